This design comes from an exercise in tuning for small area on the open sky130 flow, not from production work. Only simulation tests tie the RTL to the original design; equivalence was not proved. Runs are listed by start time; runs that overlapped did not see each other's results, and the first one shown may already differ from the original design. Some runs may be left out. An edit can pass the tests and still lose a function that they never use. Power and IR drop assume default switching activity.

--- flow/run.sh ---
#!/bin/bash
# synth_recipe.tcl (not shown) runs the flow's synth.tcl, then flattens the netlist and writes it again
# the make line also repeats each setting of config.mk as NAME=value (left out here)
make -C /OpenROAD-flow-scripts/flow DESIGN_CONFIG=/design/flow/config.mk WORK_HOME=/design/flow/orfs CLKGATE_MAP_FILE= SYNTH_SCRIPT=/design/flow/synth_recipe.tcl finish
--- flow/config.mk ---
export PLATFORM = sky130hd
export DESIGN_NAME = core
export DESIGN_NICKNAME = core
export VERILOG_FILES = /design/flow/design.v
export SDC_FILE = /design/flow/constraint.sdc
export NUM_CORES = 4
export LEC_CHECK = 0
export CAP_MARGIN = 20
export CORE_MARGIN = 2
export CORE_UTILIZATION = 40
export SLEW_MARGIN = 20
--- flow/constraint.sdc ---
create_clock -name core_clock -period 25.0 [get_ports {i_clk}]
set_input_delay 5.0000 -clock core_clock [delete_from_list [all_inputs] [get_ports {i_clk}]]
set_output_delay 5.0000 -clock core_clock [all_outputs]
set_load 0.01 [all_outputs]
--- flow/design.v ---
module pe (
    input  signed [7:0]  a,
    input  signed [7:0]  b,
    input  signed [7:0]  k0,
    input  signed [7:0]  k1,
    input  signed [7:0]  k2,
    input                px2,
    output signed [16:0] p0,
    output signed [16:0] p1,
    output signed [16:0] t0,
    output signed [15:0] t1
);
assign t0 = a * k0 + b * k1;
assign t1 = b * k0;
assign p0 = px2 ? a * k2 : t0;
assign p1 = px2 ? a * k1 + b * k2 : t1;
endmodule
module core(
            i_clk,
            i_rst,
            i_data,
            i_valid,
            o_data,
            o_valid
            );
input      i_clk;
input      i_rst;
input      i_valid;
output     o_valid;
input      [15:0] i_data;
output     [ 7:0] o_data;
parameter  idle      = 0;
parameter  kernel_in = 1;
parameter  image_in  = 2;
parameter  mul_plse  = 3;
parameter  linear    = 4;
localparam signed [21:0] MIN = 22'h200000;
reg         [7:0] data_o_w, data_o_r;
reg         o_valid_w, o_valid_r;
reg         [  3:0] channel_count, next_channel_count;
reg         [  1:0] x_axis       , next_x_axis;
reg         [  1:0] y_axis       , next_y_axis;
reg         [  5:0] x_image      , next_x_image;
reg         [  5:0] y_image      , next_y_image;
reg         [  2:0] state        , next_state;
reg  signed [ 21:0] max_out      , next_max;
reg         [  4:0] linear_count , next_linear_count;
reg         [  3:0] outcha_count , next_outcha_count;
reg         [  5:0] layer        , next_layer;
reg         [  3:0] max_new      , next_max_new;
reg         [  3:0] max_before   , next_max_before;
reg  [7:0] kr [0:7][0:8];
reg  [7:0] s0w [0:8];
reg  signed [21:0] P00, P10, P01, P11;
reg  signed [20:0] Q00, Q10, Q01, Q11;
integer i, s;
wire acc       = (state == image_in) && i_valid;
wire px2       = (x_image != 0) || x_axis[1];
wire [1:0] ky0 = y_axis;                
wire [1:0] ky1 = y_axis - 2'd1;         
wire signed [7:0] pa = i_data[15:8];
wire signed [7:0] pb = i_data[ 7:0];
wire signed [7:0] r0k0 = (ky0 == 0) ? kr[0][0] : (ky0 == 1) ? kr[0][1] : kr[0][2];
wire signed [7:0] r0k1 = (ky0 == 0) ? kr[0][3] : (ky0 == 1) ? kr[0][4] : kr[0][5];
wire signed [7:0] r0k2 = (ky0 == 0) ? kr[0][6] : (ky0 == 1) ? kr[0][7] : kr[0][8];
wire signed [7:0] r1k0 = (ky1 == 0) ? kr[0][0] : (ky1 == 1) ? kr[0][1] : kr[0][2];
wire signed [7:0] r1k1 = (ky1 == 0) ? kr[0][3] : (ky1 == 1) ? kr[0][4] : kr[0][5];
wire signed [7:0] r1k2 = (ky1 == 0) ? kr[0][6] : (ky1 == 1) ? kr[0][7] : kr[0][8];
wire signed [16:0] p0_0, p1_0, t0_0, p0_1, p1_1, t0_1;
wire signed [15:0] t1_0, t1_1;
pe PE_R0 (.a(pa), .b(pb), .k0(r0k0), .k1(r0k1), .k2(r0k2), .px2(px2),
          .p0(p0_0), .p1(p1_0), .t0(t0_0), .t1(t1_0));
pe PE_R1 (.a(pa), .b(pb), .k0(r1k0), .k1(r1k1), .k2(r1k2), .px2(px2),
          .p0(p0_1), .p1(p1_1), .t0(t0_1), .t1(t1_1));
wire row0_ok = (y_axis != 2'd3);
wire row1_ok = (y_axis != 2'd0);
wire signed [21:0] conv_out = y_axis[0] ? (x_axis[0] ? P11 : P01)
                                        : (x_axis[0] ? P10 : P00);
wire conv_gt = conv_out > max_out;
assign o_data  = data_o_r;
assign o_valid = o_valid_r;
always @(*)
begin
    next_max        = max_out;
    o_valid_w       = 0;
    data_o_w        = 0;
    next_max_new    = max_new;
    next_max_before = max_before;
    case (state)
        idle:
            next_max = MIN;
        image_in:
        begin
            if (i_valid)
            begin
                if (next_state == mul_plse) next_max = MIN;
                if (linear_count == 1 || linear_count == 11 || linear_count == 21)
                begin
                    next_max        = MIN;
                    next_max_new    = 0;
                    next_max_before = 0;
                end
            end
        end
        mul_plse:
        begin
            if (conv_gt && !conv_out[21]) next_max = conv_out;
            if ((x_axis == 1) && (y_axis == 1))
            begin
                o_valid_w = 1;
                if (layer == 30) data_o_w = {1'b0, next_max[9:3]};
                else             data_o_w = next_max[14:7];
            end
        end
        linear:
        begin
            next_max_new = max_new + 1;
            if (conv_gt)
            begin
                next_max_before = max_new;
                next_max        = conv_out;
            end
            if (linear_count == 10 || linear_count == 20 || linear_count == 30)
            begin
                o_valid_w = 1;
                data_o_w  = next_max_before;
            end
        end
        default: ;
    endcase
end
always@ (*)
begin
    next_x_axis        = x_axis;
    next_y_axis        = y_axis;
    next_state         = state;
    next_x_image       = x_image;
    next_y_image       = y_image;
    next_channel_count = channel_count;
    next_layer         = layer;
    next_linear_count  = linear_count;
    next_outcha_count  = outcha_count;
    case(state)
        idle:
        begin
            next_state            = kernel_in;
            next_x_axis           = 0;
            next_y_axis           = 0;
            next_x_image          = 0;
            next_y_image          = 0;
            next_channel_count    = 1;
            next_outcha_count     = outcha_count+1;
            if (layer == 0)
            begin
                next_layer        = 30;
                next_outcha_count = 0;
            end
            if (layer == 30 && outcha_count == 3)
            begin
                next_layer        = 14;
                next_outcha_count = 0;
            end
            if (layer == 14 && outcha_count == 7)
            begin
                next_layer        = 6;
                next_outcha_count = 0;
            end
            if (layer ==  6 && outcha_count == 3)
            begin
                next_layer        = 1;
                next_outcha_count = 0;
                next_linear_count = 1;
            end
        end
        kernel_in:
        begin
            if (i_valid)
            begin
                next_y_axis = y_axis+1;
                if (y_axis == 2)
                begin
                    next_y_axis = 0;
                    if (x_axis == 2)
                    begin
                        next_x_axis        = 0;
                        next_channel_count = channel_count+1;
                        if (channel_count == 8)
                        begin
                            next_channel_count = 1;
                            next_state         = image_in;
                        end
                    end
                    else
                        next_x_axis = x_axis+1;
                end
            end
        end
        image_in:
        begin
            if (i_valid)
            begin
                next_y_axis = y_axis+1;
                if (y_axis == 3)
                begin
                    next_y_axis = 0;
                    if (x_image == 0 && x_axis != 2)
                        next_x_axis = x_axis+2;
                    else
                    begin
                        next_x_axis        = 0;
                        next_channel_count = channel_count+1;
                        if (channel_count == 8)
                        begin
                            next_channel_count = 1;
                            next_state         = mul_plse;
                            if (x_image == 0 && layer == 1) next_state = linear;
                        end
                    end
                end
            end
        end
        mul_plse:
        begin
            if ((x_axis == 0) && (y_axis == 0))
            begin
                next_x_axis    = 1;
                next_y_axis    = 0;
            end
            else if ((x_axis == 1) && (y_axis == 0))
            begin
                next_x_axis    = 0;
                next_y_axis    = 1;
            end
            else if ((x_axis == 0) && (y_axis == 1))
            begin
                next_x_axis    = 1;
                next_y_axis    = 1;
            end
            else if ((x_axis == 1) && (y_axis == 1))
            begin
                next_x_axis    = 0;
                next_y_axis    = 0;
                next_state     = image_in;
                next_x_image   = x_image+2;
                if (x_image == layer)
                begin
                    next_x_image = 0;
                    next_y_image = y_image+2;
                    if (y_image == layer)
                    begin
                        next_y_image = 0;
                        next_state   = idle;
                    end
                end
            end
        end
        linear:
        begin
            next_state            = image_in;
            next_linear_count     = linear_count+1;
            if (linear_count == 30)
            begin
                next_state        = idle;
                next_linear_count = 0;
            end
        end
        default: ;
    endcase
end
wire wr_k  = (state == kernel_in) && i_valid;
wire rot   = (wr_k && x_axis == 2 && y_axis == 2) ||
             (acc && y_axis == 3 && (x_image != 0 || x_axis == 2));
wire [3:0] kidx = x_axis * 3 + y_axis;
wire tile_end = (state == mul_plse) && x_axis[0] && y_axis[0];
always @(*)
begin
    for (i = 0; i < 9; i = i + 1)
        s0w[i] = (wr_k && kidx == i) ? i_data[7:0] : kr[0][i];
end
always @(posedge i_clk)
begin
    if (rot)
    begin
        for (i = 0; i < 9; i = i + 1)
        begin
            kr[0][i] <= kr[7][i];
            kr[1][i] <= s0w[i];
            for (s = 2; s < 8; s = s + 1)
                kr[s][i] <= kr[s-1][i];
        end
    end
    else
    begin
        for (i = 0; i < 9; i = i + 1)
            kr[0][i] <= s0w[i];
    end
end
always @(posedge i_clk)
begin
    if (state == idle || state == linear)
    begin
        P00 <= 0; P10 <= 0; P01 <= 0; P11 <= 0;
        Q00 <= 0; Q10 <= 0; Q01 <= 0; Q11 <= 0;
    end
    else if (tile_end)
    begin
        if (x_image != layer)
        begin
            P00 <= Q00; P10 <= Q10; P01 <= Q01; P11 <= Q11;
        end
        else
        begin
            P00 <= 0; P10 <= 0; P01 <= 0; P11 <= 0;
        end
        Q00 <= 0; Q10 <= 0; Q01 <= 0; Q11 <= 0;
    end
    else if (acc)
    begin
        if (row0_ok)
        begin
            P00 <= P00 + p0_0;
            P10 <= P10 + p1_0;
            if (px2)
            begin
                Q00 <= Q00 + t0_0;
                Q10 <= Q10 + t1_0;
            end
        end
        if (row1_ok)
        begin
            P01 <= P01 + p0_1;
            P11 <= P11 + p1_1;
            if (px2)
            begin
                Q01 <= Q01 + t0_1;
                Q11 <= Q11 + t1_1;
            end
        end
    end
end
always@(posedge i_clk or negedge i_rst)
begin
    if (!i_rst)
    begin
        data_o_r      <= 0;
        o_valid_r     <= 0;
        state         <= 0;
        x_axis        <= 0;
        y_axis        <= 0;
        x_image       <= 0;
        y_image       <= 0;
        channel_count <= 1;
        max_out       <= 0;
        layer         <= 0;
        linear_count  <= 0;
        outcha_count  <= 0;
        max_new       <= 0;
        max_before    <= 0;
    end
    else
    begin
        data_o_r      <= data_o_w;
        o_valid_r     <= o_valid_w;
        state         <= next_state;
        x_axis        <= next_x_axis;
        y_axis        <= next_y_axis;
        x_image       <= next_x_image;
        y_image       <= next_y_image;
        channel_count <= next_channel_count;
        max_out       <= next_max;
        layer         <= next_layer;
        linear_count  <= next_linear_count;
        outcha_count  <= next_outcha_count;
        max_new       <= next_max_new;
        max_before    <= next_max_before;
    end
end
endmodule
==> impl_results.md, run 1 <==
* Synth area leaders: edfxtp_1 (21%), fa_1 (19%), ha_1 (11%)
* Port Buf Inserts at 27
* Most common cell after layout, fill and taps aside: inv_1
* Pre-CTS WS at 11.34 ns
* # setup viols final at 0
* EDFF count, synth at 504
* Final Skew at 0.03080 ns
* Asr flop ratio synth at 0.08892
* CP startpoint kind: primary input
* Hold Crit Class: register to register
* Final core utilization at 0.4365
* Seq/Total Area, Yosys at 0.3071
* Yosys reg bits at 821
* Most frequent cells in the layout: inv_1 (1055), fa_1 (674), ha_1 (622)
* Setup TNS at 0 ns
* Fmax at 0.07656 GHz
* Clk buf depth at 3
* ANT cells at 0
* Gr usage total at 0.2027
* TritonCTS clock tree: built
* # resized after CTS at 0
* DRT antenna net count at 0
* Die ar. at 181200 um2
* Starting DRT DRC Count at 3552
* Vias in the first global route at 50720
* Final hold violation count at 0
* Site row count at 154
* Post-synth top flop: edfxtp_1
* Slew Viols, Final at 0
* H-tree depth at 3
* Top cell type's share of synthesized area at 0.2128
* Status: no timing/DRC/antenna violations
* First-pass GRT wire length at 286600 um
* Largest net degree at the start of global routing at 180
* Worst slew pin tran at 1.091 ns
* Drt first pass iters at 5
* Setup bufs post-CTS at 0
* Hold buffer count at cts at 0
* Layout cells sized above 1 at 0.07730
* Max-cap check violation count at 0
* Nets@finish at 8345
* WP data required at 25.60 ns
* Area grow syn2layout at 8.318%
* Clock transition at the registers of the reported paths at 0.06 ns
* Max FO, Critical Path at 32
* Die Span X at 425.7 um
* Post-route setup slack at 11.94 ns
* CTS Buf Count at 88
* Fillers at 16950
* Cell Area, Synth at 71130 um2
* Gate Count Post-Synth at 7096
* Via count at 49770
* Tmin final at 13.06 ns
* Core ar. at 176500 um2
* Slew margin rel. at 0.2724
* Worst-Skew Late Latency at 0.73 ns
* CP arrival at 13.66 ns
* Routed WL at 181900 um
* Drt via density at 5.272
* Number of library cell types mapped by synthesis at 94
* Total grt overflow at 0
* DRC violations left at 0
* Critical path class: primary input to register
* DP Wirelength at 135700 um
* Register area at 21850 um2
* Die height at 425.7 um
* CTS sink count at 821
* Clk root buf: clkbuf_16
* Avg Cell Area, Syn at 10.02 um2
* Critical Path Slowest Stage Cell: a21oi_1
* Initial antenna violation count at 4
* Average wire per standard cell at 19.26 um
* Endpoint type of the worst setup path: register
* Synth warnings at 3
* Fin crit share at 0.5225
* Worst stage delay on the critical path at 0.68 ns
* Post-synth top area cell: edfxtp_1
* RSZ-0062 raised after global routing: false
* Initial Util at 0.4030
* I/O Pins at 28
* Routability cong. at 0.9125
* Multi-input logic area at 44360 um2
==> synth_stat cells (all sizes together), types with 54 or more instances <==
cell       n
clkbuf   245
dfxtp    244
nor2     381
a21o     118
o21bai    68
nor3      71
nand2    526
mux2i     66
fa       674
xor2     115
xnor2    274
mux2     157
nor2b    225
a211oi    54
a21oi    389
edfxtp   504
and2     290
ha       625
o21ai    276
dfrtp     72
inv     1056
nand3     90
==> critical path: cells and delay by family <==
kind | cells | cell delay, ns
AOI/OAI and AO/OA | 14 | 3.09
xor gates and xnor gates | 1 | 0.10
adders and majority gates | 7 | 2.92
buffers and inverters | 4 | 1.14
muxes | 2 | 0.84
and+or+nand+nor | 3 | 0.47
==> flip-flops by register name, indices dropped and copies added (netlist names), 8 cells and up <==
register  flops
max_out      22
data_o_r      8
P11          22
Q01          21
Q10          21
Q00          21
kr          576
Q11          21
P10          22
P00          22
P01          22
==> cells by family after synthesis <==
group,synth area share
multiplexers,0.04206
XOR/XNOR,0.04790
flip-flops,0.3071
buffers and inverters,0.07135
AND/OR/NAND/NOR,0.1231
AO/OA/AOI/OAI,0.1088
adder cells (fa/ha/maj),0.2996
==> layout make-up <==
type,count,share of cell area
well taps,2340,0.03800
clock buffers,129,0.03321
multi-input cells,4941,0.5758
flip-flops and latches,821,0.2836
clock inverters,36,0.005992
inverters,1056,0.05145
repair buffers,119,0.01198
==> metal layers <==
| metal | global-route usage | share of wire | vias up |
|---|---|---|---|
| met5 | 0 | 0.00016 | - |
| met4 | 0.08433 | 0.044 | 4 |
| met3 | 0.03026 | 0.051 | 320 |
| met2 | 0.3267 | 0.45 | 1160 |
| met1 | 0.2724 | 0.45 | 24830 |
| li1 | - | - | 23460 |
==> stage by stage <==
step	instance area, um2	hold WS, ns	cells
2_1_floorplan	71130	0.4003	7096
3_3_place_gp	73980	0.4001	9275
3_5_place_dp	73980	0.4045	9275
4_1_cts	77000	0.3963	9440
5_1_grt	77050	0.4122	9442
6_report	77050	0.4059	9442
==> worst paths after layout <==
check	start	endpoint	slack, ns	cells past startpoint
worst max-delay path	i_data[5]	P01[18]	11.94	31
min in group asynchronous	i_rst	layer[4]	4.43	1
worst min-delay path	kr[47][1]	kr[56][1]	0.41	0
worst max register to register	y_axis[0]	P00[21]	14.42	38
max in group asynchronous	i_rst	x_axis[0]	19.94	1
worst min register to register	kr[47][1]	kr[56][1]	0.41	0
Power of run 1 is not shown: the default activity estimate is doubtful for this run.
--- run 2: outline of the changes from run 1 ---
flow/design.v: 378 -> 3120 lines; modules unchanged: 0
  fa_c: new, 4 lines
  ha_c: new, 4 lines
  core: edited, 361 -> 3112 lines, shown in part
  removed: pe
==> module fa_c as of run 2 <==
module fa_c(input a, input b, input c, output s, output co);
assign s  = a ^ b ^ c;
assign co = (a & b) | (a & c) | (b & c);
endmodule
==> module ha_c as of run 2 <==
module ha_c(input a, input b, output s, output co);
assign s  = a ^ b;
assign co = a & b;
endmodule
==> module core, changes in run 2, first 36 of 2873 lines <==
@@ -34,31 +34,2799 @@
 reg         [  3:0] max_before   , next_max_before;
 reg  [7:0] kr [0:7][0:8];
 reg  [7:0] s0w [0:8];
-reg  signed [21:0] P00, P10, P01, P11;
-reg  signed [20:0] Q00, Q10, Q01, Q11;
+reg  [21:0] nP00, nP10, nP01, nP11;
+reg  [20:0] nQ00, nQ01;
+reg  [19:0] nQ10, nQ11;
 integer i, s;
 wire acc       = (state == image_in) && i_valid;
 wire px2       = (x_image != 0) || x_axis[1];
 wire [1:0] ky0 = y_axis;                
 wire [1:0] ky1 = y_axis - 2'd1;         
-wire signed [7:0] pa = i_data[15:8];
-wire signed [7:0] pb = i_data[ 7:0];
-wire signed [7:0] r0k0 = (ky0 == 0) ? kr[0][0] : (ky0 == 1) ? kr[0][1] : kr[0][2];
-wire signed [7:0] r0k1 = (ky0 == 0) ? kr[0][3] : (ky0 == 1) ? kr[0][4] : kr[0][5];
-wire signed [7:0] r0k2 = (ky0 == 0) ? kr[0][6] : (ky0 == 1) ? kr[0][7] : kr[0][8];
-wire signed [7:0] r1k0 = (ky1 == 0) ? kr[0][0] : (ky1 == 1) ? kr[0][1] : kr[0][2];
-wire signed [7:0] r1k1 = (ky1 == 0) ? kr[0][3] : (ky1 == 1) ? kr[0][4] : kr[0][5];
-wire signed [7:0] r1k2 = (ky1 == 0) ? kr[0][6] : (ky1 == 1) ? kr[0][7] : kr[0][8];
-wire signed [16:0] p0_0, p1_0, t0_0, p0_1, p1_1, t0_1;
-wire signed [15:0] t1_0, t1_1;
-pe PE_R0 (.a(pa), .b(pb), .k0(r0k0), .k1(r0k1), .k2(r0k2), .px2(px2),
-          .p0(p0_0), .p1(p1_0), .t0(t0_0), .t1(t1_0));
-pe PE_R1 (.a(pa), .b(pb), .k0(r1k0), .k1(r1k1), .k2(r1k2), .px2(px2),
-          .p0(p0_1), .p1(p1_1), .t0(t0_1), .t1(t1_1));
-wire row0_ok = (y_axis != 2'd3);
-wire row1_ok = (y_axis != 2'd0);
-wire signed [21:0] conv_out = y_axis[0] ? (x_axis[0] ? P11 : P01)
-                                        : (x_axis[0] ? P10 : P00);
+wire en0       = acc && (y_axis != 2'd3);
+wire en1       = acc && (y_axis != 2'd0);
+wire [7:0] ga0 = i_data[15:8] & {8{en0}};
+wire [7:0] gb0 = i_data[ 7:0] & {8{en0}};
--- a/flow/config.mk
+++ b/flow/config.mk
@@ -5,7 +5,10 @@
 export SDC_FILE = /design/flow/constraint.sdc
 export NUM_CORES = 4
 export LEC_CHECK = 0
+export ABC_AREA = 1
 export CAP_MARGIN = 20
 export CORE_MARGIN = 2
 export CORE_UTILIZATION = 40
 export SLEW_MARGIN = 20
+export SYNTH_HIERARCHICAL = 1
+export SYNTH_MINIMUM_KEEP_SIZE = 0
==> run 2 against run 1 <==
Effect of this change: routed wire length is 26% lower; sequential cell count is 2 lower; global-route usage is 0.16 points lower; core utilization is 0.52 points higher.
==> impl_results.md, run 2 <==
* Status: no timing/DRC/antenna violations
* Via count at 34000
* Worst path bufs/invs at 5
* Fin crit share at 0.6541
* # setup viols final at 0
* Port Buf Inserts at 27
* Placed Cells at 6415
* Top Family by Delay on Critical Path: adder cells
* DRC violations left at 0
* Most frequent cells in the layout: nand2_1 (1320), fa_1 (864), edfxtp_1 (504)
* Layout cells sized above 1 at 0.06354
* Total grt overflow at 0
* First-pass GRT wire length at 209600 um
* Yosys reg bits at 819
* Die ar. at 135800 um2
* Asr flop ratio synth at 0.08913
* Number of library cell types mapped by synthesis at 56
* Gr usage total at 0.2011
* WP data required at 25.55 ns
* Nets@finish at 5690
* # resized after CTS at 0
* Hold_ws at 0.4104 ns
* Critical path class: primary input to register
* Initial Util at 0.4036
* Post-synth top flop: edfxtp_1
* CP startpoint kind: primary input
* Starting DRT DRC Count at 3124
* Worst-Skew Late Latency at 0.67 ns
* Cell Area, Synth at 53130 um2
* Multi-input logic area at 29220 um2
* Most common cell after layout, fill and taps aside: nand2_1
* DP Wirelength at 94940 um
* Synth area leaders: fa_1 (33%), edfxtp_1 (28%), nand2_1 (9.3%)
* Most numerous cell in the Yosys netlist: nand2_1
* Tmin final at 16.35 ns
* CP arrival at 16.90 ns
* Gate Count Post-Synth at 4741
* Max reg flops at 576
* Fmax at 0.06115 GHz
* Vias in the first global route at 35310
* Average wire per standard cell at 20.54 um
* Hold Crit Class: register to register
* Largest net degree at the start of global routing at 164
* Worst slew pin tran at 1.058 ns
* Critical path's most frequent cell: fa_1
* TritonCTS clock tree: built
* EDFF count, synth at 504
* Synth warnings at 9
* Critical Path Slowest Stage Cell: clkdlybuf4s50_1
* Endpoint type of the worst setup path: register
* Final hold violation count at 0
* I/O Pins at 28
* Register area at 21810 um2
* RSZ-0062 raised after global routing: false
* Top cell type's share of synthesized area at 0.3255
* ANT cells at 0
* Setup bufs post-CTS at 0
* Final Skew at 0.04129 ns
* Area grow syn2layout at 9.443%
* Hold buffer count at cts at 0
* Drt first pass iters at 6
* Die Span X at 368.5 um
* Site row count at 133
* Seq/Total Area, Yosys at 0.4104
* Fillers at 12100
* H-tree depth at 3
* Initial antenna violation count at 0
* Clk buf depth at 3
* Clock transition at the registers of the reported paths at 0.07 ns
* Max-cap check violation count at 0
* Largest Register: kr
* Avg Cell Area, Syn at 11.21 um2
* Slew margin rel. at 0.2946
* Drt via density at 5.174
* Max FO, Critical Path at 22
* Layout Cells excl Fill at 6571
* CTS Buf Count at 83
* Setup TNS at 0 ns
* CTS sink count at 819
* Routability cong. at 0.8807
* Die height at 368.5 um
* Slew Viols, Final at 0
* Clk root buf: clkbuf_16
* DRT antenna net count at 0
* Routed WL at 135000 um
* Post-synth top cells: nand2_1 (1321), fa_1 (864), edfxtp_1 (504)
* Post-synth top area cell: fa_1
* Core ar. at 131600 um2
* Worst stage delay on the critical path at 0.61 ns
[run 2: cell types whose count changed after synthesis, sizes merged, moves of 86 or more]
cell / change
a21o: -117
inv: -706
mux2: -155
clkbuf: -86
xnor2: -261
nand2: +798
ha: -565
nor2b: -225
and2: -241
xor2: -106
a21oi: -277
fa: +190
[run 2: kinds of logic (layout without fill, tap and decap cells)]
kind of cell,Yosys count,after routing,share of synthesized area
simple gates,1892,1892,0.1467
mux,2,2,0.0004238
buf+inv,608,604,0.04561
flops,819,819,0.4104
fa+ha+maj,924,924,0.3397
compound gates,473,473,0.05350
other cells,1,80,0.00007058
xor+xnor,22,22,0.003627
[run 2: metrics by stage]
step | util | setup slack [ns] | instance area [um2]
after floorplan | - | 9.731 | 53430
after global placement | 0.4205 | 8.021 | 55350
after detailed placement | 0.4205 | 7.939 | 55350
after CTS | 0.4413 | 8.558 | 58090
after global routing | 0.4418 | 8.097 | 58150
final | 0.4418 | 8.647 | 58150
[run 2: modules after synthesis (local to each module, per instance)]
module / cells inside / cell area [um2] / flops+latches
ha_c: 1 / 12.51 / 0
fa_c: 1 / 20.02 / 0
core: 3863 / 35680 / 819
[run 2: area by class of cell]
class                   instances  share of cell area
inverters                     351             0.02292
multi-input cells            3393              0.5025
repair buffers                 99             0.01459
clock inverters                42            0.008607
clock buffers                 112             0.03854
flip-flops and latches        819              0.3750
well taps                    1755             0.03776
[run 2: final timing paths]
kind,from,to,slack [ns],cells after the start
worst max register to register,y_axis[0],nP00[21],12.16,35
worst min-delay path,kr[60][5],kr[69][5],0.41,0
min in group asynchronous,i_rst,layer[4],4.26,1
max in group asynchronous,i_rst,max_out[12],20.12,2
worst min register to register,kr[60][5],kr[69][5],0.41,0
worst max-delay path,i_valid,nP01[21],8.65,34
[run 2: metal layers]
layer / GRT usage / part of all wire / up-vias
li1: - / - / 15100
met1: 0.2845 / 0.43 / 17480
met2: 0.3141 / 0.46 / 1184
met3: 0.03523 / 0.069 / 228
met4: 0.06790 / 0.036 / 0
met5: 0 / 0 / -
Power of run 2 is left out: the tool's default activity adds up to more than one toggle a clock period on the data nets, which glitch-free logic cannot reach.
==> run 3: changes to the inputs <==
--- a/flow/design.v
+++ b/flow/design.v
@@ -31,8 +31,12 @@
 reg         [  3:0] channel_count, next_channel_count;
 reg         [  1:0] x_axis       , next_x_axis;
 reg         [  1:0] y_axis       , next_y_axis;
-reg         [  5:0] x_image      , next_x_image;
-reg         [  5:0] y_image      , next_y_image;
+reg         [  5:0] next_x_image;
+reg         [  4:0] x_half;                        
+wire        [  5:0] x_image = {x_half, 1'b0};
+reg         [  5:0] next_y_image;
+reg         [  4:0] y_half;
+wire        [  5:0] y_image = {y_half, 1'b0};
 reg         [  2:0] state        , next_state;
 reg  signed [ 21:0] max_out      , next_max;
 reg         [  4:0] linear_count , next_linear_count;
@@ -48,6 +52,7 @@
 integer i, s;
 wire acc       = (state == image_in) && i_valid;
 wire px2       = (x_image != 0) || x_axis[1];
+wire qen       = px2 && (x_image != layer);   
 wire [1:0] ky0 = y_axis;                
 wire [1:0] ky1 = y_axis - 2'd1;         
 wire en0       = acc && (y_axis != 2'd3);
@@ -2250,8 +2255,8 @@
 assign s0_U1 = {n715, n713, n711, n709, n707, n705, n703, n701, n699, n697, n695, n693, n691, n689, n687, n685, n683};
 assign s0_m0 = px2 ? {s0_U0[15], s0_U0} : s0_T0;
 assign s0_m1 = px2 ? s0_U1 : {s0_T1[15], s0_T1};
-assign s0_q0 = s0_T0 | {17{~px2}};
-assign s0_q1 = s0_T1 | {16{~px2}};
+assign s0_q0 = s0_T0 | {17{~qen}};
+assign s0_q1 = s0_T1 | {16{~qen}};
 fa_c u355 (.a(nP00[16]), .b(~s0_m0[16]), .c(1'b1), .s(n721), .co(n722));
 assign n723 = ~nP00[17];
 assign n724 = ~nP00[18];
@@ -2723,8 +2728,8 @@
 assign s1_U1 = {n1627, n1625, n1623, n1621, n1619, n1617, n1615, n1613, n1611, n1609, n1607, n1605, n1603, n1601, n1599, n1597, n1595};
 assign s1_m0 = px2 ? {s1_U0[15], s1_U0} : s1_T0;
 assign s1_m1 = px2 ? s1_U1 : {s1_T1[15], s1_T1};
-assign s1_q0 = s1_T0 | {17{~px2}};
-assign s1_q1 = s1_T1 | {16{~px2}};
+assign s1_q0 = s1_T0 | {17{~qen}};
+assign s1_q1 = s1_T1 | {16{~qen}};
 fa_c u794 (.a(nP01[16]), .b(~s1_m0[16]), .c(1'b1), .s(n1633), .co(n1634));
 assign n1635 = ~nP01[17];
 assign n1636 = ~nP01[18];
@@ -2835,7 +2840,15 @@
 wire [21:0] nsel = y_axis[0] ? (x_axis[0] ? nP11 : nP01)
                              : (x_axis[0] ? nP10 : nP00);
 wire signed [21:0] conv_out = ~nsel;
-wire conv_gt = conv_out > max_out;
+wire [21:0] cmp_y = {~max_out[21], max_out[20:0]};
+wire [21:0] cmp_x = {~nsel[21], nsel[20:0]};
+wire [22:0] cmp_c;
+assign cmp_c[0] = 1'b1;
+genvar gi;
+generate for (gi = 0; gi < 22; gi = gi + 1) begin : g_cmp
+    assign cmp_c[gi+1] = (cmp_y[gi] & cmp_x[gi]) | (cmp_y[gi] & cmp_c[gi]) | (cmp_x[gi] & cmp_c[gi]);
+end endgenerate
+wire conv_gt = ~cmp_c[22];
 assign o_data  = data_o_r;
 assign o_valid = o_valid_r;
 always @(*)
@@ -3063,15 +3076,8 @@
     end
     else if (tile_end)
     begin
-        if (x_image != layer)
-        begin
-            nP00 <= {nQ00[20], nQ00};      nP01 <= {nQ01[20], nQ01};
-            nP10 <= {{2{nQ10[19]}}, nQ10}; nP11 <= {{2{nQ11[19]}}, nQ11};
-        end
-        else
-        begin
-            nP00 <= {22{1'b1}}; nP10 <= {22{1'b1}}; nP01 <= {22{1'b1}}; nP11 <= {22{1'b1}};
-        end
+        nP00 <= {nQ00[20], nQ00};      nP01 <= {nQ01[20], nQ01};
+        nP10 <= {{2{nQ10[19]}}, nQ10}; nP11 <= {{2{nQ11[19]}}, nQ11};
         nQ00 <= {21{1'b1}}; nQ01 <= {21{1'b1}}; nQ10 <= {20{1'b1}}; nQ11 <= {20{1'b1}};
     end
     else
@@ -3084,37 +3090,29 @@
 begin
     if (!i_rst)
     begin
-        data_o_r      <= 0;
         o_valid_r     <= 0;
         state         <= 0;
-        x_axis        <= 0;
-        y_axis        <= 0;
-        x_image       <= 0;
-        y_image       <= 0;
-        channel_count <= 1;
-        max_out       <= 0;
         layer         <= 0;
-        linear_count  <= 0;
-        outcha_count  <= 0;
-        max_new       <= 0;
-        max_before    <= 0;
     end
     else
     begin
-        data_o_r      <= data_o_w;
         o_valid_r     <= o_valid_w;
         state         <= next_state;
-        x_axis        <= next_x_axis;
-        y_axis        <= next_y_axis;
-        x_image       <= next_x_image;
-        y_image       <= next_y_image;
-        channel_count <= next_channel_count;
-        max_out       <= next_max;
         layer         <= next_layer;
-        linear_count  <= next_linear_count;
-        outcha_count  <= next_outcha_count;
-        max_new       <= next_max_new;
-        max_before    <= next_max_before;
     end
 end
+always@(posedge i_clk)
+begin
+    data_o_r      <= data_o_w;
+    x_axis        <= next_x_axis;
+    y_axis        <= next_y_axis;
+    x_half        <= next_x_image[5:1];
+    y_half        <= next_y_image[5:1];
+    channel_count <= next_channel_count;
+    max_out       <= next_max;
+    linear_count  <= next_linear_count;
+    outcha_count  <= next_outcha_count;
+    max_new       <= next_max_new;
+    max_before    <= next_max_before;
+end
 endmodule
--- a/flow/config.mk
+++ b/flow/config.mk
@@ -9,6 +9,8 @@
 export CAP_MARGIN = 20
 export CORE_MARGIN = 2
 export CORE_UTILIZATION = 40
+export CTS_CLUSTER_DIAMETER = 70
+export CTS_CLUSTER_SIZE = 32
 export SLEW_MARGIN = 20
 export SYNTH_HIERARCHICAL = 1
 export SYNTH_MINIMUM_KEEP_SIZE = 0
==> run 3 against run 2 <==
Effect of this change: routed wire length shrank 1.7%; non-clock buffer count grew 7; fmax grew 0.16%; hold slack lost 0.016 ns; synthesized area shrank 1.5%; highest routed layer unchanged; core utilization shrank 0.68 points; critical path type unchanged; register-to-register slack lost 0.31 ns; first-iteration DRC count shrank 6.0%.
==> impl_results.md, run 3 <==
* Hold_ws at 0.3949 ns
* Total grt overflow at 0
* Avg Cell Area, Syn at 11.18 um2
* Tmin final at 16.33 ns
* # setup viols final at 0
* Critical path class: primary input to register
* Critical path's most frequent cell: fa_1
* Drt via density at 5.110
* RSZ-0062 raised after global routing: false
* Slew Viols, Final at 0
* DP Wirelength at 94790 um
* P_sw at 1.071 mW
* ANT cells at 0
* TritonCTS clock tree: built
* Endpoint type of the worst setup path: register
* Power Density at 62.12 nW/um2
* Max reg flops at 576
* Post-synth top flop: edfxtp_1
* CP startpoint kind: primary input
* Worst stage delay on the critical path at 0.74 ns
* Worst hold path depth at 0
* Most numerous cell in the Yosys netlist: nand2_1
* Initial Util at 0.4036
* Port Buf Inserts at 27
* Max IR drop VDD at 58.45 uV
* Top Usage Layer GRT: met2
* Critical Path Slowest Stage Cell: clkdlybuf4s50_1
* Drt first pass iters at 6
* DRT antenna net count at 0
* EDFF count, synth at 561
* Area after DPL at 54750 um2
* First-pass GRT wire length at 206000 um
* WP data required at 25.52 ns
* Met1 Use GR at 0.2884
* Via count at 32940
* Synth warnings at 9
* R2R cell count at 37
* Synth area leaders: fa_1 (33%), edfxtp_1 (32%), nand2_1 (9.9%)
* Average wire per standard cell at 20.59 um
* CTS Buf Count at 46
* DRC violations left at 0
* Worst slew pin tran at 1.056 ns
* Max-cap check violation count at 0
* H-tree depth at 2
* XOR/XNOR Fraction of Synth Area at 0.004351
* Most frequent cells in the layout: nand2_1 (1373), fa_1 (864), edfxtp_1 (561)
* I/O Pins at 28
* Most common cell after layout, fill and taps aside: nand2_1
* Largest family of logic cells by synthesized area: adder cells
* Routed WL at 132700 um
* Post-synthesis adder-cell area fraction at 0.3398
* Hold buffer count at cts at 0
* Die ar. at 133700 um2
* Final hold violation count at 0
* Largest Register: kr
* Final total power at 3.504 mW
* Hold Crit Class: register to register
* Initial antenna violation count at 0
* Yosys reg bits at 819
* Die Span X at 365.7 um
* Int Pwr at 2.433 mW
* Clk buf depth at 3
* Fmax at 0.06124 GHz
* M3 GR Usage at 0.03530
* Gate Count Post-Synth at 4681
* Gr usage total at 0.1999
* Layout Cells excl Fill at 6446
* Final Skew at 0.07616 ns
* Design Area, Final at 56400 um2
* Routability cong. at 0.8790
* Seq/Total Area, Yosys at 0.4214
* Asr flop ratio synth at 0.009768
* Setup bufs post-CTS at 0
* Slew margin rel. at 0.2958
* Post-synth top area cell: fa_1
* Setup TNS at 0 ns
* Largest net degree at the start of global routing at 195
* Max FO, Critical Path at 22
* Reg power frac at 0.496
* Number of library cell types mapped by synthesis at 46
* CTS sink count at 819
* Site row count at 132
* Placed Cells at 6361
* Status: no timing/DRC/antenna violations
* Synth Area in Compound Gates at 0.03864
* Clock transition at the registers of the reported paths at 0.12 ns
* Clk network pwr share at 0.255
* Post-synth top cells: nand2_1 (1374), fa_1 (864), edfxtp_1 (561)
* Area share of and/or/nand/nor cells after synthesis at 0.1532
* Worst-Skew Late Latency at 0.68 ns
* CP arrival at 16.85 ns
* Core ar. at 129600 um2
* Die height at 365.7 um
* Nets@finish at 5589
* Combinational share of power at 0.249
* Switching Share at 0.3057
* Met2 Track Usage GR at 0.3027
* Layout cells sized above 1 at 0.05655
* Cell Area, Synth at 52330 um2
* Starting DRT DRC Count at 2935
* Vias in the first global route at 33920
* # resized after CTS at 0
* Clk root buf: clkbuf_16
* Leakage at 17.69 nW
* Area grow syn2layout at 7.768%
* Mux share of post-synthesis cell area at 0
* Top cell type's share of synthesized area at 0.3305
* Fin crit share at 0.6531
run 3: final timing paths:
| path | endpoint | from | slack (ns) |
|---|---|---|---|
| min in group asynchronous | o_valid_r | i_rst | 4.67 |
| max in group asynchronous | layer[2] | i_rst | 20.01 |
| worst max register to register | nP00[21] | y_axis[0] | 11.85 |
| worst min register to register | kr[70][4] | kr[61][4] | 0.39 |
| worst max-delay path | nP00[21] | i_valid | 8.67 |
| worst min-delay path | kr[70][4] | kr[61][4] | 0.39 |
run 3: per-stage QoR:
stage / worst slack (ns) / utilization
after floorplan: 4.408 / -
after global placement: 8.301 / 0.4223
after detailed placement: 8.107 / 0.4223
after CTS: 8.769 / 0.4350
after global routing: 8.338 / 0.4350
final: 8.672 / 0.4350
run 3: final cells by class:
cell class / instances / area, um2
Clock buffer: 53 / 1177
Clock inverter: 32 / 465.4
Fill cell: 12090 / 73250
Inverter: 332 / 1249
Multi-Input combinational cell: 3362 / 28380
Sequential cell: 819 / 22050
Tap cell: 1742 / 2180
Timing Repair Buffer: 106 / 892.1
run 3: power by group through the flow:
stage	Sequential [mW]	Combinational (mW)	Clock, mW
floorplan	1.73	0.672	0
global placement	1.77	0.845	0
detailed placement	1.77	0.871	0
CTS	1.74	0.880	0.923
global route	1.77	1.03	0.963
finish	1.74	0.872	0.893
run 3: logic make-up after synthesis:
kind of cell / count (synthesis)
AO/OA/AOI/OAI: 374
XOR/XNOR: 26
adder cells (fa/ha/maj): 903
buffers and inverters: 579
flip-flops: 819
other: 1
AND/OR/NAND/NOR: 1979
run 3: worst max-delay path: cells and delay by family:
| family | cells | cell delay [ns] |
|---|---|---|
| AND/OR/NAND/NOR | 6 | 0.91 |
| buffers and inverters | 5 | 1.60 |
| AO/OA/AOI/OAI | 1 | 0.14 |
| adder cells (fa/ha/maj) | 22 | 9.13 |
run 3: routing by layer:
layer | share of wire | up-vias
met3 | 0.073 | 188
met1 | 0.44 | 16910
met2 | 0.45 | 1184
met4 | 0.041 | 0
li1 | - | 14660
met5 | 0 | -
run 3: modules after synthesis, one instance, submodules excluded:
module  area [um2]  times used  flip-flops and latches  cells
core         34880           1                     819   3803
ha_c         12.51          16                       0      1
fa_c         20.02         862                       0      1
==> run 4: changes to the inputs <==
==> flow/flow/run.sh (new file) <==
#!/bin/bash
# Own layout flow: the standard synthesis, its glue logic mapped again by
# ABC (flow/untie.py, flow/remap.ys), then the standard layout with a
# clock tree built without dummy loads.  Each tool's output goes to a log
# file in the work folder.
set -euo pipefail
W=$PWD
R=$W/orfs/results/${FLOW_PLATFORM:-sky130hd}/core/base
LIB=$FLOW_HOME/platforms/sky130hd/lib/sky130_fd_sc_hd__tt_025C_1v80.lib
YOSYS=$FLOW_HOME/../tools/install/yosys/bin/yosys
[[ -x $YOSYS ]] || YOSYS=yosys

bash standard.sh synth > log_1_synth.txt 2>&1

cp "$R/1_2_yosys.v" std_synth.v
python3 flow/untie.py std_synth.v std_untied.v 2> log_2_untie.txt
sed -e "s#@LIB@#$LIB#g" -e "s#@FLOW@#$W/flow#g" flow/remap.ys > remap.ys
"$YOSYS" -s remap.ys > log_2_remap.txt 2>&1
cp remapped.v "$R/1_2_yosys.v"
rm -f "$R/1_synth.odb" "$R/1_synth.sdc"

bash standard.sh \
  "CTS_ARGS=-sink_clustering_enable -repair_clock_nets -dont_use_dummy_load -sink_clustering_size 30 -sink_clustering_max_diameter 70" \
  finish > log_3_layout.txt 2>&1
==> flow/flow/abc.constr (new file) <==
set_driving_cell sky130_fd_sc_hd__buf_1
set_load 5
==> flow/flow/abc.script (new file) <==
strash
&get -n
&fraig -x
&put
scorr
dc2
dretime
strash
&get -n
&dch -f
&nf
&put
buffer -c
upsize -c
dnsize -c
==> flow/flow/remap.ys (new file) <==
# Re-maps the glue logic of the standard synthesis netlist (std_untied.v, the
# standard netlist with its tied full adders opened up by untie.py) with ABC.  Registers, full/half adders and tie cells are
# kept as they are (same instances and names); everything else is flattened
# to logic and mapped again.  Writes the netlist to remapped.v.
read_liberty -ignore_miss_func @LIB@
read_verilog std_untied.v
hierarchy -top core
setattr -mod -set keep_hierarchy 1 sky130_fd_sc_hd__*df* sky130_fd_sc_hd__*dl* sky130_fd_sc_hd__fa_* sky130_fd_sc_hd__ha_* sky130_fd_sc_hd__conb_*
flatten
techmap
opt -fast
opt_clean -purge
abc -script @FLOW@/abc.script -constr @FLOW@/abc.constr -D 25000 -liberty @LIB@ -dont_use sky130_fd_sc_hd__probe_p_8 -dont_use sky130_fd_sc_hd__probec_p_8 -dont_use sky130_fd_sc_hd__lpflow_bleeder_1 -dont_use sky130_fd_sc_hd__lpflow_clkbufkapwr_1 -dont_use sky130_fd_sc_hd__lpflow_clkbufkapwr_16 -dont_use sky130_fd_sc_hd__lpflow_clkbufkapwr_2 -dont_use sky130_fd_sc_hd__lpflow_clkbufkapwr_4 -dont_use sky130_fd_sc_hd__lpflow_clkbufkapwr_8 -dont_use sky130_fd_sc_hd__lpflow_clkinvkapwr_1 -dont_use sky130_fd_sc_hd__lpflow_clkinvkapwr_16 -dont_use sky130_fd_sc_hd__lpflow_clkinvkapwr_2 -dont_use sky130_fd_sc_hd__lpflow_clkinvkapwr_4 -dont_use sky130_fd_sc_hd__lpflow_clkinvkapwr_8 -dont_use sky130_fd_sc_hd__lpflow_decapkapwr_12 -dont_use sky130_fd_sc_hd__lpflow_decapkapwr_3 -dont_use sky130_fd_sc_hd__lpflow_decapkapwr_4 -dont_use sky130_fd_sc_hd__lpflow_decapkapwr_6 -dont_use sky130_fd_sc_hd__lpflow_decapkapwr_8 -dont_use sky130_fd_sc_hd__lpflow_inputiso0n_1 -dont_use sky130_fd_sc_hd__lpflow_inputiso0p_1 -dont_use sky130_fd_sc_hd__lpflow_inputiso1n_1 -dont_use sky130_fd_sc_hd__lpflow_inputiso1p_1 -dont_use sky130_fd_sc_hd__lpflow_inputisolatch_1 -dont_use sky130_fd_sc_hd__lpflow_isobufsrc_1 -dont_use sky130_fd_sc_hd__lpflow_isobufsrc_16 -dont_use sky130_fd_sc_hd__lpflow_isobufsrc_2 -dont_use sky130_fd_sc_hd__lpflow_isobufsrc_4 -dont_use sky130_fd_sc_hd__lpflow_isobufsrc_8 -dont_use sky130_fd_sc_hd__lpflow_isobufsrckapwr_16 -dont_use sky130_fd_sc_hd__lpflow_lsbuf_lh_hl_isowell_tap_1 -dont_use sky130_fd_sc_hd__lpflow_lsbuf_lh_hl_isowell_tap_2 -dont_use sky130_fd_sc_hd__lpflow_lsbuf_lh_hl_isowell_tap_4 -dont_use sky130_fd_sc_hd__lpflow_lsbuf_lh_isowell_4 -dont_use sky130_fd_sc_hd__lpflow_lsbuf_lh_isowell_tap_1 -dont_use sky130_fd_sc_hd__lpflow_lsbuf_lh_isowell_tap_2 -dont_use sky130_fd_sc_hd__lpflow_lsbuf_lh_isowell_tap_4 
opt_clean -purge
hilomap -singleton -hicell sky130_fd_sc_hd__conb_1 HI -locell sky130_fd_sc_hd__conb_1 LO
select core
write_verilog -noattr -noexpr -nohex -nodec -selected remapped.v
==> flow/flow/untie.py (new file) <==
#!/usr/bin/env python3
"""Replaces each full adder cell with an input tied to 1 by a tie cell by the
two gates it computes (x + y + 1: sum ~(x^y), carry x|y), and drops the tie
cell, so that ABC maps them in the remap step.  usage: untie.py IN OUT"""
import re, sys
txt = open(sys.argv[1]).read()
cell_re = re.compile(r'^\s*(sky130_fd_sc_hd__\w+)\s+(\S+)\s*\((.*?)\);\n', re.S | re.M)
pin_re = re.compile(r'\.(\w+)\(\s*([^()]*?)\s*\)')
cells = [(m, m.group(1), dict(pin_re.findall(m.group(3)))) for m in cell_re.finditer(txt)]
hi = {}
for m, t, p in cells:
    if t == 'sky130_fd_sc_hd__conb_1' and 'HI' in p and 'LO' not in p:
        hi[p['HI']] = m
uses = {}
for m, t, p in cells:
    for k, v in p.items():
        if v in hi and t != 'sky130_fd_sc_hd__conb_1':
            uses.setdefault(v, []).append((m, t, k))
edits = []
n = 0
for net, lst in uses.items():
    done = 0
    for m, t, k in lst:
        if t != 'sky130_fd_sc_hd__fa_1': continue
        p = dict(pin_re.findall(m.group(3)))
        xs = [p[x] for x in ('A', 'B', 'CIN') if x != k]
        if any(x in hi for x in xs): continue
        rep = (f"  assign {p['SUM']} = ~( {xs[0]} ^ {xs[1]} ) ;\n"
               f"  assign {p['COUT']} = {xs[0]} | {xs[1]} ;\n")
        edits.append((m.start(), m.end(), rep))
        done += 1
    n += done
    if done == len(lst):
        hm = hi[net]
        edits.append((hm.start(), hm.end(), ""))
for s, e, r in sorted(edits, reverse=True):
    txt = txt[:s] + r + txt[e:]
open(sys.argv[2], 'w').write(txt)
print(f"untied {n} full adders", file=sys.stderr)
==> flow/standard.sh (new file) <==
#!/bin/bash
# synth_recipe.tcl (not shown) runs the flow's synth.tcl, then flattens the netlist and writes it again
# the make line also repeats each setting of config.mk as NAME=value (left out here)
make -C /OpenROAD-flow-scripts/flow DESIGN_CONFIG=/design/flow/config.mk WORK_HOME=/design/flow/orfs CLKGATE_MAP_FILE= SYNTH_SCRIPT=/design/flow/synth_recipe.tcl "${@:-finish}"
--- a/flow/config.mk
+++ b/flow/config.mk
@@ -9,8 +9,6 @@
 export CAP_MARGIN = 20
 export CORE_MARGIN = 2
 export CORE_UTILIZATION = 40
-export CTS_CLUSTER_DIAMETER = 70
-export CTS_CLUSTER_SIZE = 32
 export SLEW_MARGIN = 20
 export SYNTH_HIERARCHICAL = 1
 export SYNTH_MINIMUM_KEEP_SIZE = 0
removed: flow/run.sh
==> run 4 against run 3 <==
Effect of this change: still clean; clock skew shrank 0.0071 ns; fmax shrank 1.1%; hold slack lost 0.014 ns; global-route usage grew 1.5 points; non-clock buffer count grew 23; largest cell class unchanged; register-to-register slack lost 0.16 ns; final cell count shrank 12%.
==> impl_results.md, run 4 <==
* Critical path's most frequent cell: fa_1
* Initial antenna violation count at 2
* TritonCTS clock tree: built
* Fillers at 11720
* Synth warnings at 9
* Largest net degree at the start of global routing at 176
* Avg Cell Area, Syn at 12.49 um2
* Multi-input logic area at 28190 um2
* Total grt overflow at 0
* Fin crit share at 0.6605
* Die Span X at 362.7 um
* Nets@finish at 4873
* Hold Crit Class: register to register
* Routability cong. at 0.9528
* Setup bufs post-CTS at 0
* Core ar. at 127700 um2
* Critical Path Slowest Stage Cell: and2_1
* Clk root buf: clkbuf_16
* Final hold violation count at 0
* ANT cells at 0
* Routed WL at 138700 um
* RSZ-0062 raised after global routing: false
* Vias in the first global route at 33490
* Drt via density at 5.628
* Crit. Startpoint: i_valid
* R2R cell count at 37
* Most common cell after layout, fill and taps aside: nand2_1
* DRT antenna net count at 0
* Final Skew at 0.06902 ns
* Starting DRT DRC Count at 3394
* CP endpoint: nP11[21]
* Worst slew pin tran at 1.101 ns
* Drt first pass iters at 6
* DRC violations left at 0
* CTS sink count at 819
* Worst stage delay on the critical path at 0.83 ns
* Gate Count Post-Synth at 4120
* Max FO, Critical Path at 49
* H-tree depth at 2
* # resized after CTS at 0
* DP Wirelength at 101200 um
* Tmin final at 16.51 ns
* Slew Viols, Final at 0
* I/O Pins at 28
* # setup viols final at 0
* Area grow syn2layout at 6.466%
* Port Buf Inserts at 27
* Fmax at 0.06056 GHz
* CP startpoint kind: primary input
* RR Startpoint: y_axis[0]
* Status: no timing/DRC/antenna violations
* Gr usage total at 0.2150
* Site row count at 131
* Max reg flops at 576
* R2R Path End: nP10[21]
* CP arrival at 17.01 ns
* Clock transition at the registers of the reported paths at 0.11 ns
* Clk buf depth at 3
* Die height at 362.7 um
* Max-cap check violation count at 0
* Hold buffer count at cts at 0
* Layout cells sized above 1 at 0.07520
* Reg-to-reg slack, setup at 11.69 ns
* Most frequent cells in the layout: nand2_1 (904), fa_1 (784), edfxtp_1 (561)
* Register area at 22050 um2
* CTS Buf Count at 47
* Setup TNS at 0 ns
* Endpoint type of the worst setup path: register
* Slew margin rel. at 0.2661
* Via count at 32030
* Die ar. at 131500 um2
* Initial Util at 0.4030
* Average wire per standard cell at 24.36 um
* WP data required at 25.50 ns
* First-pass GRT wire length at 213300 um
* Critical path class: primary input to register
* Worst-Skew Late Latency at 0.64 ns
* Largest Register: kr
* Cell Area, Synth at 51450 um2
-- run 4: how the worst min path moves through the flow --
stage / slack [ns] / depth (start not counted) / from / end
6_report: 0.38 / 0 / kr[43][5] / kr[52][5]
5_1_grt: 0.39 / 0 / kr[43][5] / kr[52][5]
4_1_cts: 0.38 / 0 / kr[43][5] / kr[52][5]
3_5_place_dp: 0.40 / 0 / kr[9][0] / kr[18][0]
3_3_place_gp: 0.40 / 0 / kr[42][4] / kr[51][4]
2_1_floorplan: 0.40 / 0 / kr[9][0] / kr[18][0]
-- run 4: through the flow --
step	instances	util	hold slack, ns	setup slack [ns]	area, um2
floorplan	4120	-	0.4003	3.386	51450
global placement	5643	0.4197	0.4004	8.104	53580
detailed placement	5644	0.4198	0.4045	7.972	53600
CTS	5691	0.4290	0.3838	8.626	54780
global route	5691	0.4290	0.3870	8.058	54780
finish	5691	0.4290	0.3808	8.488	54780
-- run 4: area by class of cell --
| class | instances | area share |
|---|---|---|
| flip-flops and latches | 819 | 0.4025 |
| multi-input cells | 2972 | 0.5146 |
| clock buffers | 47 | 0.02147 |
| well taps | 1662 | 0.03796 |
| repair buffers | 129 | 0.01921 |
| inverters | 62 | 0.004248 |
-- run 4: routing by layer --
metal / global-route usage / routed length [um] / share of wire / up-vias
li1: - / - / - / 13610
met1: 0.3045 / 59070 / 0.43 / 16720
met2: 0.3200 / 60440 / 0.44 / 1374
met3: 0.04651 / 12380 / 0.089 / 324
met4: 0.09161 / 6737 / 0.049 / 4
met5: 0 / 27 / 0.00019 / -
-- run 4: worst max-delay path: cells and delay by family --
kind | cells | cell delay, ns
compound gates | 1 | 0.09
xor+xnor | 1 | 0.15
buf+inv | 3 | 1.15
fa+ha+maj | 22 | 9.03
simple gates | 6 | 1.50
Power of run 4 is not shown: the default activity estimate is doubtful for this run.
==> run 5: changes to the inputs <==
--- a/flow/design.v
+++ b/flow/design.v
@@ -26,7 +26,6 @@
 parameter  mul_plse  = 3;
 parameter  linear    = 4;
 localparam signed [21:0] MIN = 22'h200000;
-reg         [7:0] data_o_w, data_o_r;
 reg         o_valid_w, o_valid_r;
 reg         [  3:0] channel_count, next_channel_count;
 reg         [  1:0] x_axis       , next_x_axis;
@@ -2849,13 +2848,13 @@
     assign cmp_c[gi+1] = (cmp_y[gi] & cmp_x[gi]) | (cmp_y[gi] & cmp_c[gi]) | (cmp_x[gi] & cmp_c[gi]);
 end endgenerate
 wire conv_gt = ~cmp_c[22];
-assign o_data  = data_o_r;
+assign o_data  = (layer == 1)  ? {4'b0, max_before} :
+                 (layer == 30) ? {1'b0, max_out[9:3]} : max_out[14:7];
 assign o_valid = o_valid_r;
 always @(*)
 begin
     next_max        = max_out;
     o_valid_w       = 0;
-    data_o_w        = 0;
     next_max_new    = max_new;
     next_max_before = max_before;
     case (state)
@@ -2880,8 +2879,6 @@
             if ((x_axis == 1) && (y_axis == 1))
             begin
                 o_valid_w = 1;
-                if (layer == 30) data_o_w = {1'b0, next_max[9:3]};
-                else             data_o_w = next_max[14:7];
             end
         end
         linear:
@@ -2895,7 +2892,6 @@
             if (linear_count == 10 || linear_count == 20 || linear_count == 30)
             begin
                 o_valid_w = 1;
-                data_o_w  = next_max_before;
             end
         end
         default: ;
@@ -3103,7 +3099,6 @@
 end
 always@(posedge i_clk)
 begin
-    data_o_r      <= data_o_w;
     x_axis        <= next_x_axis;
     y_axis        <= next_y_axis;
     x_half        <= next_x_image[5:1];
==> run 5 against run 4 <==
Effect of this change: final cell count is 0.40% lower; via count is 2.5% lower; fmax is 3.8% lower; sequential cell count is 8 lower; hold slack worse by 0.029 ns; synthesized cell count is 0.85% lower; die area is 0.98% lower; sequential share of layout area is 0.053 points lower; routed wire length is 4.5% lower.
==> impl_results.md, run 5 <==
* Status: no timing/DRC/antenna violations
* CP arrival at 17.65 ns
* Slew margin rel. at 0.2643
* Slew Viols, Final at 0
* CTS Buf Count at 48
* Hold Crit Class: register to register
* TritonCTS clock tree: built
* Most common cell after layout, fill and taps aside: nand2_1
* Setup bufs post-CTS at 0
* DRC violations left at 0
* Routability cong. at 0.9277
* Die ar. at 130200 um2
* Multi-input logic area at 27970 um2
* DRT antenna net count at 0
* WP data required at 25.49 ns
* Top Usage Layer GRT: met2
* Initial Util at 0.4041
* Max-cap check violation count at 0
* M3 GR Usage at 0.03967
* Via count at 31230
* H-tree depth at 2
* Average wire per standard cell at 23.36 um
* Largest net degree at the start of global routing at 198
* Most frequent cells in the layout: nand2_1 (921), fa_1 (784), edfxtp_1 (561)
* Nets@finish at 4860
* # resized after CTS at 0
* Drt first pass iters at 6
* Fmax at 0.05825 GHz
* Fillers at 11440
* Worst stage delay on the critical path at 0.92 ns
* Largest Register: kr
* Total grt overflow at 0
* # setup viols final at 0
* Max reg flops at 576
* Clock transition at the registers of the reported paths at 0.10 ns
* Avg Cell Area, Syn at 12.47 um2
* Site row count at 130
* RSZ-0062 raised after global routing: false
* CP startpoint kind: primary input
* Port Buf Inserts at 27
* Tmin final at 17.17 ns
* Gr usage total at 0.2048
* Clk root buf: clkbuf_16
* Endpoint type of the worst setup path: register
* Starting DRT DRC Count at 2910
* Cell Area, Synth at 50940 um2
* Die Span X at 360.9 um
* Hold buffer count at cts at 0
* Drt via density at 5.510
* DP Wirelength at 95990 um
* CTS sink count at 811
* Core ar. at 126100 um2
* Register area at 21890 um2
* Critical path's most frequent cell: fa_1
* Fin crit share at 0.6867
* Worst-Skew Late Latency at 0.68 ns
* Met2 Track Usage GR at 0.3087
* Routed WL at 132400 um
* Met1 Use GR at 0.2884
* Layout cells sized above 1 at 0.09114
* Area grow syn2layout at 6.889%
* Critical Path Slowest Stage Cell: and2_1
* Final Skew at 0.1039 ns
* First-pass GRT wire length at 201400 um
* Synth warnings at 9
* Final hold violation count at 0
* Vias in the first global route at 32080
* Max FO, Critical Path at 60
* Worst slew pin tran at 1.104 ns
* I/O Pins at 28
* Critical path class: primary input to register
* Gate Count Post-Synth at 4085
* Clk buf depth at 3
* Die height at 360.9 um
* Initial antenna violation count at 7
* Setup TNS at 0 ns
## run 5: critical path, delay by kind of cell
family	cells	cell delay, ns
adder cells (fa/ha/maj)	22	9.11
AND/OR/NAND/NOR	6	1.73
buffers and inverters	2	1.34
XOR/XNOR	2	0.33
AO/OA/AOI/OAI	1	0.08
## run 5: metal layers
metal  wire (um)  share of wire
met5          39        0.00029
met1       56150           0.42
met3       10590          0.080
met4        6772          0.051
met2       58840           0.44
## run 5: path summary, 6_finish.rpt
kind                           start         to  cells past startpoint  slack (ns)
min                        kr[55][4]  kr[64][4]                      0        0.35
min in group asynchronous      i_rst   state[1]                      1        4.67
min reg2reg                kr[55][4]  kr[64][4]                      0        0.35
max in group asynchronous      i_rst  o_valid_r                      1       19.98
max reg2reg                 state[1]   nP00[21]                     34       11.45
max                          i_valid   nP00[21]                     33        7.83
## run 5: layout make-up
type | count | share of cell area
diodes | 2 | 0.00009191
clock buffers | 48 | 0.02206
well taps | 1650 | 0.03791
repair buffers | 141 | 0.02114
inverters | 46 | 0.003171
flip-flops and latches | 811 | 0.4020
multi-input cells | 2970 | 0.5136
## run 5: metrics by stage
stage	util	hold slack (ns)	setup slack [ns]	instances	area (um2)
final	0.4320	0.3514	7.833	5668	54450
after global routing	0.4319	0.3510	7.397	5666	54450
after CTS	0.4319	0.3551	7.924	5666	54450
after detailed placement	0.4224	0.4045	7.275	5618	53250
after global placement	0.4224	0.4001	7.528	5618	53240
after floorplan	-	0.4003	9.370	4085	50940
Power of run 5 is not shown: the default activity estimate is doubtful for this run.
==> run 6: changes to the inputs <==
--- a/flow/flow/remap.ys
+++ b/flow/flow/remap.ys
@@ -1,11 +1,12 @@
 # Re-maps the glue logic of the standard synthesis netlist (std_untied.v, the
-# standard netlist with its tied full adders opened up by untie.py) with ABC.  Registers, full/half adders and tie cells are
+# standard netlist with its tied full adders opened up by untie.py) with ABC.
+# Registers, full adders and tie cells are
 # kept as they are (same instances and names); everything else is flattened
 # to logic and mapped again.  Writes the netlist to remapped.v.
 read_liberty -ignore_miss_func @LIB@
 read_verilog std_untied.v
 hierarchy -top core
-setattr -mod -set keep_hierarchy 1 sky130_fd_sc_hd__*df* sky130_fd_sc_hd__*dl* sky130_fd_sc_hd__fa_* sky130_fd_sc_hd__ha_* sky130_fd_sc_hd__conb_*
+setattr -mod -set keep_hierarchy 1 sky130_fd_sc_hd__*df* sky130_fd_sc_hd__*dl* sky130_fd_sc_hd__fa_* sky130_fd_sc_hd__conb_*
 flatten
 techmap
 opt -fast
==> run 6 against run 5 <==
Effect of this change: register-to-register slack gained 0.54 ns; cell area fell by 1.8%; critical path depth is the same; critical endpoint is now nP10[21].
==> impl_results.md, run 6 <==
* Status: no timing/DRC/antenna violations
* Largest Register: kr
* Initial Util at 0.4023
* Total grt overflow at 0
* DRC violations left at 0
* Site row count at 130
* CTS Buf Count at 43
* Final Skew at 0.06974 ns
* Die height at 358.9 um
* Via count at 31510
* DRT antenna net count at 0
* Drt via density at 5.610
* Clk root buf: clkbuf_16
* Avg Cell Area, Syn at 12.38 um2
* Gr usage total at 0.2155
* Max-cap check violation count at 0
* Register area at 21890 um2
* Fmax at 0.06056 GHz
* Die Span X at 358.9 um
* RSZ-0062 raised after global routing: false
* CP startpoint kind: primary input
* Largest net degree at the start of global routing at 200
* Area grow syn2layout at 6.140%
* Cell Area, Synth at 50390 um2
* DP Wirelength at 102400 um
* Critical path class: primary input to register
* Synth warnings at 9
* Layout cells sized above 1 at 0.08045
* # resized after CTS at 0
* H-tree depth at 2
* Hold Crit Class: register to register
* WP data required at 25.46 ns
* Tmin final at 16.51 ns
* Port Buf Inserts at 27
* Routed WL at 138600 um
* Multi-input logic area at 27450 um2
* Nets@finish at 4770
* Slew Viols, Final at 0
* TritonCTS clock tree: built
* Slew margin rel. at 0.2343
* Most common cell after layout, fill and taps aside: nand2_1
* Worst slew pin tran at 1.149 ns
* Setup bufs post-CTS at 0
* Die ar. at 128800 um2
* Starting DRT DRC Count at 3480
* Critical path's most frequent cell: fa_1
* Average wire per standard cell at 24.67 um
* First-pass GRT wire length at 208400 um
* Clock transition at the registers of the reported paths at 0.10 ns
* Gate Count Post-Synth at 4071
* Routability cong. at 0.9440
* Worst-Skew Late Latency at 0.65 ns
* Initial antenna violation count at 6
* Drt first pass iters at 7
* # setup viols final at 0
* Final hold violation count at 0
* Setup TNS at 0 ns
* Worst stage delay on the critical path at 0.76 ns
* Fillers at 11540
* CTS sink count at 811
* I/O Pins at 28
* Hold buffer count at cts at 0
* Core ar. at 125200 um2
* Most frequent cells in the layout: nand2_1 (985), fa_1 (784), edfxtp_1 (561)
* CP arrival at 16.97 ns
* Endpoint type of the worst setup path: register
* Max FO, Critical Path at 22
* Critical Path Slowest Stage Cell: nand2_1
* Clk buf depth at 3
* Fin crit share at 0.6605
* Max reg flops at 576
* Vias in the first global route at 32140
==> run 6: area by class of cell <==
cell class                 instances  share of cell area
sequential                       811              0.4093
timing repair buffer             103             0.01595
clock buffer                      43             0.02012
tap                             1650             0.03860
antenna                            1          0.00004679
inverter                          37            0.002737
multi-input combinational       2971              0.5133
==> run 6: worst max-delay path, delay by kind of cell <==
family,cells,cell delay (ns)
buffers and inverters,3,0.81
xor gates and xnor gates,1,0.15
and+or+nand+nor,4,1.11
AOI/OAI and AO/OA,5,1.54
adders and majority gates,20,8.33
==> run 6: final timing paths <==
check	from	endpoint	slack, ns	cells after the start
max reg2reg	state[2]	nP10[21]	11.99	33
max	i_valid	nP10[21]	8.49	33
min in group asynchronous	i_rst	layer[3]	4.68	1
min reg2reg	kr[27][2]	kr[36][2]	0.36	0
max in group asynchronous	i_rst	state[0]	20.04	1
min	kr[27][2]	kr[36][2]	0.36	0
==> run 6: metrics by stage <==
stage               setup WS, ns  instances  hold WS (ns)  instance area (um2)  utilization
floorplan                  8.566       4071        0.4003                50390            -
global placement           8.201       5572        0.4001                52400       0.4184
detailed placement         8.075       5572        0.4045                52410       0.4184
CTS                        8.707       5615        0.3603                53480       0.4270
global route               8.133       5615        0.3511                53480       0.4270
finish                     8.488       5616        0.3558                53490       0.4270
==> run 6: metal layers <==
metal  vias up  GRT usage  routed length [um]
met5         -          0                  50
met4         8    0.08828                6799
met1     16370     0.3069               58510
met3       330    0.03992               11860
met2      1442     0.3266               61330
li1      13350          -                   -
Power of run 6 is not shown: the default activity estimate is doubtful for this run.
==> run 7: changes to the inputs <==
--- a/flow/design.v
+++ b/flow/design.v
@@ -51,7 +51,7 @@
 integer i, s;
 wire acc       = (state == image_in) && i_valid;
 wire px2       = (x_image != 0) || x_axis[1];
-wire qen       = px2 && (x_image != layer);   
+wire qen       = px2 && (x_image != layer) && (layer != 1);   
 wire [1:0] ky0 = y_axis;                
 wire [1:0] ky1 = y_axis - 2'd1;         
 wire en0       = acc && (y_axis != 2'd3);
@@ -3063,22 +3063,25 @@
             kr[0][i] <= s0w[i];
     end
 end
+wire p_acc = (state == image_in) || ((state == mul_plse) && !tile_end);
+wire q_clr = (state == idle) || (state == linear) || tile_end;
 always @(posedge i_clk)
 begin
-    if (state == idle || state == linear)
+    if (p_acc)
     begin
-        nP00 <= {22{1'b1}}; nP10 <= {22{1'b1}}; nP01 <= {22{1'b1}}; nP11 <= {22{1'b1}};
-        nQ00 <= {21{1'b1}}; nQ01 <= {21{1'b1}}; nQ10 <= {20{1'b1}}; nQ11 <= {20{1'b1}};
+        nP00 <= n770; nP10 <= n820; nP01 <= n1682; nP11 <= n1732;
     end
-    else if (tile_end)
+    else
     begin
         nP00 <= {nQ00[20], nQ00};      nP01 <= {nQ01[20], nQ01};
         nP10 <= {{2{nQ10[19]}}, nQ10}; nP11 <= {{2{nQ11[19]}}, nQ11};
+    end
+    if (q_clr)
+    begin
         nQ00 <= {21{1'b1}}; nQ01 <= {21{1'b1}}; nQ10 <= {20{1'b1}}; nQ11 <= {20{1'b1}};
     end
     else
     begin
-        nP00 <= n770; nP10 <= n820; nP01 <= n1682; nP11 <= n1732;
         nQ00 <= n867; nQ10 <= n912; nQ01 <= n1779; nQ11 <= n1824;
     end
 end
--- a/flow/flow/run.sh
+++ b/flow/flow/run.sh
@@ -1,7 +1,7 @@
 #!/bin/bash
 # Own layout flow: the standard synthesis, its glue logic mapped again by
 # ABC (flow/untie.py, flow/remap.ys), then the standard layout with a
-# clock tree built without dummy loads.  Each tool's output goes to a log
+# clock tree built without dummy loads and the smallest buffer on each port.  Each tool's output goes to a log
 # file in the work folder.
 set -euo pipefail
 W=$PWD
@@ -21,4 +21,5 @@
 
 bash standard.sh \
   "CTS_ARGS=-sink_clustering_enable -repair_clock_nets -dont_use_dummy_load -sink_clustering_size 30 -sink_clustering_max_diameter 70" \
+  "BUFFER_PORTS_ARGS=-buffer_cell sky130_fd_sc_hd__buf_1" \
   finish > log_3_layout.txt 2>&1
==> run 7 against run 6 <==
Effect of this change: count of clock-buffer cells in the layout increased by 3; worst setup slack gained 0.15 ns; critical path depth is the same; sequential share of layout area increased by 0.095 points; synthesized area shrank 0.27%; fmax rose by 0.91%; clock skew increased by 0.041 ns; sequential cell count did not move; via count decreased by 2.5%; routed wire length is 2.0% lower; core utilization about the same.
==> impl_results.md, run 7 <==
* Largest net degree at the start of global routing at 192
* Register area at 21890 um2
* CP startpoint kind: primary input
* Total grt overflow at 0
* Worst-Skew Late Latency at 0.66 ns
* Setup bufs post-CTS at 0
* R2R cell count at 34
* CP arrival at 16.82 ns
* Max-cap check violation count at 0
* First-pass GRT wire length at 204300 um
* Hold Crit Class: register to register
* Clock transition at the registers of the reported paths at 0.10 ns
* H-tree depth at 2
* Via count at 30720
* Slew Viols, Final at 0
* R2R Path End: nP11[21]
* Cell Area, Synth at 50250 um2
* Critical Path Slowest Stage Cell: and2_1
* Worst slew pin tran at 1.102 ns
* WP data required at 25.45 ns
* Routability cong. at 0.9424
* Fmax at 0.06111 GHz
* Endpoint type of the worst setup path: register
* Port Buf Inserts at 27
* Critical path class: primary input to register
* Clk root buf: clkbuf_16
* Status: no timing/DRC/antenna violations
* Nets@finish at 4774
* Initial Util at 0.4018
* Fin crit share at 0.6546
* I/O Pins at 28
* Reg-to-reg slack, setup at 11.94 ns
* CTS sink count at 811
* DRC violations left at 0
* Core ar. at 125100 um2
* Routed WL at 135800 um
* Gr usage total at 0.2146
* # resized after CTS at 0
* Worst hold path depth at 0
* Slew margin rel. at 0.2655
* Starting DRT DRC Count at 3230
* Area grow syn2layout at 6.185%
* Most frequent cells in the layout: nand2_1 (1051), fa_1 (784), edfxtp_1 (561)
* Critical path's most frequent cell: fa_1
* Largest Register: kr
* Multi-input logic area at 27350 um2
* Average wire per standard cell at 24.14 um
* Die Span X at 358.4 um
* CP endpoint: nP01[21]
* Drt first pass iters at 7
* Layout cells sized above 1 at 0.08466
* Crit. Startpoint: i_valid
* Gate Count Post-Synth at 4047
* TritonCTS clock tree: built
* Fillers at 11530
* Max FO, Critical Path at 32
* # setup viols final at 0
* Vias in the first global route at 31440
* Final hold violation count at 0
* Die ar. at 128500 um2
* Synth warnings at 9
* Initial antenna violation count at 13
* Max reg flops at 576
* Setup TNS at 0 ns
* Tmin final at 16.36 ns
* Die height at 358.4 um
* DRT antenna net count at 0
* Avg Cell Area, Syn at 12.42 um2
* DP Wirelength at 100600 um
* Drt via density at 5.462
* Clk buf depth at 3
* RSZ-0062 raised after global routing: false
* Final Skew at 0.1112 ns
* RR Startpoint: y_axis[1]
* Worst stage delay on the critical path at 0.70 ns
* Most common cell after layout, fill and taps aside: nand2_1
* Site row count at 130
* CTS Buf Count at 46
* Hold buffer count at cts at 0
run 7: routing by layer:
metal | global-route usage | vias up | wire (um)
met5 | 0 | - | 105
met4 | 0.09657 | 16 | 7174
met3 | 0.05122 | 331 | 12560
met2 | 0.3149 | 1347 | 59140
met1 | 0.3033 | 15840 | 56790
li1 | - | 13180 | -
run 7: through the flow:
step | utilization | cell area [um2] | std cells | hold WS (ns) | worst slack [ns]
finish | 0.4266 | 53360 | 5624 | 0.3800 | 8.636
global route | 0.4265 | 53350 | 5620 | 0.3823 | 8.130
CTS | 0.4265 | 53350 | 5619 | 0.3782 | 8.789
detailed placement | 0.4173 | 52200 | 5573 | 0.4045 | 8.158
global placement | 0.4173 | 52190 | 5573 | 0.4002 | 8.294
floorplan | - | 50250 | 4047 | 0.4003 | 8.371
run 7: worst min-delay path by stage:
stage          startpoint        end  slack [ns]
2_1_floorplan    kr[9][0]  kr[18][0]        0.40
3_3_place_gp    kr[38][2]  kr[47][2]        0.40
3_5_place_dp    kr[14][1]  kr[23][1]        0.40
4_1_cts         kr[23][0]  kr[32][0]        0.38
5_1_grt         kr[43][2]  kr[52][2]        0.38
6_report        kr[43][2]  kr[52][2]        0.38
run 7: cell type report:
class / count / area share
multi-input cells: 2962 / 0.5125
clock buffers: 46 / 0.02157
repair buffers: 110 / 0.01381
diodes: 5 / 0.0002345
flip-flops and latches: 811 / 0.4102
well taps: 1650 / 0.03869
inverters: 40 / 0.002954
run 7: critical path, delay by kind of cell:
family / cells / cell delay, ns
compound gates: 2 / 0.16
xor+xnor: 2 / 0.33
simple gates: 6 / 1.69
fa+ha+maj: 21 / 8.93
buf+inv: 2 / 0.68
Power of run 7 is not shown: default switching activity piles up to over one toggle a cycle in this logic, so the estimate is an artifact.

[afterwards: timing with drivers on the ports]
No port has a modelled driver above. Below, the same layouts with a new extraction and two added sets of constraints.
Step 1 (the two cells are an assumption about what drives the block):
set clk [get_ports {i_clk}]
set_driving_cell -lib_cell sky130_fd_sc_hd__clkbuf_16 $clk
set_driving_cell -lib_cell sky130_fd_sc_hd__buf_2 [delete_from_list [all_inputs] $clk]
Step 2 times the ports against the registers' clock, not the clock port: input delays grow and output delays shrink by t, the midpoint of the rising clock arrivals with the driver on.
Three values: ideal ports, drivers, drivers and shift; two values: the first two.
| run | t (ns) | setup slack, ns | clock arrival spread, ns | slew at the worst register clock pin (ns) |
|---|---|---|---|---|
| run 1 | 0.794 | 11.939 / 12.000 / 11.206 | 0.031 / 0.031 | 0.06 / 0.06 |
| run 2 | 0.725 | 8.647 / 8.679 / 7.954 | 0.043 / 0.042 | 0.07 / 0.07 |
| run 3 | 0.708 | 8.672 / 8.681 / 7.973 | 0.076 / 0.076 | 0.12 / 0.12 |
| run 4 | 0.684 | 8.488 / 8.540 / 7.855 | 0.071 / 0.071 | 0.11 / 0.11 |
| run 5 | 0.696 | 7.833 / 7.854 / 7.158 | 0.104 / 0.104 | 0.11 / 0.11 |
| run 6 | 0.690 | 8.488 / 8.510 / 7.820 | 0.070 / 0.070 | 0.11 / 0.11 |
| run 7 | 0.678 | 8.636 / 8.637 / 7.959 | 0.115 / 0.115 | 0.11 / 0.11 |
After both steps setup and hold are still met in every run listed. The setup slack of run 1, which loses most, moves by +0.061 ns with the drivers and by -0.733 ns with both steps.
